This is an optimization exercise on Yosys and OpenROAD, whose aim is a short achievable clock period and few clock cycles, not a production implementation. Only simulation tests tie the RTL to the original design; equivalence was not proved. Runs are listed by start time; runs that overlapped did not see each other's results, and the first one shown may already differ from the original design. Not every run is shown, and edits may drop behaviour that the tests do not exercise.

===== config.mk =====
export PLATFORM = sky130hd
export DESIGN_NAME = processor
export DESIGN_NICKNAME = processor
export VERILOG_FILES = /design/flow/design.v
export SDC_FILE = /design/flow/constraint.sdc
export NUM_CORES = 4
export LEC_CHECK = 0
export CAP_MARGIN = 20
export CORE_MARGIN = 2
export CORE_UTILIZATION = 40
export SLEW_MARGIN = 20

===== constraint.sdc =====
create_clock -name core_clock -period 150.0 [get_ports {clk}]
set_input_delay 30.0000 -clock core_clock [delete_from_list [all_inputs] [get_ports {clk}]]
set_output_delay 30.0000 -clock core_clock [all_outputs]
set_load 0.01 [all_outputs]

===== design.v =====
`default_nettype none
module processor( input         clk, reset,
                  output [31:0] PC,
                  input  [31:0] instruction,
                  output        WE,
                  output [31:0] address_to_mem,
                  output [31:0] data_to_mem,
                  input  [31:0] data_from_mem
                );
    assign address_to_mem = ALUOut;
    assign data_to_mem = writeData;
    assign PC = program_counter;
    reg [31:0] program_counter;
    wire [31:0] PC_cable;
    wire [31:0] PCPlus4;
    wire [31:0] ALUOut;
    wire [31:0] writeData;
    always @ ( posedge clk )  begin
        program_counter <= PC_cable;
        if ( reset )
            program_counter <= { 32 { 1'b0 } };
    end
    assign PCPlus4 = program_counter + 3'b100;
    wire [31:0] rs1;
    wire [31:0] immOp;
    wire zero;
    wire [31:0] readData = data_from_mem;
    wire [31:0] branchTarget;
    wire [31:0] memToRegRes;
    wire [31:0] AluSrcOut;
    wire [31:0] branchJalReturnAddr;
    wire [31:0] branchJalrMuxIn;
    wire [31:0] srcACable;
    wire [3:0] ALUControl;
    wire [2:0] immControl;
    wire memWriteControl;
    assign WE = memWriteControl;
    wire regWriteControl;
    wire ALUSrcControl;
    wire MemToRegControl;
    wire branchBeqControl;
    wire branchBneControl;
    wire branchJalControl;
    wire branchJalrControl;
    wire branchBltControl;   
    wire auiControl;
    reg_32b registerSet ( instruction[19:15], instruction[24:20], instruction[11:7], memToRegRes, clk, regWriteControl, rs1, writeData );
    imm_decode immediate_decoder ( immControl, instruction[31:7], immOp );
    alu_32b alu ( srcACable, AluSrcOut, ALUControl, ALUOut, zero );
    control_unit cu ( instruction,
                      immControl, ALUControl, 
                      memWriteControl,
                      regWriteControl,
                      ALUSrcControl,
                      MemToRegControl,
                      branchBeqControl,
                      branchJalControl,
                      branchJalrControl,
                      branchBltControl,
                      branchBneControl,
                      auiControl );
    assign branchJalrMuxIn = immOp + program_counter;  
    mux2_1_32b ALUSrc_mux ( ALUSrcControl, writeData, immOp, AluSrcOut );
    mux2_1_32b MemToReg_mux ( MemToRegControl, branchJalReturnAddr, readData, memToRegRes );
    wire branchBX = ( branchBeqControl & zero ) | ( ALUOut & branchBltControl ) | ( branchBneControl & ! zero );
    wire branchOutcome = branchBX | branchJalControl | branchJalrControl;
    mux2_1_32b BranchOutcome_mux ( branchOutcome, PCPlus4, branchTarget, PC_cable );
    mux2_1_32b BranchJalAndJalr_mux ( branchJalControl | branchJalrControl, ALUOut, PCPlus4, branchJalReturnAddr );
    mux2_1_32b BranchJalr_mux ( branchJalrControl, branchJalrMuxIn, ALUOut, branchTarget );
    mux2_1_32b aui_mux ( auiControl, rs1, program_counter, srcACable );
endmodule
module imm_decode ( input [2:0] i_type,
                    input [31:7] imm_in,
                    output reg [31:0] imm_out );
    always @ ( * ) begin
        imm_out = 0;
        case ( i_type )
            3'b000: imm_out = 0;  
            3'b001: begin
                imm_out[11:0] = imm_in[31:20];  
                imm_out[31:12] = { 20 { imm_in[31] } };  
            end
            3'b010: begin  
                imm_out[11:5] = imm_in[31:25]; 
                imm_out[4:0] = imm_in[11:7];
                imm_out[31:12] = { 20 { imm_in[31] } };  
            end
            3'b011: begin  
                imm_out[12] = imm_in[31];
                imm_out[10:5] = imm_in[30:25];
                imm_out[11] = imm_in[7];
                imm_out[4:1] = imm_in[11:8];
                imm_out[0] = 0;
                imm_out[31:13] = { 19 { imm_in[31] } };  
            end
            3'b100: begin  
                imm_out[31:12] = imm_in[31:12]; 
                imm_out[11:0] = { 12 { 1'b0 } };
            end
            3'b101: begin  
                    imm_out[31:21] = { 11 { imm_in[31] } };  
                    imm_out[20] = imm_in[31];
                    imm_out[10:1] = imm_in[30:21];
                    imm_out[11] = imm_in[20];
                    imm_out[19:12] = imm_in[19:12];
                    imm_out[0] = 0;
            end
        endcase
    end
endmodule
module mux2_1_32b ( input sig, input [31:0] a, b,
                    output [31:0] out );
        assign out = sig ? b : a;
endmodule
module reg_32b ( input [4:0] a1, a2, a3,
                 input [31:0] wd3,
                 input clk, we3,
                 output [31:0] rd1, rd2 );
    reg [31:0] registers [31:0];
    assign rd1 = a1 == 0 ? 0 : registers[a1];
    assign rd2 = a2 == 0 ? 0 : registers[a2];
    always @ ( posedge clk )
        if ( we3 && a3 != 0 )
            registers[a3] <= wd3;
endmodule
module alu_32b ( input signed [31:0] srcA, srcB,
                 input [3:0] ALUControl,
                 output reg [31:0] ALUResult,
                 output reg zero );
    wire [31:0] magA = srcA[31] ? -srcA : srcA;
    wire [31:0] magB = srcB[31] ? -srcB : srcB;
    wire [31:0] magQ = magA / magB;
    wire [31:0] magR = magA % magB;
    wire [31:0] quot = ( srcB == 0 ) ? 32'hffffffff :
                       ( srcA[31] ^ srcB[31] ) ? -magQ : magQ;
    wire [31:0] remd = ( srcB == 0 ) ? srcA :
                       srcA[31] ? -magR : magR;
    always @ (*) begin
        ALUResult = 0;
        case ( ALUControl )
            4'b0000: ALUResult = srcA + srcB;
            4'b0001: ALUResult = srcA - srcB;
            4'b0010: ALUResult = srcA & srcB;
            4'b0011: ALUResult = srcA < srcB ? 1 : 0;  
            4'b0100: ALUResult = quot;
            4'b0101: ALUResult = remd;
            4'b0110: ALUResult = srcB;  
            4'b0111: ALUResult = srcA | srcB;
            4'b1000: ALUResult = srcA << srcB;  
            4'b1001: ALUResult = srcA >> srcB;  
            4'b1010: ALUResult = srcA >>> srcB;  
        endcase
    zero = ALUResult == 0 ? 1 : 0;
    end
endmodule
module control_unit ( input [31:0]      instruction,
                      output reg [2:0]  immControl,
                      output reg [3:0]   ALUControl,
                      output reg        memWriteControl,
                                        regWriteControl,
                                        ALUSrcControl,
                                        MemToRegControl,
                                        branchBeqControl,
                                        branchJalControl,
                                        branchJalrControl,
                                        branchBltControl,
                                        branchBneControl,
                                        auiControl );
        wire [6:0] opcode = instruction[6:0];
        wire [14:12] funct3 = instruction[14:12];
        wire [31:25] funct7 = instruction[31:25];
        always @ ( * ) begin
            immControl = 3'b000;
            ALUControl = 4'b0000;
            memWriteControl = 0;
            regWriteControl = 0;
            ALUSrcControl = 0;
            MemToRegControl = 0;
            branchBeqControl = 0;
            branchJalControl = 0;
            branchJalrControl = 0;
            branchBltControl = 0;
            branchBneControl = 0;
            auiControl = 0;
            case ( opcode )
            7'b0000011: begin  
                case ( funct3 )
                    3'b010: begin  
                      immControl = 3'b001;
                      ALUControl = 3'b000;
                      memWriteControl = 0;
                      regWriteControl = 1;
                      ALUSrcControl = 1;
                      MemToRegControl = 1;
                      branchBeqControl = 0;
                      branchJalControl = 0;
                      branchJalrControl = 0;
                      branchBltControl = 0;
                      auiControl = 0;
                      branchBneControl = 0;
                    end
                endcase
            end
            7'b0010011: begin   
                case ( funct3 )
                    3'b000: begin  
                      immControl = 3'b001;
                      ALUControl = 3'b000;
                      memWriteControl = 0;
                      regWriteControl = 1;
                      ALUSrcControl = 1;
                      MemToRegControl = 0;
                      branchBeqControl = 0;
                      branchJalControl = 0;
                      branchJalrControl = 0;
                      branchBltControl = 0;
                      auiControl = 0;
                      branchBneControl = 0;
                    end
                endcase
            end
            7'b0100011: begin   
                case ( funct3 )
                    3'b010: begin  
                        immControl = 3'b010;
                        ALUControl = 3'b000;
                        memWriteControl = 1;
                        regWriteControl = 0;
                        ALUSrcControl = 1;
                        MemToRegControl = 1;
                        branchBeqControl = 0;
                        branchJalControl = 0;
                        branchJalrControl = 0;
                        branchBltControl = 0;
                        auiControl = 0;
                        branchBneControl = 0;
                    end
                endcase
            end
            7'b0110011: begin  
                case ( funct3 )
                    3'b000: case ( funct7 )
                            7'b0000000: begin  
                                immControl = 3'b000;
                                ALUControl = 3'b000;
                                memWriteControl = 0;
                                regWriteControl = 1;
                                ALUSrcControl = 0;
                                MemToRegControl = 0;
                                branchBeqControl = 0;
                                branchJalControl = 0;
                                branchJalrControl = 0;
                                branchBltControl = 0;
                                auiControl = 0;
                                branchBneControl = 0;
                            end
                            7'b0100000: begin  
                                immControl = 3'b000;
                                ALUControl = 3'b001;
                                memWriteControl = 0;
                                regWriteControl = 1;
                                ALUSrcControl = 0;
                                MemToRegControl = 0;
                                branchBeqControl = 0;
                                branchJalControl = 0;
                                branchJalrControl = 0;
                                branchBltControl = 0;
                                auiControl = 0;
                                branchBneControl = 0;
                            end
                        endcase
                    3'b010: begin  
                        immControl = 3'b000;
                        ALUControl = 3'b011;
                        memWriteControl = 0;
                        regWriteControl = 1;
                        ALUSrcControl = 0;
                        MemToRegControl = 0;
                        branchBeqControl = 0;
                        branchJalControl = 0;
                        branchJalrControl = 0;
                        branchBltControl = 0;
                        auiControl = 0;
                        branchBneControl = 0;
                    end
                    3'b110: begin  
                        immControl = 3'b000;
                        ALUControl = 3'b101;
                        memWriteControl = 0;
                        regWriteControl = 1;
                        ALUSrcControl = 0;
                        MemToRegControl = 0;
                        branchBeqControl = 0;
                        branchJalControl = 0;
                        branchJalrControl = 0;
                        branchBltControl = 0;
                        auiControl = 0;
                        branchBneControl = 0;
                    end
                    3'b111: begin  
                        immControl = 3'b000;
                        ALUControl = 3'b010;
                        memWriteControl = 0;
                        regWriteControl = 1;
                        ALUSrcControl = 0;
                        MemToRegControl = 0;
                        branchBeqControl = 0;
                        branchJalControl = 0;
                        branchJalrControl = 0;
                        branchBltControl = 0;
                        auiControl = 0;
                        branchBneControl = 0;
                    end
                    3'b100: begin  
                        immControl = 3'b000;
                        ALUControl = 3'b100;
                        memWriteControl = 0;
                        regWriteControl = 1;
                        ALUSrcControl = 0;
                        MemToRegControl = 0;
                        branchBeqControl = 0;
                        branchJalControl = 0;
                        branchJalrControl = 0;
                        branchBltControl = 0;
                        auiControl = 0;
                        branchBneControl = 0;
                    end
                    3'b101: begin
                        case ( funct7 )
                            7'b0000000: begin  
                                immControl   = 3'b000;
                                ALUControl   = 4'b1001;
                                memWriteControl   = 0;
                                regWriteControl   = 1;
                                ALUSrcControl     = 0;
                                MemToRegControl   = 0;
                                branchBeqControl  = 0;
                                branchJalControl  = 0;
                                branchJalrControl = 0;
                                branchBltControl  = 0;
                                auiControl        = 0;
                                branchBneControl  = 0;
                            end
                            7'b0100000: begin  
                                immControl   = 3'b000;
                                ALUControl   = 4'b1010;
                                memWriteControl   = 0;
                                regWriteControl   = 1;
                                ALUSrcControl     = 0;
                                MemToRegControl   = 0;
                                branchBeqControl  = 0;
                                branchJalControl  = 0;
                                branchJalrControl = 0;
                                branchBltControl  = 0;
                                auiControl        = 0;
                                branchBneControl  = 0;
                            end
                        endcase
                    end
                    3'b001: begin  
                        immControl   = 3'b000;
                        ALUControl   = 4'b1000;
                        memWriteControl   = 0;
                        regWriteControl   = 1;
                        ALUSrcControl     = 0;
                        MemToRegControl   = 0;
                        branchBeqControl  = 0;
                        branchJalControl  = 0;
                        branchJalrControl = 0;
                        branchBltControl  = 0;
                        auiControl        = 0;
                        branchBneControl  = 0;
                    end
                endcase
            end
            7'b1100011: begin  
                case ( funct3 )
                    3'b000: begin  
                        immControl = 3'b011;
                        ALUControl = 3'b001;
                        memWriteControl = 0;
                        regWriteControl = 0;
                        ALUSrcControl = 0;
                        MemToRegControl = 0;
                        branchBeqControl = 1;
                        branchJalControl = 0;
                        branchJalrControl = 0;
                        branchBltControl = 0;
                        auiControl = 0;
                        branchBneControl = 0;
                    end
                    3'b100: begin  
                        immControl = 3'b011;
                        ALUControl = 3'b011;
                        memWriteControl = 0;
                        regWriteControl = 0;
                        ALUSrcControl = 0;
                        MemToRegControl = 0;
                        branchBeqControl = 0;
                        branchJalControl = 0;
                        branchJalrControl = 0;
                        branchBltControl = 1;
                        auiControl = 0;
                        branchBneControl = 0;
                    end
                    3'b001: begin  
                        immControl = 3'b011;
                        ALUControl = 3'b001;
                        memWriteControl = 0;
                        regWriteControl = 0;
                        ALUSrcControl = 0;
                        MemToRegControl = 0;
                        branchBeqControl = 0;
                        branchJalControl = 0;
                        branchJalrControl = 0;
                        branchBltControl = 0;
                        auiControl = 0;
                        branchBneControl = 1;
                    end
                endcase
            end
            7'b1100111: begin  
                immControl = 3'b001;
                ALUControl = 3'b000;
                memWriteControl = 0;
                regWriteControl = 1;
                ALUSrcControl = 1;
                MemToRegControl = 0;
                branchBeqControl = 0;
                branchJalControl = 0;
                branchJalrControl = 1;
                branchBltControl = 0;
                auiControl = 0;
                branchBneControl = 0;
            end
            7'b1101111: begin  
                immControl = 3'b101;
                ALUControl = 3'b000;
                memWriteControl = 0;
                regWriteControl = 1;
                ALUSrcControl = 0;
                MemToRegControl = 0;
                branchBeqControl = 0;
                branchJalControl = 1;
                branchJalrControl = 0;
                branchBltControl = 0;
                auiControl = 0;
                branchBneControl = 0;
            end
            7'b0110111: begin  
                immControl = 3'b100;
                ALUControl = 3'b110;
                memWriteControl = 0;
                regWriteControl = 1;
                ALUSrcControl = 1;
                MemToRegControl = 0;
                branchBeqControl = 0;
                branchJalControl = 0;
                branchJalrControl = 0;
                branchBltControl = 0;
                auiControl = 0;
                branchBneControl = 0;
            end
            7'b0010111: begin  
                immControl = 3'b100;
                ALUControl = 3'b000;
                memWriteControl = 0;
                regWriteControl = 1;
                ALUSrcControl = 1;
                MemToRegControl = 0;
                branchBeqControl = 0;
                branchJalControl = 0;
                branchJalrControl = 0;
                branchBltControl = 0;
                auiControl = 1;
                branchBneControl = 0;
            end
            endcase
        end
endmodule
`default_nettype wire

===== run.sh =====
#!/bin/bash
# synth_recipe.tcl (not shown) runs the flow's synth.tcl, then flattens the netlist and writes it again
# the make line also repeats each setting of config.mk as NAME=value (left out here)
make -C /OpenROAD-flow-scripts/flow DESIGN_CONFIG=/design/flow/config.mk WORK_HOME=/design/flow/orfs CLKGATE_MAP_FILE= SYNTH_SCRIPT=/design/flow/synth_recipe.tcl finish

==> run notes, run 1 <==
* Worst slew margin relative to its limit at approximately 14%
* Total I/O pin count at 163
* Startpoint of the lowest-slack register-to-register path: registerSet.registers[3][0]$_DFFE_PP_
* Number of buffer cells added on primary ports at 162
* Largest stage delay on the critical path at between 1000 and 1500 ps
* Critical path fanouts, max at 28
* Detail Route Antenna Nets at 0
* Capture endpoint of the worst hold path: program_counter[0]$_SDFFE_PP0P_
* Final Setup Violations at 0
* Clk slew on worst S/H paths at about 70 ps
* Clock tree from TritonCTS: done
* Count leader, synth: sky130_fd_sc_hd__nor2_1
* Final hold vios at 0
* Most prevalent standard cell on the critical path: sky130_fd_sc_hd__buf_4
* Met2 GRT Util at approximately two thirds
* Slowest-stage cell, CP: sky130_fd_sc_hd__a32oi_1
* Clock Skews at about 38 ps
* Die Y-Extent at 496.7 µm
* Clock Latency Late Sink at between 700 and 800 ps
* Internal reg-to-reg setup slack at 59450 ps
* Async set or reset register ratio after synthesis at 0%
* Capturing point of the worst reg2reg path: program_counter[9]$_SDFF_PP0_
* Number of CTS-inserted buffers at 90
* Via Count at about 98000
* Via count of the first global-routing pass at about 94000
* First-pass GRT wire length at approximately 740000 µm
* Worst endpoint required time at approximately 120000 ps
* Endpoint kind of the worst setup timing path: output port
* Final critical path time including I/O delays and setup at about 150000 ps
* Run status: timing/DRC/antenna clean
* Depth of the worst register-to-register path at 424
* Final critical-path share of the clock period at between 90% and 100%
* Overall die area at 246700 µm²
* Part of the Yosys area used for sequential elements at between 30 and 40%
* Post-detail-place hpwl at roughly 400000 µm
* Hold slack final at a little over 700 ps
* Fraction of layout cells with a size suffix above 1 at between 20% and 30%
* Mean post-synth cell area at 9.552 µm²
* Number of register bits inferred by synthesis at between 1000 and 1500
* # DRC at 0
* Initial antenna violation count at 32
* Data arrival, critical path at 116090 ps
* Largest net degree at the start of global routing at 82
* Overall routed net length at between 500000 and 600000 µm
* Combined global-route utilization of all metal layers at 42.12%
* Sink Count at 1056
* Post-synthesis cell count at ~10000
* Total gr overflow at 0
* Number of warnings reported in the yosys synthesis log at 5
* Worst hold path class: flip-flop to flip-flop
* Post-DR wirelength/cell at around 37 µm
* Detailed router's first-iteration violation count at 12640
* Signed area change from the synthesized netlist to the final layout at 20.20%
* Sum Neg Setup Slack at 0 ps
* Synth top cells by count: 1061 x sky130_fd_sc_hd__nor2_1, 1024 x sky130_fd_sc_hd__edfxtp_1, 873 x sky130_fd_sc_hd__nand2_1, 666 x sky130_fd_sc_hd__a21oi_1, 658 x sky130_fd_sc_hd__ha_1
* Cell at the root of the clock tree: sky130_fd_sc_hd__clkbuf_16
* Die Span X at a little under 500 µm
* Portion of synthesized cell area occupied by the leading cell type at a little under a third
* Cell types occupying the most area after synthesis: sky130_fd_sc_hd__edfxtp_1 32%, sky130_fd_sc_hd__mux4_2 9.2%, sky130_fd_sc_hd__ha_1 8.5%
* Final core area utilization at 48.42%
* Crit path max-delay family: compound AO/OA/AOI/OAI gates
* Via/cell ratio at roughly 6.7
* Post-synth top flop: sky130_fd_sc_hd__edfxtp_1
* Final Slew Violations at 0
* Gpl congestion at roughly 1.1
* Cell Area, Synth at ~97000 µm²
* Count of buffer and inverter cells on the critical path at 52
* Final net count at about 12000
* Worst setup path category: input port to output port
* Fmax achieved at 0.006845 GHz
* Floorplan core area at approximately 240000 µm²
* Min-Delay Path Depth at 2
* Number of different library cells in the post-synthesis netlist at about 140
* Met3 demand-to-capacity share in global routing at 8.747%
* Post-synth EDFFs at a little over 1000
* Hold Startpoint: program_counter[0]$_SDFFE_PP0P_
* Met1 Usage GRT at 50.06%
* Effective utilization at floorplan at 40.29%
* Number of core rows at between 150 and 200
* Pre-Repair DR Iteration Count at 8
* Number of H-tree levels at 3
* Number of violations of the max-capacitance limit at 0
* Gr busiest metal: met2
* Final Cell Area at between 100000 and 150000 µm²
* Slew at the pin closest to its max-slew limit at between 1000 and 1500 ps
* Dpl cell area at between 100000 and 150000 µm²
* Critical Path Source Type: input port
* Library cell occupying the most area in the post-synthesis netlist: sky130_fd_sc_hd__edfxtp_1
* Longest Clk Path Bufs at 3
[cell families (layout without fill, tap and decap cells)]
family | count (synthesis) | after routing | share of synthesized area, %
multiplexers | 870 | 870 | 14.25
XOR/XNOR | 465 | 465 | 4.203
flip-flops | 1056 | 1056 | 32.33
buffers and inverters | 864 | 2044 | 4.073
other | 1 | 48 | 0.003863
AND/OR/NAND/NOR | 3365 | 3365 | 16.46
adder cells (fa/ha/maj) | 662 | 662 | 8.563
AO/OA/AOI/OAI | 2881 | 2881 | 20.11
[worst min-delay path, stage by stage (launching register included)]
cell                      delay (ps)
sky130_fd_sc_hd__dfxtp_1         480
sky130_fd_sc_hd__nand2_1         120
sky130_fd_sc_hd__mux2i_1          70
[metal layers]
metal,part of all wire [%],routed length [µm]
met5,0.011,60
met4,9.5,51030
met3,9.6,51650
met2,45,240700
met1,36,193600
[flip-flops by register name, indices dropped and copies added, names as in the netlist]
| register | flops |
|---|---|
| registerSet.registers | 1024 |
| program_counter | 32 |
[cell type report]
cell class	count	area, µm²
fill	22760	124300
multi-input combinational	8275	64400
sequential	1056	31390
timing repair buffer	1550	12790
tap	3185	3985
clock buffer	113	2359
inverter	328	1236
clock inverter	53	481.7
antenna	16	40.04
[placed cells by master (no fill, tap or decap), drive strengths merged, types with 48 or more instances in the layout]
master / n
edfxtp: 1024
a22o: 48
nor3: 314
or2: 85
a31oi: 128
clkdlybuf4s50: 145
o211ai: 84
xor2: 153
a21oi: 671
and3: 95
o21bai: 56
o31ai: 78
mux2i: 366
nand3: 264
nand2b: 69
o22ai: 76
a22oi: 143
a211oi: 116
nor2: 1068
mux2: 106
or3: 100
inv: 328
nor4: 68
nand2: 879
ha: 658
xnor2: 312
mux4: 398
buf: 1395
o21a: 175
and2: 76
nand4: 100
o21ai: 577
a21o: 179
clkbuf: 115
nor2b: 105
[stage by stage]
step	worst slack (ps)	cells
6_report	3906	14580
5_1_grt	-510.7	14560
4_1_cts	17.47	14500
3_5_place_dp	-4870	14320
3_3_place_gp	-3705	14320
2_1_floorplan	59.87	10200
[worst max-delay path by stage]
stage | start | endpoint | slack, ps | cells past startpoint
after floorplan | instruction[6] | address_to_mem[24] | 60 | 456
after global placement | instruction[21] | address_to_mem[18] | -3700 | 409
after detailed placement | instruction[21] | address_to_mem[18] | -4870 | 404
after CTS | instruction[22] | address_to_mem[27] | 20 | 416
after global routing | instruction[13] | address_to_mem[30] | -510 | 442
final | instruction[18] | address_to_mem[30] | 3910 | 415
[what timing repair did]
action / CTS / global route
pin swaps: 7 / 69
endpoints found under the setup margin: 32 / 32
gates resized for setup: 88 / 337
gates cloned: 3 / 2
hold buffers: 0 / 0
setup buffers: 9 / 53
Testbench counts, summed over its fixed seeds: cycles 56,608.
Power of run 1 is not shown: the default activity estimate is doubtful for this run.
==> run 2, diff against run 1 <==
==> design.v (replaced) <==
`default_nettype none
module processor( input         clk, reset,
                  output [31:0] PC,
                  input  [31:0] instruction,
                  output        WE,
                  output [31:0] address_to_mem,
                  output [31:0] data_to_mem,
                  input  [31:0] data_from_mem
                );
    reg rst_r;
    always @(posedge clk) rst_r <= reset;
    reg  [31:0] pc_f;                        
    wire [31:0] fpc = rst_r ? 32'd0 : pc_f;
    reg  [31:0] pc_o;                        
    assign PC = pc_o;
    reg  [31:0] ir;                          
    reg  [31:0] ir_pc;
    reg         ir_v;
    reg         we_r;
    reg  [31:0] addr_r, wdata_r;
    assign WE = we_r;
    assign address_to_mem = addr_r;
    assign data_to_mem = wdata_r;
    reg  [31:0] ldr;                         
    always @(posedge clk) ldr <= data_from_mem;
    wire [6:0] opc = ir[6:0];
    wire [2:0] f3  = ir[14:12];
    wire [4:0] rd  = ir[11:7];
    wire [4:0] ra1 = ir[19:15];
    wire [4:0] ra2 = ir[24:20];
    wire is_lw   = opc == 7'b0000011 && f3 == 3'b010;
    wire is_addi = opc == 7'b0010011 && f3 == 3'b000;
    wire is_sw   = opc == 7'b0100011 && f3 == 3'b010;
    wire is_r    = opc == 7'b0110011;
    wire is_add  = is_r && f3 == 3'b000 && ir[31:25] == 7'b0000000;
    wire is_sub  = is_r && f3 == 3'b000 && ir[31:25] == 7'b0100000;
    wire is_slt  = is_r && f3 == 3'b010;
    wire is_rem  = is_r && f3 == 3'b110;
    wire is_and  = is_r && f3 == 3'b111;
    wire is_div  = is_r && f3 == 3'b100;
    wire is_srl  = is_r && f3 == 3'b101 && ir[31:25] == 7'b0000000;
    wire is_sra  = is_r && f3 == 3'b101 && ir[31:25] == 7'b0100000;
    wire is_sll  = is_r && f3 == 3'b001;
    wire is_br   = opc == 7'b1100011;
    wire is_beq  = is_br && f3 == 3'b000;
    wire is_bne  = is_br && f3 == 3'b001;
    wire is_blt  = is_br && f3 == 3'b100;
    wire is_jal  = opc == 7'b1101111;
    wire is_jalr = opc == 7'b1100111;
    wire is_lui  = opc == 7'b0110111;
    wire is_aui  = opc == 7'b0010111;
    wire is_dr   = is_div | is_rem;
    wire [31:0] immI = {{20{ir[31]}}, ir[31:20]};
    wire [31:0] immS = {{20{ir[31]}}, ir[31:25], ir[11:7]};
    wire [31:0] immB = {{20{ir[31]}}, ir[7], ir[30:25], ir[11:8], 1'b0};
    wire [31:0] immU = {ir[31:12], 12'd0};
    wire [31:0] immJ = {{12{ir[31]}}, ir[19:12], ir[20], ir[30:21], 1'b0};
    reg  [31:0] regs [1:31];
    wire [31:0] rs1 = ra1 == 5'd0 ? 32'd0 : regs[ra1];
    wire [31:0] rs2 = ra2 == 5'd0 ? 32'd0 : regs[ra2];
    wire [31:0] sum_ri  = rs1 + immI;
    wire [31:0] sum_rr  = rs1 + rs2;
    wire [31:0] dif_rr  = rs1 - rs2;
    wire        lt      = (rs1[31] ^ rs2[31]) ? rs1[31] : (rs1 < rs2);
    wire        eq      = rs1 == rs2;
    wire        shbig   = |rs2[31:5];
    wire [31:0] sll_r   = shbig ? 32'd0 : rs1 << rs2[4:0];
    wire [31:0] srl_r   = shbig ? 32'd0 : rs1 >> rs2[4:0];
    wire [31:0] sra_r   = shbig ? {32{rs1[31]}} :
                          (srl_r | ({32{rs1[31]}} & ~(32'hffffffff >> rs2[4:0])));
    wire [31:0] pc4     = ir_pc + 32'd4;
    wire [31:0] pcimm   = ir_pc + (is_aui ? immU : is_jal ? immJ : immB);
    reg  [31:0] alu;
    always @(*) begin
        alu = 32'd0;
        if (is_addi)            alu = sum_ri;
        if (is_add)             alu = sum_rr;
        if (is_sub)             alu = dif_rr;
        if (is_slt)             alu = {31'd0, lt};
        if (is_and)             alu = rs1 & rs2;
        if (is_srl)             alu = srl_r;
        if (is_sra)             alu = sra_r;
        if (is_sll)             alu = sll_r;
        if (is_jal | is_jalr)   alu = pc4;
        if (is_lui)             alu = immU;
        if (is_aui)             alu = pcimm;
    end
    localparam DK = 6;
    localparam [2:0] D_IDLE = 3'd0, D_PREP = 3'd1, D_ITER = 3'd2, D_FIX = 3'd3;
    reg  [2:0]  dv_st;
    reg  [2:0]  dv_cnt;                      
    reg  [31:0] dv_r, dv_a, dv_q, dv_b;
    reg  [3:0]  dv_x;
    reg         dv_negq, dv_negr, dv_isrem;
    wire        sa = rs1[31];
    wire        sb = rs2[31];
    wire        bz = rs2 == 32'd0;
    wire        dv_neg0 = (sa | sb) & ~bz;   
    function [5:0] blen(input [31:0] x);
        integer i;
        begin
            blen = 6'd0;
            for (i = 0; i < 32; i = i + 1)
                if (x[i]) blen = i + 1;
        end
    endfunction
    wire        prep = dv_st == D_PREP;
    wire [31:0] pa = prep ? dv_a : rs1;
    wire [31:0] pb = (dv_st == D_IDLE) ? rs2 : dv_b;
    wire [5:0]  la = blen(pa);
    wire [5:0]  lb = blen(pb);
    wire [6:0]  df = {1'b0, la} - {1'b0, lb};       
    wire        dneg = la < lb;
    wire [2:0]  nblk = (dneg | df < 7'd6)  ? 3'd0 :
                       df < 7'd12 ? 3'd1 :
                       df < 7'd18 ? 3'd2 :
                       df < 7'd24 ? 3'd3 :
                       df < 7'd30 ? 3'd4 : 3'd5;
    reg  [31:0] r0;
    reg  [35:0] a0;                          
    always @(*) begin
        case (nblk)
            3'd0: begin r0 = pa >> 6;  a0 = {pa << 26, 4'd0}; end
            3'd1: begin r0 = pa >> 12; a0 = {pa << 20, 4'd0}; end
            3'd2: begin r0 = pa >> 18; a0 = {pa << 14, 4'd0}; end
            3'd3: begin r0 = pa >> 24; a0 = {pa << 8, 4'd0};  end
            3'd4: begin r0 = pa >> 30; a0 = {pa << 2, 4'd0};  end
            default: begin r0 = 32'd0; a0 = {4'd0, pa}; end
        endcase
    end
    wire        iter = dv_st == D_ITER;
    wire [31:0] st_r = iter ? dv_r : r0;
    wire [35:0] st_a = iter ? {dv_a, dv_x} : a0;
    wire [31:0] st_q = iter ? dv_q : 32'd0;
    reg  [31:0] nr, nqv;
    reg  [35:0] na;
    reg  [32:0] t;
    integer k;
    always @(*) begin
        nr = st_r; na = st_a; nqv = st_q;
        for (k = 0; k < DK; k = k + 1) begin
            t = {nr, na[35]} - {1'b0, pb};
            if (!t[32]) nr = t[31:0];
            else        nr = {nr[30:0], na[35]};
            nqv = {nqv[30:0], ~t[32]};
            na = na << 1;
        end
    end
    wire        cur_isrem = (dv_st == D_IDLE) ? is_rem : dv_isrem;
    wire        cur_neg   = cur_isrem ? dv_negr : dv_negq;    
    wire        blk_last  = iter ? (dv_cnt == 3'd0) : (nblk == 3'd0);
    wire [31:0] blk_res   = cur_isrem ? nr : nqv;
    wire        dv_done = (dv_st == D_IDLE) ? (bz | (~dv_neg0 & blk_last)) :
                          (dv_st == D_FIX) ? 1'b1 : (blk_last & ~cur_neg);
    wire [31:0] dv_res  = (dv_st == D_FIX) ? -dv_r :
                          (dv_st == D_IDLE & bz) ? (is_rem ? rs1 : 32'hffffffff) :
                          blk_res;
    reg  [1:0]  ld_ph;
    wire        ex      = ir_v & ~rst_r;
    wire        stall   = ex & ((is_dr & ~dv_done) | (is_lw & ld_ph != 2'd2));
    wire        fire    = ex & ~stall;       
    wire        taken   = is_jal | is_jalr |
                          (is_beq & eq) | (is_bne & ~eq) | (is_blt & lt);
    wire [31:0] tgt     = is_jalr ? sum_ri : pcimm;
    wire [31:0] nxt     = taken ? tgt : pc4;
    wire        mispred = fire & (nxt != pc_f);
    wire        wr_en   = fire & (rd != 5'd0) &
                          (is_lw | is_addi | is_add | is_sub | is_slt | is_and |
                           is_dr | is_srl | is_sra | is_sll | is_jal | is_jalr |
                           is_lui | is_aui);
    wire [31:0] wr_data = is_lw ? ldr : is_dr ? dv_res : alu;
    always @(posedge clk) begin
        if (wr_en) regs[rd] <= wr_data;
    end
    reg         btb_v [0:15];
    reg  [5:0]  btb_tag [0:15];
    reg  [31:0] btb_tgt [0:15];
    wire [3:0]  fidx = fpc[5:2];
    wire        bhit = btb_v[fidx] && btb_tag[fidx] == fpc[11:6];
    wire [31:0] pred = bhit ? btb_tgt[fidx] : fpc + 32'd4;
    wire [3:0]  eidx = ir_pc[5:2];
    integer j;
    always @(posedge clk) begin
        if (rst_r) begin
            for (j = 0; j < 16; j = j + 1) btb_v[j] <= 1'b0;
        end else if (fire & (is_br | is_jal | is_jalr)) begin
            if (taken) begin
                btb_v[eidx]   <= 1'b1;
                btb_tag[eidx] <= ir_pc[11:6];
                btb_tgt[eidx] <= tgt;
            end else if (btb_tag[eidx] == ir_pc[11:6]) begin
                btb_v[eidx]   <= 1'b0;
            end
        end
    end
    always @(posedge clk) begin
        if (rst_r) begin
            pc_f  <= pred;
            ir    <= instruction;
            ir_pc <= 32'd0;
            ir_v  <= 1'b1;
        end else if (mispred) begin
            pc_f  <= nxt;
            ir_v  <= 1'b0;
        end else if (~stall) begin
            pc_f  <= pred;
            ir    <= instruction;
            ir_pc <= pc_f;
            ir_v  <= 1'b1;
        end
    end
    always @(posedge clk) begin
        if (reset)        pc_o <= 32'd0;
        else if (rst_r)   pc_o <= pred;
        else if (mispred) pc_o <= nxt;
        else if (~stall)  pc_o <= pred;
    end
    always @(posedge clk) begin
        we_r <= fire & is_sw & ~reset;
        if (ex & (is_sw | (is_lw & ld_ph == 2'd0))) addr_r <= is_sw ? rs1 + immS : sum_ri;
        if (ex & is_sw) wdata_r <= rs2;
    end
    always @(posedge clk) begin
        if (rst_r | ~ex | ~is_lw) ld_ph <= 2'd0;
        else if (ld_ph != 2'd2) ld_ph <= ld_ph + 2'd1;
        else ld_ph <= 2'd0;
    end
    always @(posedge clk) begin
        if (rst_r | ~ex | ~is_dr | dv_done) begin
            dv_st <= D_IDLE;
        end else begin
            case (dv_st)
            D_IDLE: begin
                dv_negq  <= sa ^ sb;
                dv_negr  <= sa;
                dv_isrem <= is_rem;
                if (dv_neg0) begin
                    dv_st <= D_PREP;
                    dv_a  <= sa ? -rs1 : rs1;
                    dv_b  <= sb ? -rs2 : rs2;
                end else begin
                    dv_st  <= D_ITER;
                    dv_cnt <= nblk - 3'd1;
                    dv_b   <= rs2;
                    dv_r   <= nr;
                    {dv_a, dv_x} <= na;
                    dv_q   <= nqv;
                end
            end
            default: begin       
                if (blk_last) begin
                    dv_st <= D_FIX;
                    dv_r  <= blk_res;
                end else begin
                    dv_st  <= D_ITER;
                    dv_cnt <= iter ? dv_cnt - 3'd1 : nblk - 3'd1;
                    dv_r   <= nr;
                    {dv_a, dv_x} <= na;
                    dv_q   <= nqv;
                end
            end
            endcase
        end
    end
endmodule
`default_nettype wire
==> run 2 against run 1 <==
  * Core utilization decreased by 3.3 points
  * Setup slack improved by 110000 ps
  * Sequential share of layout area increased by 17 points
  * Die area increased by 22%
  * Critical path type is now flip-flop to flip-flop
  * Highest routed layer unchanged
==> run notes, run 2 <==
* Most prevalent standard cell on the critical path: sky130_fd_sc_hd__a21o_1
* Library cell occupying the most area in the post-synthesis netlist: sky130_fd_sc_hd__edfxtp_1
* Run status: timing/DRC/antenna clean
* Number of H-tree levels at 4
* Post-DR wirelength/cell at ~35 µm
* Total gr overflow at 0
* Worst hold path class: flip-flop to flip-flop
* Final Setup Violations at 0
* Final core area utilization at a little under half
* Die Span X at between 500 and 600 µm
* Fmax achieved at approximately 0.028 GHz
* Slew at the pin closest to its max-slew limit at between 1000 and 1500 ps
* Sink Count at around 2000
* Final critical path time including I/O delays and setup at between 30000 and 40000 ps
* Post-CTS setup repair buffer count at 0
* Initial antenna violation count at 27
* Worst setup path category: flip-flop to flip-flop
* Final Cell Area at roughly 130000 µm²
* Post-synth top flop: sky130_fd_sc_hd__edfxtp_1
* Detailed router's first-iteration violation count at 13260
* Number of flip-flops in the largest register at roughly 990
* Slowest-stage cell, CP: sky130_fd_sc_hd__dfxtp_4
* Count leader, synth: sky130_fd_sc_hd__edfxtp_1
* Longest Clk Path Bufs at 4
* Die Y-Extent at ~550 µm
* Clock tree from TritonCTS: done
* Final hold vios at 0
* Clock Latency Late Sink at a little under 1000 ps
* Clk slew on worst S/H paths at roughly 60 ps
* Critical Path Source Type: flip-flop
* Number of core rows at slightly below 200
* Overall routed net length at approximately 510000 µm
* Post-CTS sizing at 0
* Final Slew Violations at 0
* Worst endpoint required time at roughly 150000 ps
* CTS Hold Buffers Added at 0
* Post-synthesis cell count at approximately 10000
* Via/cell ratio at 6.567
* Gpl congestion at a little over 1
* Cell types occupying the most area after synthesis: sky130_fd_sc_hd__edfxtp_1 48%, sky130_fd_sc_hd__mux4_2 8.2%, sky130_fd_sc_hd__mux2i_1 4.1%
* Overall die area at roughly 300000 µm²
* Effective utilization at floorplan at about two fifths
* Part of the Yosys area used for sequential elements at ~50%
* Sum Neg Setup Slack at 0 ps
* Combined global-route utilization of all metal layers at approximately a third
* Top reg by flops: regs
* Number of violations of the max-capacitance limit at 0
* Number of CTS-inserted buffers at 216
* Final net count at roughly 11000
* Worst slew margin relative to its limit at between 4 and 5%
* Most frequent standard cell in the layout excluding fill and tap cells: sky130_fd_sc_hd__edfxtp_1
* Largest stage delay on the critical path at about 900 ps
* Via Count at ~95000
* Synth top cells by count: 1872 x sky130_fd_sc_hd__edfxtp_1, 857 x sky130_fd_sc_hd__nand2_1, 818 x sky130_fd_sc_hd__a21oi_1, 737 x sky130_fd_sc_hd__nor2_1, 502 x sky130_fd_sc_hd__o21ai_0
* Dpl cell area at 125300 µm²
* Via count of the first global-routing pass at about 90000
* Critical path fanouts, max at just under 80
* Async set or reset register ratio after synthesis at 0%
* First-pass GRT wire length at approximately 710000 µm
* Clock Skews at around 160 ps
* Most frequent cells in the layout: 1872 x sky130_fd_sc_hd__edfxtp_1, 849 x sky130_fd_sc_hd__nand2_1, 810 x sky130_fd_sc_hd__a21oi_1
* # DRC at 0
* Total I/O pin count at 163
* Biggest registers after layout: regs: 992 flops, btb_tgt: 512 flops, btb_tag: 96 flops
* Number of different library cells in the post-synthesis netlist at about 120
* Unrepaired setup endpoints after global routing: false
* Cell at the root of the clock tree: sky130_fd_sc_hd__clkbuf_16
* Post-synth EDFFs at between 1500 and 2000
* Cell Area, Synth at about 120000 µm²
* Number of buffer cells added on primary ports at roughly 160
* Data arrival, critical path at around 36000 ps
* Post-detail-place hpwl at between 300000 and 400000 µm
* Pre-Repair DR Iteration Count at 10
* Largest net degree at the start of global routing at 122
* Floorplan core area at between 200000 and 300000 µm²
* Detail Route Antenna Nets at 0
* Mean post-synth cell area at approximately 11 µm²
* Portion of synthesized cell area occupied by the leading cell type at 47.56%
* Number of register bits inferred by synthesis at 1989
* Signed area change from the synthesized netlist to the final layout at 12.14%
* Number of warnings reported in the yosys synthesis log at 1
* Final critical-path share of the clock period at a little under a quarter
* Endpoint kind of the worst setup timing path: flip-flop
* Fraction of layout cells with a size suffix above 1 at around 14%
[run 2: final timing paths]
path,startpoint,endpoint,slack [ps],depth (start not counted)
setup / recovery,flip-flop,regs[27][28]$_DFFE_PP_,114290,124
hold / removal,ld_ph[0]$_SDFF_PP0_,ld_ph[0]$_SDFF_PP0_,430,1
setup reg to reg,flip-flop,regs[27][28]$_DFFE_PP_,114290,124
hold reg to reg,ld_ph[0]$_SDFF_PP0_,ld_ph[0]$_SDFF_PP0_,430,1
[run 2: cell type report]
cell class,instances,area (µm²)
diodes,9,22.52
clock buffers,272,5718
clock inverters,127,1516
fillers,26710,161500
inverters,273,1031
multi-input cells,7367,56540
flip-flops and latches,1989,58590
well taps,3919,4903
repair buffers,498,4243
[run 2: kinds of logic after synthesis]
logic type | Yosys count | share of synthesized area, %
AO/OA/AOI/OAI | 2823 | 15.59
AND/OR/NAND/NOR | 2641 | 10.38
flip-flops | 1989 | 49.54
multiplexers | 1084 | 13.92
buffers and inverters | 947 | 3.329
XOR/XNOR | 463 | 3.443
adder cells (fa/ha/maj) | 356 | 3.802
[run 2: critical path, delay by kind of cell, from the launching register on]
family / cells / cell delay [ps]
muxes: 3 / 1100
buffers and inverters: 14 / 6570
DFF: 1 / 880
AOI/OAI and AO/OA: 72 / 17060
and+or+nand+nor: 23 / 5050
xor gates and xnor gates: 4 / 1290
adders and majority gates: 8 / 3050
[run 2: per-layer routing]
metal  wire [µm]  vias to the layer above  GRT usage, %
li1            -                    39870             -
met1      196400                    47750         42.68
met2      226200                     6009         50.74
met3       53150                     1266         7.690
met4       36430                       24         19.86
met5         365                        -        0.5223
[run 2: stage by stage]
step	setup WS (ps)	cells	hold slack (ps)
floorplan	119240	10300	400.6
global placement	115250	14040	410.4
detailed placement	115000	14040	420.5
CTS	114820	14440	428.9
global route	112090	14450	459.7
finish	114290	14450	429.8
Testbench counts for the RTL of run 2, summed over its fixed seeds: cycles 57,982.
Power of run 2 is left out: the tool's default activity adds up to more than one toggle a clock period on the data nets, which glitch-free logic cannot reach.
==> run 3, diff against run 2 <==
==> design.v (replaced) <==
`default_nettype none
module processor( input         clk, reset,
                  output [31:0] PC,
                  input  [31:0] instruction,
                  output        WE,
                  output [31:0] address_to_mem,
                  output [31:0] data_to_mem,
                  input  [31:0] data_from_mem
                );
    reg rst_r;
    always @(posedge clk) rst_r <= reset;
    reg         c_v   [0:31];
    reg  [4:0]  c_tag [0:31];
    reg  [31:0] c_ins [0:31];
    reg         c_ptk [0:31];               
    reg  [31:0] jr_tgt;                      
    reg  [31:0] pfa_r;
    wire [31:0] pfa = rst_r ? 32'd0 : pfa_r;
    reg  [31:0] pc_o;                        
    assign PC = pc_o;
    reg  [31:0] fill_ins;
    reg  [9:0]  fill_a;
    reg         fill_v;
    always @(posedge clk) begin
        fill_ins <= instruction;
        fill_a   <= pfa[11:2];
        fill_v   <= ~reset;
    end
    reg  [31:0] fpc_r;
    wire [31:0] fpc = rst_r ? 32'd0 : fpc_r;
    wire [31:0] fp0 = fpc;
    wire [31:0] fp1 = fpc + 32'd4;
    wire [31:0] fp2 = fpc + 32'd8;
    wire [4:0]  fx0 = fp0[6:2], fx1 = fp1[6:2], fx2 = fp2[6:2];
    wire        hit0 = c_v[fx0] && c_tag[fx0] == fp0[11:7];
    wire        hit1 = c_v[fx1] && c_tag[fx1] == fp1[11:7];
    wire        hit2 = c_v[fx2] && c_tag[fx2] == fp2[11:7];
    wire [31:0] fi0 = c_ins[fx0], fi1 = c_ins[fx1], fi2 = c_ins[fx2];
    wire        fk0 = c_ptk[fx0], fk1 = c_ptk[fx1], fk2 = c_ptk[fx2];
    wire [31:0] fg0 = ftgt(fi0, fp0), fg1 = ftgt(fi1, fp1), fg2 = ftgt(fi2, fp2);
    wire        w0, w1, w2, u10, u11, u12, u20, u21, u22, m0, m1, m2, d0, d1, d2;
    predec pd0 (fi0, w0, u10, u20, m0, d0);
    predec pd1 (fi1, w1, u11, u21, m1, d1);
    predec pd2 (fi2, w2, u12, u22, m2, d2);
    function [31:0] ftgt(input [31:0] ir, input [31:0] pc);
        if (ir[6:0] == 7'b1100111)
            ftgt = jr_tgt;
        else if (ir[6:0] == 7'b1101111)
            ftgt = pc + {{12{ir[31]}}, ir[19:12], ir[20], ir[30:21], 1'b0};
        else
            ftgt = pc + {{20{ir[31]}}, ir[7], ir[30:25], ir[11:8], 1'b0};
    endfunction
    function dep(input [31:0] ii, input wi, input [31:0] ij, input u1, input u2);
        dep = wi && ii[11:7] != 5'd0 &&
              ((u1 && ij[19:15] == ii[11:7]) || (u2 && ij[24:20] == ii[11:7]));
    endfunction
    wire        s0 = hit0;
    wire        s1 = s0 & hit1 & ~fk0 & ~m0 & ~dep(fi0, w0, fi1, u11, u21) & ~(d0 & d1);
    wire        s2 = s1 & hit2 & ~fk1 & ~m1 & ~dep(fi0, w0, fi2, u12, u22) &
                     ~dep(fi1, w1, fi2, u12, u22) & ~(d2 & (d0 | d1));
    wire [31:0] fnext = s2 ? (fk2 ? fg2 : fpc + 32'd12) :
                        s1 ? (fk1 ? fg1 : fp2) :
                             (fk0 ? fg0 : fp1);
    wire        f_wait = fp0[11:2] == pfa[11:2] || (fill_v && fp0[11:2] == fill_a);
    wire [31:0] pf_ahead = pfa - fpc;
    wire [31:0] pfa_nx = (~hit0 & ~f_wait) ? fp0 :
                         (pf_ahead < 32'd32) ? pfa + 32'd4 : pfa;
    always @(posedge clk) begin
        pfa_r <= pfa_nx;
        if (reset) pc_o <= 32'd0;
        else       pc_o <= pfa_nx;
    end
    reg  [2:0]  e_v;
    reg  [31:0] e_i0, e_i1, e_i2;
    reg  [31:0] e_p0, e_p1, e_p2;
    reg  [31:0] e_pn;                        
    wire [2:0]  ev = e_v & {3{~rst_r}};
    reg  [31:0] regs [1:31];
    wire [31:0] a0 = e_i0[19:15] == 5'd0 ? 32'd0 : regs[e_i0[19:15]];
    wire [31:0] b0 = e_i0[24:20] == 5'd0 ? 32'd0 : regs[e_i0[24:20]];
    wire [31:0] a1 = e_i1[19:15] == 5'd0 ? 32'd0 : regs[e_i1[19:15]];
    wire [31:0] b1 = e_i1[24:20] == 5'd0 ? 32'd0 : regs[e_i1[24:20]];
    wire [31:0] a2 = e_i2[19:15] == 5'd0 ? 32'd0 : regs[e_i2[19:15]];
    wire [31:0] b2 = e_i2[24:20] == 5'd0 ? 32'd0 : regs[e_i2[24:20]];
    wire        wr0, wr1, wr2, tk0, tk1, tk2, lw0, lw1, lw2, sw0, sw1, sw2;
    wire        dr0, dr1, dr2, rm0, rm1, rm2, br0, br1, br2;
    wire [31:0] r0, r1, r2, n0, n1, n2, ma0, ma1, ma2;
    exu x0 (e_i0, e_p0, a0, b0, wr0, tk0, n0, r0, lw0, sw0, ma0, dr0, rm0, br0);
    exu x1 (e_i1, e_p1, a1, b1, wr1, tk1, n1, r1, lw1, sw1, ma1, dr1, rm1, br1);
    exu x2 (e_i2, e_p2, a2, b2, wr2, tk2, n2, r2, lw2, sw2, ma2, dr2, rm2, br2);
    wire        mis0 = ev[0] & (ev[1] ? tk0 : (n0 != e_pn));
    wire        mis1 = ev[1] & (ev[2] ? tk1 : (n1 != e_pn));
    wire        mis2 = ev[2] & (n2 != e_pn);
    wire        c0 = ev[0];
    wire        c1 = ev[1] & ~mis0;
    wire        c2 = ev[2] & ~mis0 & ~mis1;
    wire [31:0] da = dr0 ? a0 : dr1 ? a1 : a2;
    wire [31:0] db = dr0 ? b0 : dr1 ? b1 : b2;
    wire        dis_rem = dr0 ? rm0 : dr1 ? rm1 : rm2;
    wire        dgo = (c0 & dr0) | (c1 & dr1) | (c2 & dr2);
    wire        dv_done;
    wire [31:0] dv_res;
    divider dv (clk, rst_r, dgo, dis_rem, da, db, dv_done, dv_res);
    reg  [1:0]  ld_ph;
    wire        lgo = (c0 & lw0) | (c1 & lw1) | (c2 & lw2);
    reg  [31:0] ldr;
    always @(posedge clk) ldr <= data_from_mem;
    wire        stall = (dgo & ~dv_done) | (lgo & ld_ph != 2'd2);
    wire        go = ~stall;
    always @(posedge clk) begin
        if (~lgo | go) ld_ph <= 2'd0;
        else           ld_ph <= ld_ph + 2'd1;
    end
    wire [31:0] wd0 = lw0 ? ldr : dr0 ? dv_res : r0;
    wire [31:0] wd1 = lw1 ? ldr : dr1 ? dv_res : r1;
    wire [31:0] wd2 = lw2 ? ldr : dr2 ? dv_res : r2;
    wire        we0 = go & c0 & wr0;
    wire        we1 = go & c1 & wr1;
    wire        we2 = go & c2 & wr2;
    wire [4:0]  rd0 = e_i0[11:7], rd1 = e_i1[11:7], rd2 = e_i2[11:7];
    integer q;
    always @(posedge clk) begin
        for (q = 1; q < 32; q = q + 1) begin
            if (we2 && rd2 == q)      regs[q] <= wd2;
            else if (we1 && rd1 == q) regs[q] <= wd1;
            else if (we0 && rd0 == q) regs[q] <= wd0;
        end
    end
    reg         we_r;
    reg  [31:0] addr_r, wdata_r;
    assign WE = we_r;
    assign address_to_mem = addr_r;
    assign data_to_mem = wdata_r;
    wire        sgo = (c0 & sw0) | (c1 & sw1) | (c2 & sw2);
    wire [31:0] mad = (sw0 | lw0) ? ma0 : (sw1 | lw1) ? ma1 : ma2;
    wire [31:0] sdt = sw0 ? b0 : sw1 ? b1 : b2;
    always @(posedge clk) begin
        we_r <= go & sgo & ~reset;
        if (sgo | (lgo & ld_ph == 2'd0)) addr_r <= mad;
        if (sgo) wdata_r <= sdt;
    end
    wire        redir = go & ((c0 & mis0) | (c1 & mis1) | (c2 & mis2));
    wire [31:0] rtgt  = mis0 ? n0 : mis1 ? n1 : n2;
    wire [31:0] rpc   = mis0 ? e_p0 : mis1 ? e_p1 : e_p2;
    wire        rtk   = mis0 ? tk0 : mis1 ? tk1 : tk2;
    wire        rbr   = mis0 ? br0 : mis1 ? br1 : br2;
    wire        rjr   = mis0 ? (e_i0[6:0] == 7'b1100111) :
                        mis1 ? (e_i1[6:0] == 7'b1100111) : (e_i2[6:0] == 7'b1100111);
    always @(posedge clk) begin
        if (rst_r) begin
            e_v   <= 3'b000;
            fpc_r <= 32'd0;
        end else if (redir) begin
            e_v   <= 3'b000;
            fpc_r <= rtgt;
        end else if (go) begin
            e_v   <= {s2, s1, s0};
            e_i0  <= fi0; e_i1 <= fi1; e_i2 <= fi2;
            e_p0  <= fp0; e_p1 <= fp1; e_p2 <= fp2;
            e_pn  <= fnext;
            if (s0) fpc_r <= fnext;
        end
    end
    wire [4:0]  ux = rpc[6:2];
    wire [4:0]  fw = fill_a[4:0];
    wire        fhit = c_v[fw] && c_tag[fw] == fill_a[9:5];
    integer j;
    always @(posedge clk) begin
        if (redir & rjr) jr_tgt <= rtgt;
        if (rst_r) begin
            for (j = 0; j < 32; j = j + 1) c_v[j] <= 1'b0;
        end else begin
            if (redir & rbr & c_v[ux] & c_tag[ux] == rpc[11:7])
                c_ptk[ux] <= rtk;
            if (fill_v & ~fhit) begin
                c_v[fw]   <= 1'b1;
                c_tag[fw] <= fill_a[9:5];
                c_ins[fw] <= fill_ins;
                c_ptk[fw] <= 1'b0;
            end
        end
    end
endmodule
module predec ( input [31:0] ir,
                output wr, u1, u2, mem, dr );
    wire [6:0] opc = ir[6:0];
    wire br  = opc == 7'b1100011;
    wire st  = opc == 7'b0100011;
    wire rr  = opc == 7'b0110011;
    wire ld  = opc == 7'b0000011;
    assign wr  = ~(br | st);
    assign u1  = ~(opc == 7'b0110111 || opc == 7'b0010111 || opc == 7'b1101111);
    assign u2  = br | st | rr;
    assign mem = st | ld | dr;              
    assign dr  = rr && (ir[14:12] == 3'b100 || ir[14:12] == 3'b110);
endmodule
module exu ( input  [31:0] ir, pc, rs1, rs2,
             output        wr,           
             output        taken,
             output [31:0] nxt,          
             output reg [31:0] res,
             output        is_lw, is_sw,
             output [31:0] maddr,
             output        is_dr, is_rem, is_br );
    wire [6:0] opc = ir[6:0];
    wire [2:0] f3  = ir[14:12];
    wire       f7z = ir[31:25] == 7'b0000000;
    wire       f7s = ir[31:25] == 7'b0100000;
    assign is_lw   = opc == 7'b0000011 && f3 == 3'b010;
    wire   is_addi = opc == 7'b0010011 && f3 == 3'b000;
    assign is_sw   = opc == 7'b0100011 && f3 == 3'b010;
    wire   is_r    = opc == 7'b0110011;
    wire   is_add  = is_r && f3 == 3'b000 && f7z;
    wire   is_sub  = is_r && f3 == 3'b000 && f7s;
    wire   is_slt  = is_r && f3 == 3'b010;
    assign is_rem  = is_r && f3 == 3'b110;
    wire   is_and  = is_r && f3 == 3'b111;
    wire   is_div  = is_r && f3 == 3'b100;
    wire   is_srl  = is_r && f3 == 3'b101 && f7z;
    wire   is_sra  = is_r && f3 == 3'b101 && f7s;
    wire   is_sll  = is_r && f3 == 3'b001;
    wire   is_b    = opc == 7'b1100011;
    wire   is_beq  = is_b && f3 == 3'b000;
    wire   is_bne  = is_b && f3 == 3'b001;
    wire   is_blt  = is_b && f3 == 3'b100;
    wire   is_jal  = opc == 7'b1101111;
    wire   is_jalr = opc == 7'b1100111;
    wire   is_lui  = opc == 7'b0110111;
    wire   is_aui  = opc == 7'b0010111;
    assign is_dr   = is_div | is_rem;
    assign is_br   = is_beq | is_bne | is_blt | is_jal | is_jalr;
    assign wr = is_lw | is_addi | is_add | is_sub | is_slt | is_and | is_dr |
                is_srl | is_sra | is_sll | is_jal | is_jalr | is_lui | is_aui;
    wire [31:0] immI = {{20{ir[31]}}, ir[31:20]};
    wire [31:0] immS = {{20{ir[31]}}, ir[31:25], ir[11:7]};
    wire [31:0] immB = {{20{ir[31]}}, ir[7], ir[30:25], ir[11:8], 1'b0};
    wire [31:0] immU = {ir[31:12], 12'd0};
    wire [31:0] immJ = {{12{ir[31]}}, ir[19:12], ir[20], ir[30:21], 1'b0};
    wire [31:0] sum_ri = rs1 + immI;
    wire        lt     = (rs1[31] ^ rs2[31]) ? rs1[31] : (rs1 < rs2);
    wire        eq     = rs1 == rs2;
    wire        shbig  = |rs2[31:5];
    wire [31:0] srl_r  = shbig ? 32'd0 : rs1 >> rs2[4:0];
    wire [31:0] sll_r  = shbig ? 32'd0 : rs1 << rs2[4:0];
    wire [31:0] sra_r  = shbig ? {32{rs1[31]}} :
                         (srl_r | ({32{rs1[31]}} & ~(32'hffffffff >> rs2[4:0])));
    wire [31:0] pc4    = pc + 32'd4;
    wire [31:0] pcimm  = pc + (is_aui ? immU : is_jal ? immJ : immB);
    always @(*) begin
        res = 32'd0;
        if (is_addi)          res = sum_ri;
        if (is_add)           res = rs1 + rs2;
        if (is_sub)           res = rs1 - rs2;
        if (is_slt)           res = {31'd0, lt};
        if (is_and)           res = rs1 & rs2;
        if (is_srl)           res = srl_r;
        if (is_sra)           res = sra_r;
        if (is_sll)           res = sll_r;
        if (is_jal | is_jalr) res = pc4;
        if (is_lui)           res = immU;
        if (is_aui)           res = pcimm;
    end
    assign taken = is_jal | is_jalr | (is_beq & eq) | (is_bne & ~eq) | (is_blt & lt);
    assign nxt   = taken ? (is_jalr ? sum_ri : pcimm) : pc4;
    assign maddr = is_sw ? rs1 + immS : sum_ri;
endmodule
module divider ( input clk, rst, go, is_rem,
                 input [31:0] rs1, rs2,
                 output done,
                 output [31:0] res );
    localparam DK = 6;
    localparam [1:0] D_IDLE = 2'd0, D_PREP = 2'd1, D_ITER = 2'd2, D_FIX = 2'd3;
    reg  [1:0]  st;
    reg  [2:0]  cnt;                         
    reg  [31:0] dr, da, dq, dbv;
    reg  [3:0]  dx;                          
    reg         negq, negr, isrem;
    wire        sa = rs1[31];
    wire        sb = rs2[31];
    wire        bz = rs2 == 32'd0;
    wire        neg0 = (sa | sb) & ~bz;
    function [5:0] blen(input [31:0] x);
        integer i;
        begin
            blen = 6'd0;
            for (i = 0; i < 32; i = i + 1)
                if (x[i]) blen = i + 1;
        end
    endfunction
    wire        idle = st == D_IDLE;
    wire [31:0] pa = idle ? rs1 : da;
    wire [31:0] pb = idle ? rs2 : dbv;
    wire [5:0]  la = blen(pa);
    wire [5:0]  lb = blen(pb);
    wire [6:0]  df = {1'b0, la} - {1'b0, lb};
    wire        dneg = la < lb;
    wire [2:0]  nblk = (dneg | df < 7'd6) ? 3'd0 :
                       df < 7'd12 ? 3'd1 :
                       df < 7'd18 ? 3'd2 :
                       df < 7'd24 ? 3'd3 :
                       df < 7'd30 ? 3'd4 : 3'd5;
    reg  [31:0] r0;
    reg  [35:0] a0;
    always @(*) begin
        case (nblk)
            3'd0: begin r0 = pa >> 6;  a0 = {pa << 26, 4'd0}; end
            3'd1: begin r0 = pa >> 12; a0 = {pa << 20, 4'd0}; end
            3'd2: begin r0 = pa >> 18; a0 = {pa << 14, 4'd0}; end
            3'd3: begin r0 = pa >> 24; a0 = {pa << 8, 4'd0};  end
            3'd4: begin r0 = pa >> 30; a0 = {pa << 2, 4'd0};  end
            default: begin r0 = 32'd0; a0 = {4'd0, pa}; end
        endcase
    end
    wire        iter = st == D_ITER;
    wire [31:0] st_r = iter ? dr : r0;
    wire [35:0] st_a = iter ? {da, dx} : a0;
    wire [31:0] st_q = iter ? dq : 32'd0;
    reg  [31:0] nr, nq;
    reg  [35:0] na;
    reg  [32:0] t;
    integer k;
    always @(*) begin
        nr = st_r; na = st_a; nq = st_q;
        for (k = 0; k < DK; k = k + 1) begin
            t = {nr, na[35]} - {1'b0, pb};
            if (!t[32]) nr = t[31:0];
            else        nr = {nr[30:0], na[35]};
            nq = {nq[30:0], ~t[32]};
            na = na << 1;
        end
    end
    wire        cur_rem  = idle ? is_rem : isrem;
    wire        cur_neg  = cur_rem ? negr : negq;
    wire        blk_last = iter ? (cnt == 3'd0) : (nblk == 3'd0);
    wire [31:0] blk_res  = cur_rem ? nr : nq;
    assign done = idle ? (bz | (~neg0 & blk_last)) :
                  (st == D_FIX) ? 1'b1 : (blk_last & ~cur_neg);
    assign res  = (st == D_FIX) ? -dr :
                  (idle & bz) ? (is_rem ? rs1 : 32'hffffffff) :
                  blk_res;
    always @(posedge clk) begin
        if (rst | ~go | done) begin
            st <= D_IDLE;
        end else begin
            case (st)
            D_IDLE: begin
                negq  <= sa ^ sb;
                negr  <= sa;
                isrem <= is_rem;
                if (neg0) begin
                    st  <= D_PREP;
                    da  <= sa ? -rs1 : rs1;
                    dbv <= sb ? -rs2 : rs2;
                end else begin
                    st  <= D_ITER;
                    cnt <= nblk - 3'd1;
                    dbv <= rs2;
                    dr  <= nr;
                    {da, dx} <= na;
                    dq  <= nq;
                end
            end
            default: begin
                if (blk_last) begin
                    st <= D_FIX;
                    dr <= blk_res;
                end else begin
                    st  <= D_ITER;
                    cnt <= iter ? cnt - 3'd1 : nblk - 3'd1;
                    dr  <= nr;
                    {da, dx} <= na;
                    dq  <= nq;
                end
            end
            endcase
        end
    end
endmodule
`default_nettype wire
==> run 3 against run 2 <==
  * The run now fails in 5_1_grt
  * Synthesized area grew 120%
  * Synthesized cell count grew to 2.9 times the previous value
==> run notes, run 3 <==
* Exit stage: 5_1_grt
* First error in the log: [ERROR GRT-0116] Global routing finished with congestion. Check the congestion regions in the DRC Viewer.
* Cell at the root of the clock tree: sky130_fd_sc_hd__clkbuf_16
* Number of H-tree levels at 5
* Synth top cells by count: 3042 x sky130_fd_sc_hd__nand2_1, 2619 x sky130_fd_sc_hd__edfxtp_1, 2115 x sky130_fd_sc_hd__a21oi_1, 2016 x sky130_fd_sc_hd__nor2_1, 1914 x sky130_fd_sc_hd__clkbuf_1
* Total gr overflow at around 13000
* Run status: did not finish
* Cell Area, Synth at 258400 µm²
* Count leader, synth: sky130_fd_sc_hd__nand2_1
* Longest Clk Path Bufs at 4
* Combined global-route utilization of all metal layers at between 80% and 90%
* Via count of the first global-routing pass at 344500
* Post-synth top flop: sky130_fd_sc_hd__edfxtp_1
* Number of different library cells in the post-synthesis netlist at 128
* Largest net degree at the start of global routing at roughly 100
* Post-CTS setup repair buffer count at 0
* Portion of synthesized cell area occupied by the leading cell type at a little over 30%
* Die Y-Extent at ~810 µm
* Library cell occupying the most area in the post-synthesis netlist: sky130_fd_sc_hd__edfxtp_1
* Post-detail-place hpwl at about 1800000 µm
* Number of CTS-inserted buffers at around 350
* Gpl congestion at about 1.5
* Dpl cell area at 279300 µm²
* Post-synthesis cell count at about 30000
* Die Span X at between 800 and 900 µm
* Cell types occupying the most area after synthesis: sky130_fd_sc_hd__edfxtp_1 30%, sky130_fd_sc_hd__mux2i_1 5.5%, sky130_fd_sc_hd__mux4_2 5.4%
* Number of register bits inferred by synthesis at 2863
* Sink Count at about 2900
* Effective utilization at floorplan at 40.09%
* CTS Hold Buffers Added at 0
* Number of core rows at between 200 and 300
* Post-CTS sizing at 0
* Async set or reset register ratio after synthesis at 0%
* Total I/O pin count at between 150 and 200
* Part of the Yosys area used for sequential elements at between 30% and 40%
* Mean post-synth cell area at between 8 and 9 µm²
* Number of warnings reported in the yosys synthesis log at 36
* Number of buffer cells added on primary ports at between 150 and 200
* Worst slack at placement at ~110000 ps
* Post-synth EDFFs at about 2600
* First-pass GRT wire length at around 3700000 µm
run 3: per-stage QoR:
| stage | std cells | hold slack, ps |
|---|---|---|
| 4_1_cts | 38410 | 464.9 |
| 3_5_place_dp | 37760 | 454.2 |
| 3_3_place_gp | 37750 | 440.5 |
| 2_1_floorplan | 29750 | 427.3 |
run 3: logic make-up after synthesis:
logic type                 synth area share [%]
adders and majority gates                 3.705
AOI/OAI and AO/OA                         24.25
and+or+nand+nor                           19.15
xor gates and xnor gates                  3.383
muxes                                     11.96
buffers and inverters                     5.220
DFF                                       32.33
run 3: worst max path at each step:
stage,start,to,slack [ps],cells after the start
after floorplan,e_i2[21]$_DFFE_PP_,regs[16][14]$_DFFE_PP_,118970,175
after global placement,e_i0[24]$_DFFE_PP_,regs[20][17]$_DFFE_PP_,105750,164
after detailed placement,e_i0[24]$_DFFE_PP_,regs[8][17]$_DFFE_PP_,108550,162
after CTS,e_i0[24]$_DFFE_PP_,regs[23][17]$_DFFE_PP_,108380,162
run 3: per-layer routing:
layer  overflow  track usage (%)
met4       2441            75.39
met5        249            60.43
met1       2512            86.30
met2       6117            92.77
met3       2127            76.96
Testbench counts for the RTL of run 3, summed over its fixed seeds: cycles 21,841.
==> run 4, diff against run 3 <==
==> design.v (replaced) <==
`default_nettype none
module processor( input         clk, reset,
                  output [31:0] PC,
                  input  [31:0] instruction,
                  output        WE,
                  output [31:0] address_to_mem,
                  output [31:0] data_to_mem,
                  input  [31:0] data_from_mem
                );
    localparam W = 6;
    reg rst_r;
    always @(posedge clk) rst_r <= reset;
    reg         c_v   [0:31];
    reg  [4:0]  c_tag [0:31];
    reg  [31:0] c_ins [0:31];
    reg  [31:0] jr_tgt;                      
    reg  [31:0] pfa_r;
    wire [31:0] pfa = rst_r ? 32'd0 : pfa_r;
    reg  [31:0] pc_o;                        
    assign PC = pc_o;
    reg  [31:0] fill_ins;
    reg  [9:0]  fill_a;
    reg         fill_v;
    always @(posedge clk) begin
        fill_ins <= instruction;
        fill_a   <= pfa[11:2];
        fill_v   <= ~reset;
    end
    reg  [31:0] fpc_r;
    wire [31:0] fpc = rst_r ? 32'd0 : fpc_r;
    function [31:0] ftgt(input [31:0] ir, input [31:0] pc);
        if (ir[6:0] == 7'b1100111)
            ftgt = jr_tgt;
        else if (ir[6:0] == 7'b1101111)
            ftgt = pc + {{12{ir[31]}}, ir[19:12], ir[20], ir[30:21], 1'b0};
        else
            ftgt = pc + {{20{ir[31]}}, ir[7], ir[30:25], ir[11:8], 1'b0};
    endfunction
    function dep(input [31:0] ii, input wi, input [31:0] ij, input u1, input u2);
        dep = wi && ii[11:7] != 5'd0 &&
              ((u1 && ij[19:15] == ii[11:7]) || (u2 && ij[24:20] == ii[11:7]));
    endfunction
    function ftk(input [31:0] ir);
        ftk = ir[6:0] == 7'b1101111 || ir[6:0] == 7'b1100111 ||
              (ir[6:0] == 7'b1100011 && ir[31]);
    endfunction
    wire [8*32-1:0] ak_i, bk_i;
    wire [8*5-1:0]  ak_t, bk_t;
    wire [7:0]      ak_v, bk_v;
    wire [31:0]     tb;                      
    genvar gb;
    generate
        for (gb = 0; gb < 8; gb = gb + 1) begin : bank
            wire [2:0] offa = gb - fpc[4:2];
            wire [4:0] wa = fpc[6:2] + {2'b00, offa};
            wire [4:0] xa = {wa[4:3], gb[2:0]};
            assign ak_i[32*gb +: 32] = c_ins[xa];
            assign ak_t[5*gb +: 5]   = c_tag[xa];
            assign ak_v[gb]          = c_v[xa];
            wire [2:0] offb = gb - tb[4:2];
            wire [4:0] wb = tb[6:2] + {2'b00, offb};
            wire [4:0] xb = {wb[4:3], gb[2:0]};
            assign bk_i[32*gb +: 32] = c_ins[xb];
            assign bk_t[5*gb +: 5]   = c_tag[xb];
            assign bk_v[gb]          = c_v[xb];
        end
    endgenerate
    wire [32*W-1:0] ap, ai, ag;
    wire [W-1:0]    ah, atk;
    genvar gj, gi;
    generate
        for (gj = 0; gj < W; gj = gj + 1) begin : asl
            wire [31:0] p = fpc + 4 * gj;
            wire [2:0]  bx = fpc[4:2] + gj;
            wire [31:0] ins = ak_i[32*bx +: 32];
            assign ap[32*gj +: 32] = p;
            assign ai[32*gj +: 32] = ins;
            assign ah[gj] = ak_v[bx] && ak_t[5*bx +: 5] == p[11:7];
            assign atk[gj] = ftk(ins);
            assign ag[32*gj +: 32] = ftgt(ins, p);
        end
    endgenerate
    reg  [W-1:0] fold;
    reg  [31:0]  tbr;
    reg          fdn;
    integer fo;
    always @(*) begin
        fold = {W{1'b0}}; tbr = ag[31:0]; fdn = 1'b0;
        for (fo = 0; fo < W; fo = fo + 1)
            if (!fdn) begin
                if (!ah[fo]) fdn = 1'b1;
                else if (atk[fo]) begin
                    fdn = 1'b1;
                    tbr = ag[32*fo +: 32];
                    if (fo < W - 1) fold[fo] = 1'b1;
                end
            end
    end
    assign tb = tbr;
    wire [32*(W-1)-1:0] bp, bi;
    wire [W-2:0]        bh;
    generate
        for (gj = 0; gj < W - 1; gj = gj + 1) begin : bsl
            wire [31:0] p = tb + 4 * gj;
            wire [2:0]  bx = tb[4:2] + gj;
            assign bp[32*gj +: 32] = p;
            assign bi[32*gj +: 32] = bk_i[32*bx +: 32];
            assign bh[gj] = bk_v[bx] && bk_t[5*bx +: 5] == p[11:7];
        end
    endgenerate
    reg  [32*W-1:0] mp, mi;
    reg  [W-1:0]    mh, aft;
    integer mj, mk;
    always @(*) begin
        mp = ap; mi = ai; mh = ah; aft = {W{1'b0}};
        for (mj = 1; mj < W; mj = mj + 1)
            for (mk = 0; mk < mj; mk = mk + 1)
                if (fold[mk]) begin
                    aft[mj] = 1'b1;
                    mp[32*mj +: 32] = bp[32*(mj-mk-1) +: 32];
                    mi[32*mj +: 32] = bi[32*(mj-mk-1) +: 32];
                    mh[mj] = bh[mj-mk-1];
                end
    end
    wire [32*W-1:0] fp, fi, fg;
    wire [W-1:0]    hit, fk, fw, fu1, fu2, fm, fd, fl, fb, s, ff1, ff2;
    generate
        for (gj = 0; gj < W; gj = gj + 1) begin : fsl
            wire [31:0] p = mp[32*gj +: 32];
            wire [31:0] ins = mi[32*gj +: 32];
            assign fp[32*gj +: 32] = p;
            assign fi[32*gj +: 32] = ins;
            assign hit[gj] = mh[gj];
            assign fk[gj]  = ftk(ins);
            assign fg[32*gj +: 32] = aft[gj] ? ftgt(ins, p) : ag[32*gj +: 32];
            predec pd (ins, fw[gj], fu1[gj], fu2[gj], fm[gj], fd[gj], fl[gj], fb[gj]);
            if (gj == 0) begin : s0
                assign s[0]   = hit[0] & fit[0];
                assign ff1[0] = 1'b0;
                assign ff2[0] = 1'b0;
            end else begin : sj
                wire [31:0] pi = fi[32*(gj-1) +: 32];
                assign ff1[gj] = fw[gj-1] && pi[11:7] != 5'd0 && fu1[gj] && ins[19:15] == pi[11:7];
                assign ff2[gj] = fw[gj-1] && pi[11:7] != 5'd0 && fu2[gj] && ins[24:20] == pi[11:7];
                wire [gj-1:0] old;
                wire [gj-1:0] dvs, mms;
                for (gi = 0; gi < gj; gi = gi + 1) begin : dd
                    if (gi < gj - 1) begin : o
                        assign old[gi] = dep(fi[32*gi +: 32], fw[gi], ins, fu1[gj], fu2[gj]);
                    end else begin : n
                        assign old[gi] = 1'b0;
                    end
                    assign dvs[gi] = fd[gi] | fl[gi];
                    assign mms[gi] = fm[gi];
                end
                assign s[gj] = s[gj-1] & hit[gj] & ~(fk[gj-1] & ~fold[gj-1]) & ~(|old) & fit[gj] &
                               (~(ff1[gj] | ff2[gj]) | (fb[gj] & ~fl[gj-1])) &
                               ~((fd[gj] | fl[gj]) & (|dvs)) &
                               ~(fm[gj] & (|mms));
            end
        end
    endgenerate
    localparam NP = 4;
    reg  [5*NP-1:0] pr;                      
    reg  [NP-1:0]   pv;                      
    reg  [NP*W-1:0] ps1, ps2;                
    reg  [W-1:0]    fit;
    reg  [NP-1:0]   pm;
    reg  [4:0]      rr;
    reg             nd;
    integer aj, ao, ak;
    always @(*) begin
        pr = {5*NP{1'b0}}; pv = {NP{1'b0}};
        ps1 = {NP*W{1'b0}}; ps2 = {NP*W{1'b0}};
        fit = {W{1'b1}};
        for (aj = 0; aj < W; aj = aj + 1)
            for (ao = 0; ao < 2; ao = ao + 1) begin
                rr = ao == 0 ? fi[32*aj+15 +: 5] : fi[32*aj+20 +: 5];
                nd = rr != 5'd0 && (ao == 0 ? (fu1[aj] & ~ff1[aj]) : (fu2[aj] & ~ff2[aj]));
                for (ak = 0; ak < NP; ak = ak + 1)
                    pm[ak] = pv[ak] && pr[5*ak +: 5] == rr;
                if (nd) begin
                    if (pm == {NP{1'b0}}) begin
                        if (pv[NP-1]) fit[aj] = 1'b0;
                        for (ak = NP - 1; ak >= 0; ak = ak - 1)
                            if (!pv[ak]) pm = {{NP-1{1'b0}}, 1'b1} << ak;
                        for (ak = 0; ak < NP; ak = ak + 1)
                            if (pm[ak]) begin pv[ak] = 1'b1; pr[5*ak +: 5] = rr; end
                    end
                    if (ao == 0) ps1[NP*aj +: NP] = pm;
                    else         ps2[NP*aj +: NP] = pm;
                end
            end
    end
    reg  [31:0] fnext;
    integer fj;
    always @(*) begin
        fnext = fpc + 32'd4;
        for (fj = 0; fj < W; fj = fj + 1)
            if (s[fj]) fnext = fk[fj] ? fg[32*fj +: 32] : fp[32*fj +: 32] + 32'd4;
    end
    wire        f_wait = fpc[11:2] == pfa[11:2] || (fill_v && fpc[11:2] == fill_a);
    wire [31:0] pf_ahead = pfa - fpc;
    wire [31:0] pfa_nx = (~hit[0] & ~f_wait) ? fpc :
                         (pf_ahead < 32'd32) ? pfa + 32'd4 : pfa;
    always @(posedge clk) begin
        pfa_r <= pfa_nx;
        if (reset) pc_o <= 32'd0;
        else       pc_o <= pfa_nx;
    end
    reg  [W-1:0]    e_v, e_f1, e_f2, e_ds, e_ms, e_fo;
    reg  [32*NP-1:0] e_pval;                
    reg  [NP*W-1:0] e_s1, e_s2;
    reg  [32*W-1:0] e_i, e_p;
    reg  [31:0]     e_pn;                    
    wire [W-1:0] ev = e_v & {W{~rst_r}};
    reg  [31:0] regs [1:31];
    wire [W-1:0]    wr, tk, lw, sw, dr, rm, br, mis, c;
    wire [32*W-1:0] r, n, ma, rav, rbv, fv;
    wire [31:0]     dv_res;
    wire [32*NP-1:0] pval = e_pval;
    function [31:0] psel(input [NP-1:0] sel, input [32*NP-1:0] v);
        integer i;
        begin
            psel = 32'd0;
            for (i = 0; i < NP; i = i + 1)
                psel = psel | (v[32*i +: 32] & {32{sel[i]}});
        end
    endfunction
    generate
        for (gj = 0; gj < W; gj = gj + 1) begin : esl
            wire [31:0] ir = e_i[32*gj +: 32];
            wire [31:0] ra = psel(e_s1[NP*gj +: NP], pval);
            wire [31:0] rb = psel(e_s2[NP*gj +: NP], pval);
            wire [31:0] a, b;
            if (gj == 0) begin : f0
                assign a = ra;
                assign b = rb;
            end else begin : fj
                assign a = e_f1[gj] ? fv[32*(gj-1) +: 32] : ra;
                assign b = e_f2[gj] ? fv[32*(gj-1) +: 32] : rb;
            end
            assign rav[32*gj +: 32] = ra;
            assign rbv[32*gj +: 32] = rb;
            exu x (ir, e_p[32*gj +: 32], ra, rb, a, b, wr[gj], tk[gj], n[32*gj +: 32],
                   r[32*gj +: 32], lw[gj], sw[gj], ma[32*gj +: 32], dr[gj], rm[gj], br[gj]);
            assign fv[32*gj +: 32] = e_ds[gj] ? dv_res : r[32*gj +: 32];
            if (gj < W - 1) begin : m
                assign mis[gj] = ev[gj] & (ev[gj+1] ? (e_fo[gj] ? n[32*gj +: 32] != e_p[32*(gj+1) +: 32] : tk[gj]) :
                                                      (n[32*gj +: 32] != e_pn));
            end else begin : ml
                assign mis[gj] = ev[gj] & (n[32*gj +: 32] != e_pn);
            end
            if (gj == 0) begin : c0
                assign c[0] = ev[0];
            end else begin : cj
                assign c[gj] = ev[gj] & ~(|mis[gj-1:0]);
            end
        end
    endgenerate
    reg  [31:0] e_da, e_db;
    reg         e_drem;
    wire        dgo = |(c & e_ds);
    wire        dv_done;
    divider dv (clk, rst_r, dgo, e_drem, e_da, e_db, dv_done, dv_res);
    reg         ld_ph;
    wire        lgo = |(c & lw);
    wire        stall = (dgo & ~dv_done) | (lgo & ~ld_ph);
    wire        go = ~stall;
    always @(posedge clk) begin
        if (~lgo | go) ld_ph <= 1'b0;
        else           ld_ph <= 1'b1;
    end
    wire [W-1:0] we = c & wr & ~(lw & {W{~ld_ph}}) & ~(dr & {W{~dv_done}});
    function [32:0] wval(input [4:0] q);
        integer i, j;
        reg [W-1:0] sel;
        reg         ld;
        reg [31:0]  v;
        begin
            for (i = 0; i < W; i = i + 1) begin
                sel[i] = we[i] && e_i[32*i+7 +: 5] == q;
                for (j = i + 1; j < W; j = j + 1)
                    if (we[j] && e_i[32*j+7 +: 5] == q) sel[i] = 1'b0;
            end
            ld = |(sel & lw);
            v = 32'd0;
            for (i = 0; i < W; i = i + 1)
                v = v | (fv[32*i +: 32] & {32{sel[i] & ~lw[i]}});
            wval = {|sel, ld ? data_from_mem : v};
        end
    endfunction
    genvar gq;
    generate
        for (gq = 1; gq < 32; gq = gq + 1) begin : wb
            wire [32:0] w = wval(gq);
            always @(posedge clk)
                if (w[32]) regs[gq] <= w[31:0];
        end
    endgenerate
    function [31:0] rnew(input [4:0] a);
        reg [32:0] w;
        begin
            w = wval(a);
            rnew = a == 5'd0 ? 32'd0 : w[32] ? w[31:0] : regs[a];
        end
    endfunction
    reg  [4:0]  dra, drb;
    reg         drm;
    integer k7;
    always @(*) begin
        dra = 5'd0; drb = 5'd0; drm = 1'b0;
        for (k7 = 0; k7 < W; k7 = k7 + 1)
            if (s[k7] & fd[k7]) begin
                dra = fi[32*k7+15 +: 5]; drb = fi[32*k7+20 +: 5]; drm = fi[32*k7+13];
            end
    end
    wire [31:0] dnew_a = rnew(dra);
    wire [31:0] dnew_b = rnew(drb);
    reg  [32*NP-1:0] pnew;
    reg  [32:0]      pw;
    integer k5;
    always @(*) begin
        for (k5 = 0; k5 < NP; k5 = k5 + 1) begin
            pw = wval(pr[5*k5 +: 5]);
            pnew[32*k5 +: 32] = pr[5*k5 +: 5] == 5'd0 ? 32'd0 :
                                pw[32] ? pw[31:0] : regs[pr[5*k5 +: 5]];
        end
    end
    reg         we_r;
    reg  [31:0] addr_r, wdata_r;
    assign WE = we_r;
    assign address_to_mem = addr_r;
    assign data_to_mem = wdata_r;
    wire        sgo = |(c & sw);
    reg  [31:0] mad, sdt;
    integer k3;
    always @(*) begin
        mad = 32'd0; sdt = 32'd0;
        for (k3 = 0; k3 < W; k3 = k3 + 1)
            if (e_ms[k3]) begin mad = ma[32*k3 +: 32]; sdt = rbv[32*k3 +: 32]; end
    end
    always @(posedge clk) begin
        we_r <= go & sgo & ~reset;
        if (sgo | (lgo & ~ld_ph)) addr_r <= mad;
        if (sgo) wdata_r <= sdt;
    end
    wire        redir = go & |(c & mis);
    reg  [31:0] rtgt;
    reg         rjr;
    integer k4;
    always @(*) begin
        rtgt = 32'd0; rjr = 1'b0;
        for (k4 = W - 1; k4 >= 0; k4 = k4 - 1)
            if (mis[k4]) begin
                rtgt = n[32*k4 +: 32];
                rjr = e_i[32*k4 +: 7] == 7'b1100111;
            end
    end
    always @(posedge clk) begin
        if (go) begin
            e_i   <= fi;
            e_p   <= fp;
            e_f1  <= ff1;
            e_f2  <= ff2;
            e_fo  <= fold;
            e_pval <= pnew;
            e_da  <= dnew_a;
            e_db  <= dnew_b;
            e_drem <= drm;
            e_s1  <= ps1;
            e_s2  <= ps2;
            e_ds  <= s & fd;
            e_ms  <= s & fm;
            e_pn  <= fnext;
        end
        if (rst_r | redir) e_v <= {W{1'b0}};
        else if (go)       e_v <= s;
        if (rst_r)             fpc_r <= 32'd0;
        else if (redir)        fpc_r <= rtgt;
        else if (go & s[0])    fpc_r <= fnext;
    end
    wire [4:0]  fwi = fill_a[4:0];
    wire        fhit = c_v[fwi] && c_tag[fwi] == fill_a[9:5];
    integer j;
    always @(posedge clk) begin
        if (rst_r)             jr_tgt <= 32'd0;
        else if (redir & rjr) jr_tgt <= rtgt;
        if (rst_r) begin
            for (j = 0; j < 32; j = j + 1) c_v[j] <= 1'b0;
        end else begin
            if (fill_v & ~fhit) begin
                c_v[fwi]   <= 1'b1;
                c_tag[fwi] <= fill_a[9:5];
                c_ins[fwi] <= fill_ins;
            end
        end
    end
endmodule
module predec ( input [31:0] ir,
                output wr, u1, u2, mem, dr, ld, cbr );
    wire [6:0] opc = ir[6:0];
    wire br  = opc == 7'b1100011;
    wire st  = opc == 7'b0100011;
    wire rr  = opc == 7'b0110011;
    assign ld  = opc == 7'b0000011;
    assign wr  = ~(br | st);
    assign u1  = ~(opc == 7'b0110111 || opc == 7'b0010111 || opc == 7'b1101111);
    assign u2  = br | st | rr;
    assign mem = st | ld;
    assign dr  = rr && (ir[14:12] == 3'b100 || ir[14:12] == 3'b110);
    assign cbr = br;
endmodule
module exu ( input  [31:0] ir, pc, rs1, rs2, ca, cb,
             output        wr,           
             output        taken,
             output [31:0] nxt,          
             output reg [31:0] res,
             output        is_lw, is_sw,
             output [31:0] maddr,
             output        is_dr, is_rem, is_br );
    wire [6:0] opc = ir[6:0];
    wire [2:0] f3  = ir[14:12];
    wire       f7z = ir[31:25] == 7'b0000000;
    wire       f7s = ir[31:25] == 7'b0100000;
    assign is_lw   = opc == 7'b0000011 && f3 == 3'b010;
    wire   is_addi = opc == 7'b0010011 && f3 == 3'b000;
    assign is_sw   = opc == 7'b0100011 && f3 == 3'b010;
    wire   is_r    = opc == 7'b0110011;
    wire   is_add  = is_r && f3 == 3'b000 && f7z;
    wire   is_sub  = is_r && f3 == 3'b000 && f7s;
    wire   is_slt  = is_r && f3 == 3'b010;
    assign is_rem  = is_r && f3 == 3'b110;
    wire   is_and  = is_r && f3 == 3'b111;
    wire   is_div  = is_r && f3 == 3'b100;
    wire   is_srl  = is_r && f3 == 3'b101 && f7z;
    wire   is_sra  = is_r && f3 == 3'b101 && f7s;
    wire   is_sll  = is_r && f3 == 3'b001;
    wire   is_b    = opc == 7'b1100011;
    wire   is_beq  = is_b && f3 == 3'b000;
    wire   is_bne  = is_b && f3 == 3'b001;
    wire   is_blt  = is_b && f3 == 3'b100;
    wire   is_jal  = opc == 7'b1101111;
    wire   is_jalr = opc == 7'b1100111;
    wire   is_lui  = opc == 7'b0110111;
    wire   is_aui  = opc == 7'b0010111;
    assign is_dr   = is_div | is_rem;
    assign is_br   = is_beq | is_bne | is_blt | is_jal | is_jalr;
    assign wr = is_lw | is_addi | is_add | is_sub | is_slt | is_and | is_dr |
                is_srl | is_sra | is_sll | is_jal | is_jalr | is_lui | is_aui;
    wire [31:0] immI = {{20{ir[31]}}, ir[31:20]};
    wire [31:0] immS = {{20{ir[31]}}, ir[31:25], ir[11:7]};
    wire [31:0] immB = {{20{ir[31]}}, ir[7], ir[30:25], ir[11:8], 1'b0};
    wire [31:0] immU = {ir[31:12], 12'd0};
    wire [31:0] immJ = {{12{ir[31]}}, ir[19:12], ir[20], ir[30:21], 1'b0};
    wire [31:0] sum_ri = rs1 + immI;
    wire        lt     = (rs1[31] ^ rs2[31]) ? rs1[31] : (rs1 < rs2);
    wire        clt    = (ca[31] ^ cb[31]) ? ca[31] : (ca < cb);
    wire        eq     = ca == cb;
    wire        shbig  = |rs2[31:5];
    wire [31:0] srl_r  = shbig ? 32'd0 : rs1 >> rs2[4:0];
    wire [31:0] sll_r  = shbig ? 32'd0 : rs1 << rs2[4:0];
    wire [31:0] sra_r  = shbig ? {32{rs1[31]}} :
                         (srl_r | ({32{rs1[31]}} & ~(32'hffffffff >> rs2[4:0])));
    wire [31:0] pc4    = pc + 32'd4;
    wire [31:0] pcimm  = pc + (is_aui ? immU : is_jal ? immJ : immB);
    always @(*) begin
        res = 32'd0;
        if (is_addi)          res = sum_ri;
        if (is_add)           res = rs1 + rs2;
        if (is_sub)           res = rs1 - rs2;
        if (is_slt)           res = {31'd0, lt};
        if (is_and)           res = rs1 & rs2;
        if (is_srl)           res = srl_r;
        if (is_sra)           res = sra_r;
        if (is_sll)           res = sll_r;
        if (is_jal | is_jalr) res = pc4;
        if (is_lui)           res = immU;
        if (is_aui)           res = pcimm;
    end
    assign taken = is_jal | is_jalr | (is_beq & eq) | (is_bne & ~eq) | (is_blt & clt);
    assign nxt   = taken ? (is_jalr ? sum_ri : pcimm) : pc4;
    assign maddr = is_sw ? rs1 + immS : sum_ri;
endmodule
module divider ( input clk, rst, go, is_rem,
                 input [31:0] rs1, rs2,
                 output done,
                 output [31:0] res );
    parameter  DK = 6;                       
    localparam NB = (32 + DK - 1) / DK;      
    localparam WA = DK * NB;                 
    localparam [1:0] D_IDLE = 2'd0, D_PREP = 2'd1, D_ITER = 2'd2, D_FIX = 2'd3;
    reg  [1:0]  st;
    reg  [2:0]  cnt;                         
    reg  [31:0] dr, da, dq, dbv;
    reg  [WA-33:0] dx;                       
    reg         negq, negr, isrem;
    wire        sa = rs1[31];
    wire        sb = rs2[31];
    wire        bz = rs2 == 32'd0;
    wire        neg0 = (sa | sb) & ~bz;
    wire        idle = st == D_IDLE;
    wire [31:0] pa = idle ? rs1 : da;
    wire [31:0] pb = idle ? rs2 : dbv;
    reg  [2:0]  nblk;
    reg  [31:0] r0;
    reg  [WA-1:0] a0;
    reg         fnd;
    integer m;
    always @(*) begin
        nblk = NB - 1; r0 = 32'd0; a0 = {{WA-32{1'b0}}, pa} << (WA - DK * NB);
        fnd = 1'b0;
        for (m = 0; m < NB - 1; m = m + 1)
            if (!fnd && (pa >> (DK * (m + 1))) < pb) begin
                fnd  = 1'b1;
                nblk = m;
                r0   = pa >> (DK * (m + 1));
                a0   = {{WA-32{1'b0}}, pa} << (WA - DK * (m + 1));
            end
    end
    wire        iter = st == D_ITER;
    wire [31:0] st_r = iter ? dr : r0;
    wire [WA-1:0] st_a = iter ? {da, dx} : a0;
    wire [31:0] st_q = iter ? dq : 32'd0;
    wire [33:0] b3 = {2'b00, pb} + {1'b0, pb, 1'b0};
    reg  [31:0] nr, nq;
    reg  [WA-1:0] na;
    reg  [33:0] rr;
    reg  [34:0] t1, t2, t3;
    integer k;
    always @(*) begin
        nr = st_r; na = st_a; nq = st_q;
        for (k = 0; k < DK / 2; k = k + 1) begin
            rr = {nr, na[WA-1], na[WA-2]};
            t1 = {1'b0, rr} - {3'b000, pb};
            t2 = {1'b0, rr} - {2'b00, pb, 1'b0};
            t3 = {1'b0, rr} - {1'b0, b3};
            if (!t3[34])      begin nr = t3[31:0]; nq = {nq[29:0], 2'd3}; end
            else if (!t2[34]) begin nr = t2[31:0]; nq = {nq[29:0], 2'd2}; end
            else if (!t1[34]) begin nr = t1[31:0]; nq = {nq[29:0], 2'd1}; end
            else              begin nr = rr[31:0]; nq = {nq[29:0], 2'd0}; end
            na = na << 2;
        end
    end
    wire        cur_rem  = idle ? is_rem : isrem;
    wire        cur_neg  = cur_rem ? negr : negq;
    wire        blk_last = iter ? (cnt == 3'd0) : (nblk == 3'd0);
    wire [31:0] blk_res  = cur_rem ? nr : nq;
    assign done = idle ? (bz | (~neg0 & blk_last)) :
                  (st == D_FIX) ? 1'b1 : (blk_last & ~cur_neg);
    assign res  = (st == D_FIX) ? -dr :
                  (idle & bz) ? (is_rem ? rs1 : 32'hffffffff) :
                  blk_res;
    always @(posedge clk) begin
        if (rst | ~go | done) begin
            st <= D_IDLE;
        end else begin
            case (st)
            D_IDLE: begin
                negq  <= sa ^ sb;
                negr  <= sa;
                isrem <= is_rem;
                if (neg0) begin
                    st  <= D_PREP;
                    da  <= sa ? -rs1 : rs1;
                    dbv <= sb ? -rs2 : rs2;
                end else begin
                    st  <= D_ITER;
                    cnt <= nblk - 3'd1;
                    dbv <= rs2;
                    dr  <= nr;
                    {da, dx} <= na;
                    dq  <= nq;
                end
            end
            default: begin
                if (blk_last) begin
                    st <= D_FIX;
                    dr <= blk_res;
                end else begin
                    st  <= D_ITER;
                    cnt <= iter ? cnt - 3'd1 : nblk - 3'd1;
                    dr  <= nr;
                    {da, dx} <= na;
                    dq  <= nq;
                end
            end
            endcase
        end
    end
endmodule
`default_nettype wire
==> flow/run.sh (new file) <==
#!/bin/bash
set -euo pipefail
MARGIN=$(cat "$(dirname "$0")/margin.txt")
bash standard.sh SETUP_SLACK_MARGIN="$MARGIN" finish > make_finish.log 2>&1
==> flow/margin.txt (new file) <==
117
==> standard.sh (new file) <==
#!/bin/bash
# synth_recipe.tcl (not shown) runs the flow's synth.tcl, then flattens the netlist and writes it again
# the make line also repeats each setting of config.mk as NAME=value (left out here)
make -C /OpenROAD-flow-scripts/flow DESIGN_CONFIG=/design/flow/config.mk WORK_HOME=/design/flow/orfs CLKGATE_MAP_FILE= SYNTH_SCRIPT=/design/flow/synth_recipe.tcl "${@:-finish}"
--- a/config.mk
+++ b/config.mk
@@ -9,3 +9,6 @@
 export CORE_MARGIN = 2
-export CORE_UTILIZATION = 40
+export CORE_UTILIZATION = 25
+export PLACE_DENSITY = 0.33
 export SLEW_MARGIN = 20
+export SYNTH_HIERARCHICAL = 1
+export TNS_END_PERCENT = 10
removed: run.sh
==> run 4 against run 3 <==
  * The flow again stops in 5_1_grt
  * Synthesized cell count up 76%
  * Synthesized area is 64% higher
==> run notes, run 4 <==
* Effective utilization at floorplan at about 25%
* First error in the log: [ERROR GRT-0116] Global routing finished with congestion. Check the congestion regions in the DRC Viewer.
* Number of buffer cells added on primary ports at ~160
* Gpl congestion at roughly 1.2
* Mean post-synth cell area at ~8 µm²
* Cell Area, Synth at 422600 µm²
* Number of H-tree levels at 5
* First-pass GRT wire length at ~7100000 µm
* Via count of the first global-routing pass at approximately 570k
* Worst slack at placement at 111540 ps
* Total I/O pin count at around 160
* Post-detail-place hpwl at 4040000 µm
* Combined global-route utilization of all metal layers at 64.24%
* Longest Clk Path Bufs at 5
* Die Span X at around 1300 µm
* Cell at the root of the clock tree: sky130_fd_sc_hd__clkbuf_16
* Exit stage: 5_1_grt
* Sink Count at about 3300
* Run status: did not finish
* Die Y-Extent at around 1300 µm
* Number of CTS-inserted buffers at between 400 and 500
* Post-synthesis cell count at 52330
* Number of core rows at approximately 480
* Number of warnings reported in the yosys synthesis log at 42
* Largest net degree at the start of global routing at ~130
* CTS Hold Buffers Added at 0
* Total gr overflow at 125
==> run 4: worst min-delay path by stage <==
stage / to / cells after the start
after floorplan: e_v[3]$_SDFFE_PP0N_ / 2
after detailed placement: e_v[0]$_SDFFE_PP0N_ / 2
after global placement: e_v[0]$_SDFFE_PP0N_ / 2
after CTS: e_v[0]$_SDFFE_PP0N_ / 2
==> run 4: per-stage QoR <==
stage	hold slack (ps)	util [%]	instances	cell area [µm²]
floorplan	445.6	-	52330	422600
global placement	464.0	27.95	73710	471200
detailed placement	468.6	28.07	73790	473300
CTS	483.0	29.08	74690	490200
==> run 4: what timing repair did <==
item,4_1_cts
buffers inserted,41
gates cloned,3
endpoints found under the setup margin,3158
pin swaps,19
resized for setup,202
==> run 4: metal layers <==
layer	global-route usage [%]	GRT overflow
met1	68.04	2
met2	80.60	49
met3	42.69	17
met4	64.19	57
met5	19.34	0
Testbench counts for the RTL of run 4, summed over its fixed seeds: cycles 11,360.
==> run 5, diff against run 4 <==
==> design.v: back to that of run 2 <==
--- a/config.mk
+++ b/config.mk
@@ -9,6 +9,4 @@
 export CORE_MARGIN = 2
-export CORE_UTILIZATION = 25
-export PLACE_DENSITY = 0.33
+export CORE_UTILIZATION = 40
 export SLEW_MARGIN = 20
-export SYNTH_HIERARCHICAL = 1
 export TNS_END_PERCENT = 10
==> run 5 against run 4 <==
  * Now clean on timing, DRC and antenna
  * Synthesized cell count down 80%
  * Synthesized area down 72%
==> run notes, run 5 <==
* Most frequent standard cell in the layout excluding fill and tap cells: sky130_fd_sc_hd__edfxtp_1
* Synth top cells by count: 1872 x sky130_fd_sc_hd__edfxtp_1, 857 x sky130_fd_sc_hd__nand2_1, 818 x sky130_fd_sc_hd__a21oi_1, 737 x sky130_fd_sc_hd__nor2_1, 502 x sky130_fd_sc_hd__o21ai_0
* Floorplan core area at 294100 µm²
* Detailed router's first-iteration violation count at 13500
* Critical Path Source Type: flip-flop
* Total I/O pin count at 163
* Top reg by flops: regs
* Initial antenna violation count at 24
* Final Slew Violations at 0
* Async set or reset register ratio after synthesis at 0%
* Post-synth EDFFs at around 1900
* Portion of synthesized cell area occupied by the leading cell type at between 40% and 50%
* Via count of the first global-routing pass at roughly 90000
* Number of flip-flops in the largest register at 992
* Final critical-path share of the clock period at between 20% and 30%
* Largest net degree at the start of global routing at around 120
* Effective utilization at floorplan at about two fifths
* Part of the Yosys area used for sequential elements at approximately half
* Detail Route Antenna Nets at 0
* First-pass GRT wire length at approximately 710000 µm
* Overall die area at between 200000 and 300000 µm²
* Count of buffer and inverter cells on the critical path at 1
* Most frequent cells in the layout: 1872 x sky130_fd_sc_hd__edfxtp_1, 848 x sky130_fd_sc_hd__nand2_1, 810 x sky130_fd_sc_hd__a21oi_1
* Overall routed net length at roughly 510000 µm
* # DRC at 0
* Worst slew margin relative to its limit at between 8 and 9%
* Final critical path time including I/O delays and setup at between 30000 and 40000 ps
* Run status: timing/DRC/antenna clean
* Clock Skews at 162.5 ps
* Clk slew on worst S/H paths at approximately 60 ps
* Pre-Repair DR Iteration Count at 10
* Worst setup path category: flip-flop to output port
* Unrepaired setup endpoints after global routing: false
* Number of buffer cells added on primary ports at approximately 160
* Worst hold path class: flip-flop to flip-flop
* Largest stage delay on the critical path at between 600 and 700 ps
* Critical path fanouts, max at 1
* Number of different library cells in the post-synthesis netlist at approximately 120
* Depth of the worst register-to-register path at 123
* Data arrival, critical path at roughly 1900 ps
* Final net count at 10780
* Sink Count at around 2000
* Post-synthesis cell count at approximately 10000
* Gpl congestion at around 1.0
* Cell Area, Synth at between 100000 and 150000 µm²
* Via/cell ratio at 6.579
* Worst slack at placement at approximately 110000 ps
* Library cell occupying the most area in the post-synthesis netlist: sky130_fd_sc_hd__edfxtp_1
* Combined global-route utilization of all metal layers at 33.13%
* Crit path max-delay family: buffers and inverters
* Cell types occupying the most area after synthesis: sky130_fd_sc_hd__edfxtp_1 48%, sky130_fd_sc_hd__mux4_2 8.2%, sky130_fd_sc_hd__mux2i_1 4.1%
* Sum Neg Setup Slack at 0 ps
* Count leader, synth: sky130_fd_sc_hd__edfxtp_1
* Final core area utilization at about 45%
* Biggest registers after layout: regs: 992 flops, btb_tgt: 512 flops, btb_tag: 96 flops
* Setup slack after layout at between 100000 and 150000 ps
* Fraction of layout cells with a size suffix above 1 at between 10% and 20%
* Die Span X at between 500 and 600 µm
* Slew at the pin closest to its max-slew limit at ~1400 ps
* Signed area change from the synthesized netlist to the final layout at 12.52%
* Number of violations of the max-capacitance limit at 0
* Cell Chain, Critical Path: clkdlybuf4s50_1
* Hold slack final at roughly 430 ps
* Clock Latency Late Sink at slightly below 1000 ps
* Fmax achieved at between 0.03 and 0.04 GHz
* Via Count at approximately 95000
* Die Y-Extent at between 500 and 600 µm
* Critical Path Stages at 1
* Clock tree from TritonCTS: done
* Final hold vios at 0
* Cell at the root of the clock tree: sky130_fd_sc_hd__clkbuf_16
* Number of warnings reported in the yosys synthesis log at 1
* Final Setup Violations at 0
* Min-Delay Path Depth at 1
* Number of H-tree levels at 4
* Number of CTS-inserted buffers at about 220
* Longest Clk Path Bufs at 4
* Total gr overflow at 0
* Post-detail-place hpwl at 350900 µm
* Mean post-synth cell area at ~11 µm²
* Number of fill cells at around 27000
* Worst endpoint required time at roughly 120000 ps
* Slowest-stage cell, CP: sky130_fd_sc_hd__clkdlybuf4s50_1
* Number of register bits inferred by synthesis at between 1500 and 2000
* Endpoint kind of the worst setup timing path: output port
* Post-synth top flop: sky130_fd_sc_hd__edfxtp_1
* Number of core rows at between 150 and 200
* Post-DR wirelength/cell at approximately 36 µm
## run 5: path summary, 6_finish.rpt
kind                             start                endpoint  slack (ps)
hold reg to reg    ld_ph[0]$_SDFF_PP0_     ld_ph[0]$_SDFF_PP0_         430
setup / recovery  addr_r[30]$_DFFE_PP_      address_to_mem[30]      118060
setup reg to reg      ir[20]$_DFFE_PP_  regs[27][28]$_DFFE_PP_      118580
hold / removal     ld_ph[0]$_SDFF_PP0_     ld_ph[0]$_SDFF_PP0_         430
## run 5: kinds of logic (layout without fill, tap and decap cells)
kind of cell | count (synthesis) | after routing | synth area share [%]
simple gates | 2641 | 2641 | 10.38
fa+ha+maj | 356 | 356 | 3.802
mux | 1084 | 1084 | 13.92
other cells | 0 | 11 | 0
flops | 1989 | 1989 | 49.54
buf+inv | 947 | 1180 | 3.329
compound gates | 2823 | 2823 | 15.59
xor+xnor | 463 | 463 | 3.443
## run 5: timing repair
item | in CTS | in global routing
hold buffers | 0 | 0
resized for setup | 29 | 49
buffers inserted | 1 | 5
endpoints found under the setup margin | 1025 | 1025
gates cloned | 1 | 2
## run 5: final cells by class
class	count	area (µm²)	share of cell area [%]
Sequential cell	1989	58590	44.05
Multi-Input combinational cell	7367	56660	42.60
Tap cell	3919	4903	3.687
Clock buffer	272	5718	4.299
Timing Repair inverter	1	7.507	0.005644
Clock inverter	127	1516	1.140
Inverter	273	1052	0.7912
Timing Repair Buffer	507	4528	3.405
Antenna cell	11	27.53	0.02070
## run 5: layer usage
| layer | wire length [µm] | track usage (%) |
|---|---|---|
| met1 | 196800 | 42.55 |
| met2 | 226200 | 50.82 |
| met3 | 53590 | 7.846 |
| met4 | 37400 | 19.90 |
| met5 | 346 | 0.5223 |
## run 5: stage by stage
step / std cells / area [µm²]
6_report: 14470 / 133000
4_1_cts: 14450 / 132600
5_1_grt: 14460 / 133000
3_3_place_gp: 14040 / 125200
3_5_place_dp: 14040 / 125300
2_1_floorplan: 10300 / 118200
Testbench counts for the RTL of run 5, summed over its fixed seeds: cycles 57,982.
Power of run 5 is left out for the same reason.

## static timing again, ports no longer ideal
No port has a modelled driver above. Below, the same layouts with a new extraction and two added sets of constraints. Step 1: set_driving_cell puts a clkbuf_16 on clk and a buf_2 on each other input, an assumption about the parent block. Step 2 adds t to the input delays and takes it off the output delays; t is the mean of the earliest and latest rising clock arrival at the registers after step 1. Input paths then give back, and output paths get back, about the clock's delay inside the block. Three values: ideal ports, drivers, drivers and shift; two values: the first two.
run | shift t [ns] | setup WS [ns] | hold slack, ns | worst setup path at the end | cell pins on the clock port's net
run 1 | 0.779 | 3.906 / 3.869 / 3.869 | 0.717 / 0.717 / 0.717 | input to output | 1
run 2 | 0.996 | 114.293 / 114.293 / 114.293 | 0.430 / 0.430 / 0.430 | register to register | 1
run 5 | 0.996 | 118.056 / 117.965 / 118.581 | 0.429 / 0.429 / 0.429 | register to register | 1
After both steps every run listed still meets setup and hold. For run 1, which loses most, drivers alone change the setup slack by -0.037 ns; drivers and shift together by -0.037 ns.
